What follows belongs to an exercise in optimizing a design on an open flow for small area; a production flow would make more cautious choices. At most, simulation tests tie the RTL to the original design; equivalence was not proved. Runs are listed by start time; runs that overlapped did not see each other's results, and the first one shown may already differ from the original design. Not every run is shown, and edits may drop behaviour that the tests do not exercise. No functional check of the RTL was part of run 3. In runs 9 to 14 the design's own scripts or RTL, not TritonCTS, make the clock network. The clock input has no modelled driver; a real chip could not lean on it and would need a root buffer or a full tree. Power and IR drop assume default switching activity.

$ cat config.mk
export PLATFORM = sky130hd
export DESIGN_NAME = Vending_Machine
export DESIGN_NICKNAME = Vending_Machine
export VERILOG_FILES = /design/flow/design.v
export SDC_FILE = /design/flow/constraint.sdc
export NUM_CORES = 4
export LEC_CHECK = 0
export CAP_MARGIN = 20
export CORE_MARGIN = 2
export CORE_UTILIZATION = 40
export SLEW_MARGIN = 20
$ cat constraint.sdc
create_clock -name core_clock -period 10.0 [get_ports {clk}]
set_input_delay 2.0000 -clock core_clock [delete_from_list [all_inputs] [get_ports {clk}]]
set_output_delay 2.0000 -clock core_clock [all_outputs]
set_load 0.01 [all_outputs]
$ cat design.v
module DFF (input clk, input rst, input ce, input in, output reg out);
always @ (posedge clk)
begin
if (rst)
out <= 1'b0;
else if (ce)
out <= in;
end
endmodule
module synch (input clk, input rst, input ce, input in, output out);
wire meta;
DFF d4(clk,rst,ce,in,meta);
DFF d5 (clk,rst,ce,meta,out);
endmodule
module Debouncer (input clk, input rst, input ce, input in, output out);
wire q1,q2,q3;
DFF d1 (clk,rst,ce,in,q1);
DFF d2 (clk,rst,ce,q1,q2);
DFF d3 (clk,rst,ce,q2,q3);
assign out = q1&q2&q3;
endmodule
module Edge_Detector(input clk, input reset, input level, output reg tick);
localparam [1:0]
zero = 2'b00,
edg = 2'b01,
one = 2'b10;
reg [1:0] state_reg, state_next;
always @(posedge clk)
    if(reset)
        state_reg <= zero;
         else
         state_reg <= state_next;
always @* begin
    state_next = state_reg;        
         tick = 1'b0;              
         case (state_reg)
             zero:
                 if(level)
                     state_next = edg;
             edg:
                 begin
                     tick = 1'b1;
                     if(level)
                         state_next = one;
                     else
                         state_next = zero;
                 end
             one:
                 if(~level)
                     state_next = zero;
             default:
                state_next = zero;
         endcase
     end
endmodule
module Clock_Divider #(parameter n=500000) (input clk,rst, output clk_out, output tick);
reg [31:0]count;
reg clk_ou;
always @(posedge clk) begin
        if (rst == 1'b1) begin
       count <= 32'b0;
       clk_ou <= 1'b0;
end
else if (count ==n-1)begin
       count <=32'b0;
   clk_ou<=~clk_ou;
end
else
     count<=count+1;
end
assign clk_out=clk_ou;
assign tick = (count == n-1) && (clk_ou == 1'b0);
endmodule
module Binary_Counter #(parameter n=4)(input clk, reset, ce, UpDown, Inc, output [n-1:0]count);
reg [n-1:0]temp;
always @(posedge clk) begin
 if (reset == 1)
 temp <= 0; 
 else if (ce == 1) begin
    if((UpDown ==1)&&(Inc == 0) )
        temp <= temp-1;
    else if ((UpDown ==1)&&(Inc ==1))
             temp <= temp-2;
     else if((UpDown ==0)&&(Inc == 0))
        temp <= temp + 1;
     else
            temp <= temp + 2;
            end
end
assign count =temp;
endmodule
module UART #(parameter reset_key = 8'b01100001) (  
input clk,  
input rst,  
input RxD,  
output [7:0] RxData,  
output output_level);  
reg [3:0] bitcounter;  
reg [1:0] samplecounter;  
reg clear_bitcounter, inc_bitcounter, inc_samplecounter, clear_samplecounter;  
reg [13:0] counter;  
reg state;  
reg nextstate;  
reg shift;  
reg [9:0] rxshiftreg;  
reg output_reset;  
reg [31:0] time_counter;  
parameter clk_freq = 16_000;  
parameter baud_rate = 1_000;  
parameter oversamples = 4;  
parameter reset_counter = clk_freq/(baud_rate*oversamples);  
parameter counter_mid_sample = (oversamples/2);  
parameter num_bit = 10;  
parameter reset_high_seconds = 1;
parameter reset_time_counter = clk_freq*reset_high_seconds;
assign RxData = rxshiftreg [8:1];  
assign output_level = output_reset;
always @ (posedge clk) begin
if (rst) begin
counter <= 0;
state <= 0;
rxshiftreg <= 0;
samplecounter <= 0;
bitcounter <= 0;
output_reset <= 0;
time_counter <= 0;
end else begin
counter <= counter +1;  
if (counter >= reset_counter-1) begin  
counter <=0;  
state <= nextstate;  
if (shift)rxshiftreg <= {RxD,rxshiftreg[9:1]};  
if (clear_samplecounter) samplecounter <=0;  
if (inc_samplecounter) samplecounter <= samplecounter +1;  
if (clear_bitcounter) bitcounter <=0;  
if (inc_bitcounter)bitcounter <= bitcounter +1;  
end
if (output_reset == 0 && rxshiftreg[8:1] == reset_key)
output_reset <= 1;
if (output_reset == 1)
if (time_counter >= reset_time_counter) begin
time_counter <= 0;
output_reset <= 0;
rxshiftreg[8:1] <= 0;
end
else time_counter <= time_counter +1;
end
end
always @ (posedge clk) begin  
if (rst) begin
shift <= 0;
clear_samplecounter <= 0;
inc_samplecounter <= 0;
clear_bitcounter <= 0;
inc_bitcounter <= 0;
nextstate <= 0;
end else begin
shift <= 0;  
clear_samplecounter <=0;  
inc_samplecounter <=0;  
clear_bitcounter <=0;  
inc_bitcounter <=0;  
nextstate <=0;  
case (state)
0: begin  
if (RxD)  
nextstate <=0;  
else begin  
nextstate <=1;  
clear_bitcounter <=1;  
clear_samplecounter <=1;  
end
end
1: begin  
nextstate <= 1;  
if (samplecounter == counter_mid_sample - 1) shift <= 1;  
if (samplecounter == oversamples - 1) begin  
if (bitcounter == num_bit - 1)  
nextstate <= 0;  
inc_bitcounter <=1;  
clear_samplecounter <=1;  
end
else inc_samplecounter <=1;  
end
default: nextstate <=0;  
endcase
end
end
endmodule
module fsm(input one,five,ten, input stop, input reset,input clk, input rst, output reg[4:0] number,output reg water_indicator,output reg w,x,y, output [4:0] outLED);
localparam [4:0]
State_zero = 5'b00000,
State_one = 5'b00001,
State_two = 5'b00010,
State_three = 5'b00011,
State_four = 5'b00100,
State_five = 5'b00101,
State_six = 5'b00110,
State_seven = 5'b00111,
State_eight = 5'b01000,
State_nine = 5'b01001,
State_ten = 5'b01010,
State_eleven = 5'b01011,
State_twelve = 5'b01100,
State_thirteen = 5'b01101,
State_fourteen = 5'b01110,
State_fifteen = 5'b01111,
State_sixteen = 5'b10000,
State_seventeen = 5'b10001,
State_eighteen = 5'b10010,
State_nineteen = 5'b10011,
State_twenty = 5'b10100,
State_twenty_one = 5'b10101,
State_twenty_two = 5'b10110,
State_twenty_three = 5'b10111,
State_twenty_four = 5'b11000,
State_twenty_five = 5'b11001,
State_twenty_six = 5'b11010,
State_twenty_seven = 5'b11011,
State_twenty_eight = 5'b11100,
State_twenty_nine = 5'b11101;
reg [4:0] state, next_state;
wire clk_out1, tick1;
Clock_Divider #(500) cd2 (clk, rst, clk_out1, tick1); 
wire[4:0] count;
assign outLED = count;
reg reseter;
Binary_Counter #(5) bc2 (clk, reseter | rst, tick1, 1'b0,1'b0, count);
always @ (*)
begin
if(one || five || ten || stop||reset)
begin
reseter <= 1;
end
else
begin
reseter <= 0;
end
end
always @(*)
begin
case(state)
State_zero: begin
water_indicator <= 1'b0;
if(one)
next_state <= State_one;
else if (five)
next_state <= State_five;
else if (ten)
next_state <= State_ten;
else
next_state <= State_zero;
end
State_one: begin
water_indicator <= 1'b0;
if(one)
next_state <= State_two;
else if (five)
next_state <= State_six;
else if (ten)
next_state <= State_eleven;
else
next_state <= State_one;
end
State_two: begin
water_indicator <= 1'b0;
if(one)
next_state <= State_three;
else if (five)
next_state <= State_seven;
else if (ten)
next_state <= State_twelve;
else
next_state <= State_two;
end
State_three: begin
water_indicator <= 1'b0;
if(one)
next_state <= State_four;
else if (five)
next_state <= State_eight;
else if (ten)
next_state <= State_thirteen;
else
next_state <= State_three;
end
State_four: begin
water_indicator <= 1'b0;
if(one)
next_state <= State_five;
else if (five)
next_state <= State_nine;
else if (ten)
next_state <= State_fourteen;
else
next_state <= State_four;
end
State_five: begin
water_indicator <= 1'b0;
if(one)
next_state <= State_six;
else if (five)
next_state <= State_ten;
else if (ten)
next_state <= State_fifteen;
else
next_state <= State_five;
end
State_six: begin
water_indicator <= 1'b0;
if(one)
next_state <= State_seven;
else if (five)
next_state <= State_eleven;
else if (ten)
next_state <= State_sixteen;
else
next_state <= State_six;
end
State_seven: begin
water_indicator <= 1'b0;
if(one)
next_state <= State_eight;
else if (five)
next_state <= State_twelve;
else if (ten)
next_state <= State_seventeen;
else
next_state <= State_seven;
end
State_eight: begin
water_indicator <= 1'b0;
if(one)
next_state <= State_nine;
else if (five)
next_state <= State_thirteen;
else if (ten)
next_state <= State_eighteen;
else
next_state <= State_eight;
end
State_nine: begin
water_indicator <= 1'b0;
if(one)
next_state <= State_ten;
else if (five)
next_state <= State_fourteen;
else if (ten)
next_state <= State_nineteen;
else
next_state <= State_nine;
end
State_ten: begin
water_indicator <= 1'b0;
if(one)
next_state <= State_eleven;
else if (five)
next_state <= State_fifteen;
else if (ten)
next_state <= State_twenty;
else
next_state <= State_ten;
end
State_eleven: begin
water_indicator <= 1'b0;
if(one)
next_state <= State_twelve;
else if (five)
next_state <= State_sixteen;
else if (ten)
next_state <= State_twenty_one;
else
next_state <= State_eleven;
end
State_twelve: begin
water_indicator <= 1'b0;
if(one)
next_state <= State_thirteen;
else if (five)
next_state <= State_seventeen;
else if (ten)
next_state <= State_twenty_two;
else
next_state <= State_twelve;
end
State_thirteen: begin
water_indicator <= 1'b0;
if(one)
next_state <= State_fourteen;
else if (five)
next_state <= State_eighteen;
else if (ten)
next_state <= State_twenty_three;
else
next_state <= State_thirteen;
end
State_fourteen: begin
water_indicator <= 1'b0;
if(one)
next_state <= State_fifteen;
else if (five)
next_state <= State_nineteen;
else if (ten)
next_state <= State_twenty_four;
else
next_state <= State_fourteen;
end
State_fifteen: begin
water_indicator <= 1'b0;
if(one)
next_state <= State_sixteen;
else if (five)
next_state <= State_twenty;
else if (ten)
next_state <= State_twenty_five;
else
next_state <= State_fifteen;
end
State_sixteen: begin
water_indicator <= 1'b0;
if(one)
next_state <= State_seventeen;
else if (five)
next_state <= State_twenty_one;
else if (ten)
next_state <= State_twenty_six;
else
next_state <= State_sixteen;
end
State_seventeen: begin
water_indicator <= 1'b0;
if(one)
next_state <= State_eighteen;
else if (five)
next_state <= State_twenty_two;
else if (ten)
next_state <= State_twenty_seven;
else
next_state <= State_seventeen;
end
State_eighteen: begin
water_indicator <= 1'b0;
if(one)
next_state <= State_nineteen;
else if (five)
next_state <= State_twenty_three;
else if (ten)
next_state <= State_twenty_eight;
else
next_state <= State_eighteen;
end
State_nineteen: begin
water_indicator <= 1'b0;
if(one)
next_state <= State_twenty;
else if (five)
next_state <= State_twenty_four;
else if (ten)
next_state <= State_twenty_nine;
else
next_state <= State_nineteen;
end
State_twenty: begin
water_indicator <= 1'b1;
if(stop)
begin
next_state<=State_zero;
end
else
begin
next_state <= state;
end
end
State_twenty_one: begin
water_indicator <= 1'b1;
if(stop)
begin
next_state<=State_one;
end
else
begin
next_state <= state;
end
end
State_twenty_two: begin
water_indicator <= 1'b1;
if(stop)
begin
next_state<=State_two;
end
else
begin
next_state <= state;
end
end
State_twenty_three: begin
water_indicator <= 1'b1;
if(stop)
begin
next_state<=State_three;
end
else
begin
next_state <= state;
end
end
State_twenty_four: begin
water_indicator <= 1'b1;
if(stop)
begin
next_state<=State_four;
end
else
begin
next_state <= state;
end
end
State_twenty_five: begin
water_indicator <= 1'b1;
if(stop)
begin
next_state<=State_five;
end
else
begin
next_state <= state;
end
end
State_twenty_six: begin
water_indicator <= 1'b1;
if(stop)
begin
next_state<=State_six;
end
else
begin
next_state <= state;
end
end
State_twenty_seven: begin
water_indicator <= 1'b1;
if(stop)
begin
next_state<=State_seven;
end
else
begin
next_state <= state;
end
end
State_twenty_eight: begin
water_indicator <= 1'b1;
if(stop)
begin
next_state<=State_eight;
end
else
begin
next_state <= state;
end
end
State_twenty_nine: begin
water_indicator <= 1'b1;
if(stop)
begin
next_state<=State_nine;
end
else
begin
next_state <= state;
end
end
default: begin
water_indicator <= 1'b0;
next_state <= State_zero;
end
endcase
end
always @ (posedge clk)
begin
if (rst) begin
state <= State_zero;
number <= 5'd0;
end else begin
state <= next_state;
if(reset)
state <= State_zero;
else 
begin
if(count == 30)
begin
state<=State_zero;
end
case(state)
State_zero: begin
number<= 5'd0;
end
State_one: begin
number<= 5'd1;
end
State_two: begin
number<= 5'd2;
end
State_three: begin
number<= 5'd3;
end
State_four: begin
number<= 5'd4;
end
State_five: begin
number<= 5'd5;
end
State_six: begin
number<= 5'd6;
end
State_seven: begin
number<= 5'd7;
end
State_eight: begin
number<= 5'd8;
end
State_nine: begin
number<= 5'd9;
end
State_ten: begin
number<= 5'd10;
end
State_eleven: begin
number<= 5'd11;
end
State_twelve: begin
number<= 5'd12;
end
State_thirteen: begin
number<= 5'd13;
end
State_fourteen: begin
number<= 5'd14;
end
State_fifteen: begin
number<= 5'd15;
end
State_sixteen: begin
number<= 5'd16;
end
State_seventeen: begin
number<= 5'd17;
end
State_eighteen: begin
number<= 5'd18;
end
State_nineteen: begin
number<= 5'd19;
end
State_twenty: begin
number<= 5'd20;
end
State_twenty_one: begin
number<= 5'd1;
end
State_twenty_two: begin
number<= 5'd2;
end
State_twenty_three: begin
number<= 5'd3;
end
State_twenty_four: begin
number<= 5'd4;
end
State_twenty_five: begin
number<= 5'd5;
end
State_twenty_six: begin
number<= 5'd6;
end
State_twenty_seven: begin
number<= 5'd7;
end
State_twenty_eight: begin
number<= 5'd8;
end
State_twenty_nine: begin
number<= 5'd9;
end
endcase
end
end
end
always @(*)begin
w<= (state==State_zero);
x<= (state==State_one);
y<= (state==State_two);
end
endmodule
module Splitter (input [4:0] number, output reg[3:0] b1,output reg[3:0]b2);
always @ (number)
begin
b1 = number[4:0] % 4'b1010;
b2 = (number[4:0]/4'b1010) % 4'b1010;
end
endmodule
module BCD (in, en,temp);
input wire [3:0] in;
input wire en;
output reg [6:0] temp;
            always @(*) begin
            temp = 7'b1111111;
            if (en==1) begin
                case(in)
                    4'b0000:
                    temp = 7'b0000001;
                    4'b0001:
                    temp = 7'b1001111;
                    4'b0010:
                    temp = 7'b0010010;
                    4'b0011:
                    temp = 7'b0000110;
                    4'b0100:
                    temp = 7'b1001100;
                    4'b0101:
                    temp = 7'b0100100;
                    4'b0110:
                    temp = 7'b0100000;
                    4'b0111:
                    temp = 7'b0001111;
                    4'b1000:
                    temp = 7'b0000000;
                    4'b1001:
                    temp = 7'b0000100;
                    4'b1010:
                    temp = 7'b0001000;
                    4'b1011:
                    temp = 7'b1100000;
                    4'b1100:
                    temp = 7'b0110001;
                    4'b1101:
                    temp = 7'b1000010;
                    4'b1110:
                    temp = 7'b0110000;
                    4'b1111:
                    temp = 7'b0111000;
                endcase
           end
end  
endmodule
module Decoder(input in, output [3:0]out);
assign out[0]= ~(~in);
assign out[1]= ~(in);
assign out[2]= 1;
assign out[3]= 1;
endmodule
module MUX(input [6:0]in1, in2, input sel , output reg [6:0] inseg );
always @(in1,in2,sel) begin
if(sel)
inseg = in2;
else
inseg = in1;
end
endmodule
module Vending_Machine(input clk,input rst,input RxD, output [6:0] out, output [3:0] en, output reg indicator);
wire A,B,C,S,R;
wire As,Bs,Cs,Ss,Rs;
wire Ad,Bd,Cd,Sd,Rd;
wire one, five, ten, stop, reset;
wire clk_out;
wire tick;
wire count;
wire [6:0] bcd_out1;
wire [6:0] bcd_out2;
wire [3:0] b1;
wire [3:0] b2;
wire[4:0] number;
wire water_indicator;
wire w,x,y;
wire[4:0] outLED;
wire [7:0] out1, out2, out3, out4, out5;
Clock_Divider #(100) cd (clk, rst, clk_out, tick);
UART #(8'd97)U1 (clk, rst, RxD,out1, A);
UART #(8'd98)U2 (clk, rst, RxD,out2, B);
UART #(8'd99)U3 (clk, rst, RxD,out3, C);
UART #(8'd115)U4 (clk, rst, RxD,out4, S);
UART #(8'd114)U5 (clk, rst, RxD,out5, R);
synch s1 (clk, rst, tick, A,As);
synch s2 (clk, rst, tick, B,Bs);
synch s3 (clk, rst, tick, C,Cs);
synch s4 (clk, rst, tick, S,Ss);
synch s5 (clk, rst, tick, R,Rs);
Debouncer d1 (clk, rst, tick, As,Ad);
Debouncer d2 (clk, rst, tick, Bs,Bd);
Debouncer d3 (clk, rst, tick, Cs,Cd);
Debouncer d4 (clk, rst, tick, Ss,Sd);
Debouncer d5 (clk, rst, tick, Rs,Rd);
Edge_Detector e1 (clk, rst, Ad, one);
Edge_Detector e2 (clk, rst, Bd, five);
Edge_Detector e3 (clk, rst, Cd, ten);
Edge_Detector e4 (clk, rst, Sd, stop);
Edge_Detector e5 (clk, rst, Rd, reset);
fsm f (one,five,ten,stop,reset,clk,rst,number,water_indicator,w,x,y,outLED);
always @(water_indicator)begin
if(water_indicator == 1'b1)
begin
indicator <= 1;
end
else
begin
indicator <= 0;
end
end
Splitter Sp (number, b1, b2);
Binary_Counter #(1) bc (clk, rst, tick, 1'b0,1'b0, count);
BCD bcd1 (b1, 1'b1, bcd_out1);
BCD bcd2 (b2, 1'b1, bcd_out2);
Decoder d (count, en);
MUX M (bcd_out1, bcd_out2, count, out);
endmodule
$ cat run.sh
#!/bin/bash
# synth_recipe.tcl (not shown) runs the flow's synth.tcl, then flattens the netlist and writes it again
# the make line also repeats each setting of config.mk as NAME=value (left out here)
make -C /OpenROAD-flow-scripts/flow DESIGN_CONFIG=/design/flow/config.mk WORK_HOME=/design/flow/orfs CLKGATE_MAP_FILE= SYNTH_SCRIPT=/design/flow/synth_recipe.tcl finish
==> results.yml, run 1 <==
sta:
  period_needed_ns: 6.10
  fin_crit_sh: 0.610
  fmax_mhz: 164
  rsz0062_at_grt: "no"
  worst_slew_pin_slew_ns: 0.904
  slew-limit-headroom: 0.393
  hold_viol: 0
  setup_viol: 0
  slew_viol_final: 0
  fin_setup_tns_ns: 0
  worst_clock_skew_ns: 0.0186
detailed_routing:
  drc: 0
  vias: 13900
  drtAntennaViolNets: 0
  wl_per_cell_um: 11.9
  first_iter_violations: 759
  vias_per_cell: 5.01
  drtPass1Iterations: 5
  totalWireLength_mm: 33.0
critical_path:
  startpoint: "f.number[4]"
  path_max_fanout: 10
  cp-endpoint: "out[3]"
  crit_slowest_cell: "clkdlybuf4s50_1"
  max_stage_delay_ns: 0.52
  cp_cell_sequence: "nor2b_1 > a21oi_1 > ha_1 > nor2_1 > o21ai_0 > a21boi_0 > xnor2_1 > inv_1 > ha_1 > mux2_2 > nand2_1 > o311ai_0 > clkdlybuf4s50_1"
  crit_path_frequent_cell: "ha_1"
  crit-reg2reg-launch: "U4.output_reset"
  cp-start-kind: "flop"
  reg2reg_depth: 5
  timing.rr.end: "U4.time_counter[27]"
  regToRegSetupSlack_ns: 7.63
  crit_path_end_kind: "primary output"
  arrival_ns: 4.10
  crit_type: "reg -> out"
  crit_required_ns: 8.00
clocking:
  htreeDepth: 2
  cts_tree: "built"
  hold_buffers: 0
  cts.clk_slew.worst_paths_ns: 0.06
  cts_root_buf: "clkbuf_16"
  cts_resized: 0
  cts_buffer_depth: 3
  clock_latency_ns: 0.60
  post_cts_buffers: 0
  numCtsBuffers: 49
  clock_sinks: 462
worst_hold_path:
  hold_path.class: "reg -> reg"
synthesis:
  ys_ff_latch: 462
  yosys.area.top_type: "dfxtp_1"
  ys_seq_area_frac: 0.504
  synthFlopType: "dfxtp_1"
  synth_common_cells: "dfxtp_1, nor2_1, nand2_1"
  synthTopCellsByArea: "dfxtp_1, nor2_1, nand2_1, xor2_1, a21oi_1"
  synth_edf_count: 0
  synthArstFlopShare: 0
  synth_area_per_cell_sq_um: 8.80
  synth_top_area_share: 0.504
  synth_most_common_cell: "dfxtp_1"
  syn_area_sq_um: 18400
  syn-instance-count: 2087
  yosysWarnings: 16
  synth.distinct_cells: 67
floorplan:
  dieArea_sq_um: 47600
  fp.dieW_um: 218
  initial_core_util: 0.405
  coreArea_sq_um: 45400
  io_pins: 15
  num_rows: 78
  die_y_um: 218
global_routing:
  grt_max_degree: 64
  grt_first_pass_wirelength_mm: 58.2
  grt_pass1_vias: 13151
  met2_usage: 0.235
  antenna_found_initial: 0
  gr-usage-met1: 0.179
  grt-busiest-layer: "met2"
  overflow: 0
  grt_usage: 0.141
  use_met3: 0.0320
placement:
  place_hpwl_mm: 21.5
  portBuffers: 12
  gp_congestion: 0.807
power_and_ir_drop:
  power.leakage_nw: 7.68
  powerDensity_nw_per_um2: 181
  peakVddDrop_mv: 0.122
  clock_power_share: 0.493
  p_int_mw: 3.00
  power_frac_seq: 0.493
  p_sw_uw: 786
  swShare: 0.207
  combPwrFrac: 0.013
final_layout:
  fill_cells: 4321
  antenna-diode-count: 0
  postLayoutCoreUtil: 0.460
  drive_gt1_frac: 0.0525
  multi_input_area_sq_um: 8830
  regArea_sq_um: 9250
  fin_nets: 2186
  area_growth_pct: 13.8
outcome:
  status: "timing/DRC/antenna clean"
job:
  maxCapViolations: 0
[worst min path at each step]
stage | startpoint | endpoint | slack [ns] | cells past startpoint
detailed placement | U5.counter[0] | U5.counter[0] | 0.43 | 1
global route | U1.counter[0] | U1.counter[0] | 0.46 | 1
global placement | U4.counter[0] | U4.counter[0] | 0.42 | 1
floorplan | U1.counter[0] | U1.counter[0] | 0.41 | 1
finish | U2.counter[0] | U2.counter[0] | 0.43 | 1
CTS | U5.counter[0] | U5.counter[0] | 0.44 | 1
[per-layer routing]
metal / vias to the layer above / part of all wire
met5: - / 0
li1: 7199 / -
met1: 6454 / 0.49
met2: 177 / 0.45
met3: 70 / 0.038
met4: 0 / 0.022
[power by group through the flow]
stage | clock (mW) | sequential, mW | combinational, mW
6_report | 1.87 | 1.87 | 0.0500
5_1_grt | 2.01 | 1.87 | 0.0579
4_1_cts | 1.94 | 1.87 | 0.0506
3_5_place_dp | 0 | 1.91 | 0.0504
3_3_place_gp | 0 | 1.91 | 0.0498
2_1_floorplan | 0 | 1.91 | 0.0400
[metrics by stage]
stage / cells / total power [mW] / hold WS (ns) / cell area, sq um / setup slack [ns]
6_report: 2772 / 3.79 / 0.433 / 20900 / 3.90
5_1_grt: 2772 / 3.94 / 0.464 / 20900 / 3.46
4_1_cts: 2772 / 3.86 / 0.440 / 20900 / 3.87
3_5_place_dp: 2685 / 1.96 / 0.428 / 19200 / 4.51
3_3_place_gp: 2685 / 1.96 / 0.416 / 19200 / 4.68
2_1_floorplan: 2147 / 1.95 / 0.408 / 18600 / 5.33
[worst max-delay path: cells and delay by family (launching register included)]
kind            cells  cell delay [ns]
compound gates      4             0.67
fa+ha+maj           2             0.59
simple gates        3             0.59
flops               1             0.46
xor+xnor            1             0.27
buf+inv             2             0.67
mux                 1             0.27
[kinds of logic after synthesis]
| family | synth area share |
|---|---|
| and+or+nand+nor | 0.259 |
| DFF | 0.504 |
| AOI/OAI and AO/OA | 0.0879 |
| xor gates and xnor gates | 0.0687 |
| buffers and inverters | 0.0283 |
| adders and majority gates | 0.0320 |
| muxes | 0.0197 |
| other | 0.000409 |
[cell usage in the layout (no fill, tap or decap), drive strengths merged, types with 13 or more instances in the layout]
cell	instances
conb	62
and3	36
nor2	399
and4	20
nand2b	18
nand4	57
xor2	89
inv	51
nand3	71
nor3	50
ha	47
a21oi	124
mux2i	35
o21ai	32
clkbuf	69
dfxtp	462
nand2	213
a31oi	33
nor4	46
and2	26
a41oi	13
xnor2	55
[layout make-up]
cell class	instances	share of cell area
clock inverters	18	0.0130
repair buffers	19	0.00815
flip-flops and latches	462	0.443
multi-input cells	1554	0.423
clock buffers	69	0.0685
inverters	50	0.00898
well taps	600	0.0359
==> inputs of run 2 (changes only) <==
==> design.v (replaced) <==
module UART #(parameter [7:0] KEY = 8'd97) (
  input clk, input rst,
  input [8:1] S,    
  input sh,         
  input ph1, ph3,   
  input tk,         
  input evc,        
  output ev);
reg P, f;
reg [11:0] u;
reg m;
integer j;
always @* begin
  m = 1'b1;
  for (j = 1; j <= 8; j = j + 1) begin
    if (j == 1) begin
      if (KEY[0]) m = m & S[1] & u[3];
      else        m = m & (~S[1] | ~u[3]);
    end else begin
      if (KEY[j-1]) m = m & S[j] & (u[3] | (u[2:0] >= 9 - j));
      else          m = m & (~S[j] | ~(u[3] | (u[2:0] >= 9 - j)));
    end
  end
end
wire match = ~P & m;
wire fin = P & ph1 & (&u[11:7]) & u[5];    
assign ev = evc & P & ~f & (u >= 12'd201);
wire clr = rst | match | fin;
wire inc = ph3 & (P | (sh & ~u[3]));
always @(posedge clk) begin
  u <= clr ? 12'd0 : u + {11'd0, inc};
  P <= ~rst & (match | (P & ~fin));
  f <= ~rst & ~(tk & ~P) & (f | ev);
end
endmodule
module Vending_Machine(input clk, input rst, input RxD, output [6:0] out, output [3:0] en, output indicator);
reg [7:0] c;
wire tk = &c;
wire ph3 = c[1] & c[0];
wire ph1 = ~c[1] & c[0];
wire evc = (c == 8'd57);           
always @(posedge clk)
  if (rst) c <= 8'd156;
  else c <= (c + 8'd1) | {2'b00, {3{tk}}, 3'b000};
reg [2:0] q;
reg sel;
wire tick1 = tk & q[2];
always @(posedge clk)
  if (rst) begin q <= 3'd2; sel <= 1'b0; end
  else if (tk) begin q <= q[2] ? 3'd0 : q + 3'd1; sel <= ~sel; end
reg r;
reg [5:0] p;
reg [9:1] S;
wire idle = p[5] & p[3];
wire sh = ph3 & ~idle & (p[1:0] == 2'b01);
always @(posedge clk) begin
  r <= RxD;
  if (rst) p <= 6'd40;
  else if (ph3) begin
    if (idle) begin if (~r) p <= 6'd0; end
    else p <= p + 6'd1;
  end
  if (rst) S <= 9'd0;
  else if (sh) S <= {RxD, S[9:2]};
end
wire one, five, ten, stop, reset;
UART #(8'd97)  U1 (clk, rst, S[8:1], sh, ph1, ph3, tk, evc, one);
UART #(8'd98)  U2 (clk, rst, S[8:1], sh, ph1, ph3, tk, evc, five);
UART #(8'd99)  U3 (clk, rst, S[8:1], sh, ph1, ph3, tk, evc, ten);
UART #(8'd115) U4 (clk, rst, S[8:1], sh, ph1, ph3, tk, evc, stop);
UART #(8'd114) U5 (clk, rst, S[8:1], sh, ph1, ph3, tk, evc, reset);
reg [4:0] st, num, cnt;
wire any = one | five | ten | stop | reset;
always @(posedge clk) begin
  if (rst | any) cnt <= 5'd0;
  else if (tick1) cnt <= cnt + 5'd1;
  if (rst | reset | (cnt == 5'd30)) st <= 5'd0;
  else if (st < 5'd20) st <= one ? st + 5'd1 : five ? st + 5'd5 : ten ? st + 5'd10 : st;
  else if (stop) st <= st - 5'd20;
  if (rst) num <= 5'd0;
  else if (~reset) num <= (st > 5'd20) ? st - 5'd20 : st;
end
assign indicator = (st >= 5'd20);
wire [3:0] ones = num % 5'd10;
wire [3:0] tens = num / 5'd10;
wire [3:0] dig = sel ? tens : ones;
reg [6:0] seg;
always @* begin
  case (dig)
    4'd0: seg = 7'b0000001;
    4'd1: seg = 7'b1001111;
    4'd2: seg = 7'b0010010;
    4'd3: seg = 7'b0000110;
    4'd4: seg = 7'b1001100;
    4'd5: seg = 7'b0100100;
    4'd6: seg = 7'b0100000;
    4'd7: seg = 7'b0001111;
    4'd8: seg = 7'b0000000;
    default: seg = 7'b0000100;
  endcase
end
assign out = seg;
assign en = {2'b11, ~sel, sel};
endmodule
==> run 2 against run 1 <==
Still clean on timing, DRC and antenna. Flip-flop and latch count fell by 349. First-iteration DRC count fell by 49%. Via count fell by 65%. Global-route usage rose by 2.5 points. Wire length fell by 63%. Hold slack improved by 0.019 ns. Sequential power fell by 76%. Clock power fell by about 70%. Synthesized cell count fell by 66%. Largest power group is now clock.
==> results.yml, run 2 <==
outcome:
  status: "timing/DRC/antenna clean"
final_layout:
  regArea_sq_um: 2260
  final_cells: 919
  fill_cells: 1411
  fin_nets: 758
  drive_gt1_frac: 0.0639
  mostFrequentLayoutCells: "nor2_1, dfxtp_1, nand2_1"
  area_growth_pct: 14.3
  multi_input_area_sq_um: 3330
  layout_commonest_cell: "nor2_1"
  postLayoutCoreUtil: 0.463
  antenna-diode-count: 0
sta:
  fin_crit_sh: 0.586
  setup_viol: 0
  hold_viol: 0
  period_needed_ns: 5.86
  slew_viol_final: 0
  worst_clock_skew_ns: 0.00895
  slew-limit-headroom: 0.356
  fin_setup_tns_ns: 0
  worst_slew_pin_slew_ns: 0.965
  rsz0062_at_grt: "no"
  fmax_mhz: 171
clocking:
  post_cts_buffers: 0
  hold_buffers: 0
  cts_tree: "built"
  cts.clk_slew.worst_paths_ns: 0.05
  numCtsBuffers: 17
  clock_sinks: 113
  clock_latency_ns: 0.42
  cts_resized: 0
  cts_buffer_depth: 2
  cts_root_buf: "clkbuf_16"
  htreeDepth: 4
detailed_routing:
  wl_per_cell_um: 13.3
  totalWireLength_mm: 12.2
  drc: 0
  first_iter_violations: 386
  drtPass1Iterations: 5
  drtAntennaViolNets: 0
  vias: 4802
  vias_per_cell: 5.23
synthesis:
  ys_seq_area_frac: 0.388
  syn_area_sq_um: 5830
  synthTopCellsByArea: "dfxtp_1, nor2_1, ha_1, xnor2_1, nand3_1"
  synth_top_area_share: 0.388
  synth_area_per_cell_sq_um: 8.21
  yosys.area_share.simple: 0.264
  synth_top_family_by_area: "simple AND/OR/NAND/NOR gates"
  synth-xor-area-share: 0.0902
  synth_common_cells: "nor2_1, dfxtp_1, nand2_1"
  synth_most_common_cell: "nor2_1"
  yosys.area.top_type: "dfxtp_1"
  synth.distinct_cells: 61
  synthArstFlopShare: 0
  synthAdderAreaFrac: 0.0687
  synth_compound_area_frac: 0.136
  muxShareOfSynthArea: 0.0103
  synth_edf_count: 0
  ys_ff_latch: 113
  syn-instance-count: 710
  synthFlopType: "dfxtp_1"
  yosysWarnings: 6
floorplan:
  dieArea_sq_um: 15500
  io_pins: 15
  coreArea_sq_um: 14400
  die_y_um: 125
  initial_core_util: 0.405
  fp.dieW_um: 125
  num_rows: 44
job:
  maxCapViolations: 0
placement:
  dp_cells: 888
  gp_congestion: 0.822
  portBuffers: 12
  place_hpwl_mm: 8.70
global_routing:
  antenna_found_initial: 0
  grt_max_degree: 44
  overflow: 0
  grt_pass1_vias: 4707
  grt_first_pass_wirelength_mm: 21.4
  grt_usage: 0.165
power_and_ir_drop:
  swShare: 0.216
  p_int_uw: 809
  p_sw_uw: 223
  power.leakage_nw: 2.39
  power_frac_seq: 0.442
  clock_power_share: 0.538
  powerDensity_nw_per_um2: 155
  peakVddDrop_mv: 0.123
  combPwrFrac: 0.020
critical_path:
  crit_type: "reg -> out"
  crit_required_ns: 8.00
  arrival_ns: 3.86
  path_max_fanout: 10
  cp-start-kind: "flop"
  crit_path_end_kind: "primary output"
worst_hold_path:
  hold_path.class: "reg -> reg"
-- run 2: changes by cell type in the layout (fill, tap and decap cells not counted), moves of 32 or more --
cell       before  now
conb_1         62    2
a21oi_1       124   35
nor2_1        399  126
nor4_1         43    4
dfxtp_1       462  113
clkbuf_16      49   17
nand4_1        56   13
nor3_1         48   12
nand2_1       213   59
xor2_1         89   23
-- run 2: power groups by stage --
stage	Clock [mW]	Combinational [mW]	Sequential [mW]
final	0.555	0.0210	0.456
after global routing	0.590	0.0234	0.456
after CTS	0.568	0.0213	0.456
after detailed placement	0	0.0210	0.465
after global placement	0	0.0207	0.465
after floorplan	0	0.0149	0.464
-- run 2: critical path: stages, from the launching register on --
cell	delay, ns
dfxtp_1	0.50
inv_1	0.17
nor3_1	0.22
nor2_1	0.10
ha_1	0.26
o31ai_1	0.30
a21oi_1	0.11
o31ai_1	0.52
inv_1	0.14
ha_1	0.34
inv_1	0.07
mux2i_1	0.07
nor2_1	0.10
clkdlybuf4s50_1	0.54
-- run 2: kinds of logic (layout without fill, tap and decap cells) --
group,count (synthesis),after routing
DFF,113,113
and+or+nand+nor,325,325
muxes,6,6
xor gates and xnor gates,60,60
AOI/OAI and AO/OA,114,114
other,1,2
buffers and inverters,59,83
adders and majority gates,32,32
-- run 2: final timing paths --
kind	depth (start not counted)	slack, ns	from	to
worst max-delay path	13	4.14	num[3]	out[3]
worst min-delay path	2	0.45	S[9]	S[8]
worst max register to register	12	6.68	c[0]	U2.u[10]
worst min register to register	2	0.45	S[9]	S[8]
-- run 2: per-layer routing --
metal  track usage  wire [um]  up-vias  share of wire
met2         0.268       5740       87           0.47
li1              -          -     2479              -
met4        0.0496        137        0          0.011
met5             0          0        -              0
met3        0.0515        537       14          0.044
met1         0.211       5830     2222           0.48
-- run 2: cell type report --
class	count	share of cell area
inverter	34	0.0192
clock buffer	20	0.0686
clock inverter	11	0.0135
multi-input combinational	539	0.500
timing repair buffer	18	0.0248
sequential	113	0.340
tap	184	0.0346
-- run 2: stage by stage --
step	cell area (sq um)	setup slack, ns	hold slack (ns)	total power [mW]
after global placement	6110	4.88	0.440	0.485
final	6660	4.14	0.452	1.03
after CTS	6660	4.15	0.454	1.05
after detailed placement	6110	4.58	0.446	0.486
after floorplan	5830	5.42	0.432	0.479
after global routing	6660	3.67	0.471	1.07
==> inputs of run 3 (changes only) <==
--- a/design.v
+++ b/design.v
@@ -23,13 +23,12 @@
   end
 end
 wire match = ~P & m;
-wire fin = P & ph1 & (&u[11:7]) & u[5];    
-assign ev = evc & P & ~f & (u >= 12'd201);
-wire clr = rst | match | fin;
-wire inc = ph3 & (P | (sh & ~u[3]));
+assign ev = evc & P & ~f & (u >= 12'd296);
+wire inc = P ? ph1 : (sh & ~u[3]);
+wire [12:0] nx = {P, u} + {12'd0, inc};
 always @(posedge clk) begin
-  u <= clr ? 12'd0 : u + {11'd0, inc};
-  P <= ~rst & (match | (P & ~fin));
+  u <= match ? 12'd95 : nx[11:0];
+  P <= ~rst & (match | nx[12]);
   f <= ~rst & ~(tk & ~P) & (f | ev);
 end
 endmodule
@@ -69,21 +68,28 @@
 UART #(8'd99)  U3 (clk, rst, S[8:1], sh, ph1, ph3, tk, evc, ten);
 UART #(8'd115) U4 (clk, rst, S[8:1], sh, ph1, ph3, tk, evc, stop);
 UART #(8'd114) U5 (clk, rst, S[8:1], sh, ph1, ph3, tk, evc, reset);
-reg [4:0] st, num, cnt;
+reg [1:0] t, nt;
+reg [3:0] o, no;
+reg [4:0] cnt;
 wire any = one | five | ten | stop | reset;
+wire o9 = o[3] & o[0];
+wire o5 = o[3] | (o[2] & (o[1] | o[0]));
 always @(posedge clk) begin
   if (rst | any) cnt <= 5'd0;
   else if (tick1) cnt <= cnt + 5'd1;
-  if (rst | reset | (cnt == 5'd30)) st <= 5'd0;
-  else if (st < 5'd20) st <= one ? st + 5'd1 : five ? st + 5'd5 : ten ? st + 5'd10 : st;
-  else if (stop) st <= st - 5'd20;
-  if (rst) num <= 5'd0;
-  else if (~reset) num <= (st > 5'd20) ? st - 5'd20 : st;
+  if (rst | reset | (cnt == 5'd30)) begin t <= 2'd0; o <= 4'd0; end
+  else if (~t[1]) begin
+    if (one) begin
+      if (o9) begin t <= t + 2'd1; o <= 4'd0; end else o <= o + 4'd1;
+    end else if (five) begin
+      if (o5) begin t <= t + 2'd1; o <= o - 4'd5; end else o <= o + 4'd5;
+    end else if (ten) t <= t + 2'd1;
+  end else if (stop) t <= 2'd0;
+  if (rst) begin nt <= 2'd0; no <= 4'd0; end
+  else if (~reset) begin no <= o; nt <= (t[1] & (o != 4'd0)) ? 2'd0 : t; end
 end
-assign indicator = (st >= 5'd20);
-wire [3:0] ones = num % 5'd10;
-wire [3:0] tens = num / 5'd10;
-wire [3:0] dig = sel ? tens : ones;
+assign indicator = t[1];
+wire [3:0] dig = sel ? {2'b00, nt} : no;
 reg [6:0] seg;
 always @* begin
   case (dig)
--- a/config.mk
+++ b/config.mk
@@ -7,5 +7,6 @@
 export LEC_CHECK = 0
 export CAP_MARGIN = 20
 export CORE_MARGIN = 2
-export CORE_UTILIZATION = 40
+export CORE_UTILIZATION = 70
+export CTS_BUF_LIST = sky130_fd_sc_hd__clkbuf_4
 export SLEW_MARGIN = 20
==> run 3 against run 2 <==
Final area is 11% lower. Wire length is 14% lower. Hold slack better by 0.017 ns. Critical endpoint unchanged. Clock skew is 0.0097 ns higher. Sequential share of layout area is 4.7 points higher. Clock power is 41% lower. Die area is 44% lower. First-iteration DRC count is 54% lower. Count of clock-buffer cells in the layout is 1 higher. Fmax is 23% higher. Critical path depth is 6 lower. Register-to-register slack worse by 0.07 ns.
==> results.yml, run 3 <==
power_and_ir_drop:
  power.leakage_nw: 2.42
  combPwrFrac: 0.021
  powerDensity_nw_per_um2: 136
  clock_power_share: 0.403
  peakVddDrop_mv: 0.159
  power_frac_seq: 0.576
  p_int_uw: 626
  p_sw_uw: 186
  swShare: 0.229
synthesis:
  synthFlopType: "dfxtp_1"
  syn-instance-count: 639
  ys_ff_latch: 115
  synth_most_common_cell: "dfxtp_1"
  yosysWarnings: 6
  synthTopCellsByArea: "dfxtp_1, xor2_1, ha_1, nand2_1, nor2_1"
  synth_common_cells: "dfxtp_1, nand2_1, nor2_1"
  syn_area_sq_um: 5540
  synth_top_area_share: 0.416
  synth_area_per_cell_sq_um: 8.67
  synth_edf_count: 0
  yosys.area.top_type: "dfxtp_1"
  synth.distinct_cells: 63
  synthArstFlopShare: 0
  ys_seq_area_frac: 0.416
sta:
  setup_viol: 0
  fmax_mhz: 210
  worst_clock_skew_ns: 0.0186
  slew-limit-headroom: 0.509
  fin_setup_tns_ns: 0
  period_needed_ns: 4.75
  slew_viol_final: 0
  hold_viol: 0
  worst_slew_pin_slew_ns: 0.732
  fin_crit_sh: 0.475
  rsz0062_at_grt: "no"
global_routing:
  gr-usage-met1: 0.311
  grt_max_degree: 45
  grt_usage: 0.263
  antenna_found_initial: 0
  grt_pass1_vias: 4224
  overflow: 0
  grt-busiest-layer: "met2"
  grt_first_pass_wirelength_mm: 18.2
  use_met3: 0.0675
  met2_usage: 0.449
critical_path:
  crit_path_end_kind: "primary output"
  cp-start-kind: "flop"
  arrival_ns: 2.75
  crit_type: "reg -> out"
  crit_required_ns: 8.00
  path_max_fanout: 9
clocking:
  post_cts_buffers: 0
  numCtsBuffers: 17
  cts_root_buf: "clkbuf_4"
  hold_buffers: 0
  htreeDepth: 4
  cts_resized: 0
  clock_latency_ns: 0.55
  cts_tree: "built"
  cts.clk_slew.worst_paths_ns: 0.10
  clock_sinks: 115
  cts_buffer_depth: 2
outcome:
  status: "timing/DRC/antenna clean"
floorplan:
  coreArea_sq_um: 7690
  io_pins: 15
  die_y_um: 93.0
  initial_core_util: 0.721
  dieArea_sq_um: 8640
  fp.dieW_um: 93.0
  num_rows: 32
final_layout:
  fill_cells: 550
  mostFrequentLayoutCells: "dfxtp_1, nand2_1, nor2_1"
  fin_nets: 677
  area_growth_pct: 7.54
  postLayoutCoreUtil: 0.775
  regArea_sq_um: 2300
  layout_commonest_cell: "dfxtp_1"
  multi_input_area_sq_um: 3060
  drive_gt1_frac: 0.0682
  antenna-diode-count: 0
placement:
  gp_congestion: 0.823
  place_hpwl_mm: 7.32
  portBuffers: 12
detailed_routing:
  first_iter_violations: 178
  drtAntennaViolNets: 0
  drc: 0
  totalWireLength_mm: 10.6
  drtPass1Iterations: 5
  vias_per_cell: 5.79
  wl_per_cell_um: 13.9
  vias: 4414
job:
  maxCapViolations: 0
worst_hold_path:
  hold_path.class: "reg -> reg"
## run 3: cell count changes after synthesis, moves of 13 or more
cell / delta
nor2_1: -56
nand3_1: -18
inv_1: -15
xor2_1: +15
nand2_1: +24
xnor2_1: -13
## run 3: area by class of cell
cell class,count,area share
clock buffer,21,0.0265
clock inverter,11,0.0189
inverter,19,0.0120
multi-input combinational,481,0.513
sequential,115,0.386
tap,102,0.0214
timing repair buffer,13,0.0214
## run 3: cells by family after synthesis
family          synth area share
compound gates             0.126
xor+xnor                  0.0980
fa+ha+maj                 0.0623
buf+inv                   0.0341
flops                      0.416
mux                       0.0163
other cells             0.000677
simple gates               0.247
## run 3: path summary, 6_finish.rpt
check | start | end | slack, ns | cells after the start
setup / recovery | sel | out[3] | 5.25 | 7
hold / removal | S[6] | S[5] | 0.47 | 2
setup reg to reg | c[0] | U5.P | 6.61 | 11
hold reg to reg | S[6] | S[5] | 0.47 | 2
## run 3: per-stage QoR
| stage | area [sq um] | cells | setup slack, ns | power, mW | hold WS, ns |
|---|---|---|---|---|---|
| floorplan | 5540 | 640 | 6.32 | 0.491 | 0.432 |
| global placement | 5680 | 730 | 5.88 | 0.494 | 0.436 |
| detailed placement | 5680 | 730 | 5.79 | 0.495 | 0.458 |
| CTS | 5950 | 762 | 5.23 | 0.815 | 0.477 |
| global route | 5960 | 762 | 5.05 | 0.841 | 0.496 |
| finish | 5960 | 762 | 5.25 | 0.812 | 0.469 |
## run 3: worst max-delay path, cell delays in order (launching register included)
cell and delay (ns):
dfxtp_1 0.53, mux2i_1 0.45, inv_1 0.13, ha_1 0.23, nor2b_1 0.14, a31oi_1 0.16, o21ai_0 0.09, clkdlybuf4s50_1 0.49
## run 3: power groups by stage
stage / clock (mW) / combinational, mW / sequential (mW)
after CTS: 0.330 / 0.0172 / 0.468
after detailed placement: 0 / 0.0170 / 0.478
final: 0.327 / 0.0172 / 0.468
after global routing: 0.352 / 0.0195 / 0.469
after global placement: 0 / 0.0161 / 0.478
after floorplan: 0 / 0.0136 / 0.477
## run 3: routing by layer
layer / wire length (um) / part of all wire
met1: 4800 / 0.45
met2: 5180 / 0.49
met3: 350 / 0.033
met4: 242 / 0.023
met5: 0 / 0
==> inputs of run 4 (changes only) <==
--- a/design.v
+++ b/design.v
@@ -23,7 +23,7 @@
   end
 end
 wire match = ~P & m;
-assign ev = evc & P & ~f & (u >= 12'd296);
+assign ev = evc & P & ~f & u[8] & (u[6] | (u[5] & (u[4] | u[3])));
 wire inc = P ? ph1 : (sh & ~u[3]);
 wire [12:0] nx = {P, u} + {12'd0, inc};
 always @(posedge clk) begin
@@ -69,42 +69,44 @@
 UART #(8'd115) U4 (clk, rst, S[8:1], sh, ph1, ph3, tk, evc, stop);
 UART #(8'd114) U5 (clk, rst, S[8:1], sh, ph1, ph3, tk, evc, reset);
 reg [1:0] t, nt;
-reg [3:0] o, no;
+reg h, nh;
+reg [2:0] l, nl;
 reg [4:0] cnt;
 wire any = one | five | ten | stop | reset;
-wire o9 = o[3] & o[0];
-wire o5 = o[3] | (o[2] & (o[1] | o[0]));
+wire l4 = l[2];
 always @(posedge clk) begin
   if (rst | any) cnt <= 5'd0;
   else if (tick1) cnt <= cnt + 5'd1;
-  if (rst | reset | (cnt == 5'd30)) begin t <= 2'd0; o <= 4'd0; end
+  if (rst | reset | (cnt == 5'd30)) begin t <= 2'd0; h <= 1'b0; l <= 3'd0; end
   else if (~t[1]) begin
     if (one) begin
-      if (o9) begin t <= t + 2'd1; o <= 4'd0; end else o <= o + 4'd1;
+      l <= l4 ? 3'd0 : l + 3'd1;
+      if (l4) begin h <= ~h; if (h) t <= t + 2'd1; end
     end else if (five) begin
-      if (o5) begin t <= t + 2'd1; o <= o - 4'd5; end else o <= o + 4'd5;
+      h <= ~h; if (h) t <= t + 2'd1;
     end else if (ten) t <= t + 2'd1;
   end else if (stop) t <= 2'd0;
-  if (rst) begin nt <= 2'd0; no <= 4'd0; end
-  else if (~reset) begin no <= o; nt <= (t[1] & (o != 4'd0)) ? 2'd0 : t; end
+  if (rst) begin nt <= 2'd0; nh <= 1'b0; nl <= 3'd0; end
+  else if (~reset) begin nh <= h; nl <= l; nt <= (t[1] & (h | (l != 3'd0))) ? 2'd0 : t; end
 end
 assign indicator = t[1];
-wire [3:0] dig = sel ? {2'b00, nt} : no;
-reg [6:0] seg;
-always @* begin
-  case (dig)
-    4'd0: seg = 7'b0000001;
-    4'd1: seg = 7'b1001111;
-    4'd2: seg = 7'b0010010;
-    4'd3: seg = 7'b0000110;
-    4'd4: seg = 7'b1001100;
-    4'd5: seg = 7'b0100100;
-    4'd6: seg = 7'b0100000;
-    4'd7: seg = 7'b0001111;
-    4'd8: seg = 7'b0000000;
-    default: seg = 7'b0000100;
+function [6:0] seg7(input [3:0] d);
+  case (d)
+    4'd0: seg7 = 7'b0000001;
+    4'd1: seg7 = 7'b1001111;
+    4'd2: seg7 = 7'b0010010;
+    4'd3: seg7 = 7'b0000110;
+    4'd4: seg7 = 7'b1001100;
+    4'd5: seg7 = 7'b0100100;
+    4'd6: seg7 = 7'b0100000;
+    4'd7: seg7 = 7'b0001111;
+    4'd8: seg7 = 7'b0000000;
+    default: seg7 = 7'b0000100;
   endcase
-end
+endfunction
+wire nl34 = nl[2] | (nl[1] & nl[0]);
+wire [3:0] d1 = {nh & nl34, nh ? ~nl34 : nl[2], nh ? nl[1] ^ nl[0] : nl[1], nh ^ nl[0]};
+wire [6:0] seg = seg7(sel ? {2'b00, nt} : d1);
 assign out = seg;
 assign en = {2'b11, ~sel, sel};
 endmodule
--- a/config.mk
+++ b/config.mk
@@ -7,6 +7,7 @@
 export LEC_CHECK = 0
 export CAP_MARGIN = 20
 export CORE_MARGIN = 2
-export CORE_UTILIZATION = 70
-export CTS_BUF_LIST = sky130_fd_sc_hd__clkbuf_4
+export CORE_UTILIZATION = 85
+export CTS_BUF_LIST = sky130_fd_sc_hd__clkbuf_8
+export CTS_CLUSTER_SIZE = 30
 export SLEW_MARGIN = 20
==> run 4 against run 3 <==
The run now fails in 4_1_cts. Synthesized cell count down 4.4%. Area after synthesis down 3.6%.
==> results.yml, run 4 <==
synthesis:
  synthTopCellsByArea: "dfxtp_1, xor2_1, ha_1, nand2_1, nor2_1"
  synth_edf_count: 0
  synth_area_per_cell_sq_um: 8.74
  ys_seq_area_frac: 0.431
  yosysWarnings: 6
  synthFlopType: "dfxtp_1"
  synth_top_area_share: 0.431
  synth_common_cells: "dfxtp_1, nand2_1, nor2_1"
  synthArstFlopShare: 0
  synth_most_common_cell: "dfxtp_1"
  syn-instance-count: 611
  syn_area_sq_um: 5340
  synth.distinct_cells: 54
  ys_ff_latch: 115
  yosys.area.top_type: "dfxtp_1"
clocking:
  clock_sinks: 115
  hold_buffers: 0
  numCtsBuffers: 17
  htreeDepth: 4
  cts_resized: 0
  cts_buffer_depth: 2
  cts_root_buf: "clkbuf_8"
  post_cts_buffers: 0
outcome:
  status: "aborted with a tool error"
  failing_step: "4_1_cts"
  error_line: "[ERROR DPL-0033] detailed placement checks failed during check placement."
floorplan:
  die_y_um: 83.3
  fp.dieW_um: 83.3
  num_rows: 28
  initial_core_util: 0.892
  io_pins: 15
placement:
  place_hpwl_mm: 8.06
  gp_congestion: 0.813
  portBuffers: 12
[run 4: worst max-delay path by stage]
stage,start,endpoint,slack [ns]
2_1_floorplan,nl[0],out[3],6.26
3_3_place_gp,nl[0],out[3],5.77
3_5_place_dp,nl[0],out[3],5.56
[run 4: kinds of logic after synthesis]
kind of cell,share of synthesized area
muxes,0.0169
and+or+nand+nor,0.253
xor gates and xnor gates,0.102
other,0.000702
AOI/OAI and AO/OA,0.0984
adders and majority gates,0.0585
buffers and inverters,0.0396
DFF,0.431
[run 4: through the flow]
step                      power (mW)  instances  setup slack [ns]  area [sq um]
after floorplan                0.491        612              6.26          5350
after global placement         0.494        676              5.77          5440
after detailed placement       0.496        676              5.56          5440
[run 4: power groups by stage]
stage          Clock, mW  Sequential [mW]  Combinational (mW)
2_1_floorplan          0            0.477              0.0138
3_5_place_dp           0            0.478              0.0173
3_3_place_gp           0            0.478              0.0157
==> inputs of run 5 (changes only) <==
--- a/config.mk
+++ b/config.mk
@@ -7,7 +7,7 @@
 export LEC_CHECK = 0
 export CAP_MARGIN = 20
 export CORE_MARGIN = 2
-export CORE_UTILIZATION = 85
-export CTS_BUF_LIST = sky130_fd_sc_hd__clkbuf_8
-export CTS_CLUSTER_SIZE = 30
+export CORE_UTILIZATION = 80
+export CTS_BUF_LIST = sky130_fd_sc_hd__clkbuf_4
+export CTS_CLUSTER_SIZE = 20
 export SLEW_MARGIN = 20
==> run 5 against run 4 <==
The run now finishes clean. Area after synthesis unchanged. Synthesized cell count is the same.
==> results.yml, run 5 <==
outcome:
  status: "timing/DRC/antenna clean"
critical_path:
  crit_family: "buffers and inverters"
  cp-endpoint: "out[3]"
  crit_slowest_cell: "clkdlybuf4s50_1"
  reg2reg_depth: 11
  cp-start-kind: "flop"
  crit_required_ns: 8.00
  path_max_fanout: 4
  startpoint: "nl[0]"
  crit-reg2reg-launch: "c[0]"
  path_buf_inv: 2
  regToRegSetupSlack_ns: 6.26
  crit_path_frequent_cell: "ha_1"
  cp_cell_sequence: "ha_1 > mux2i_1 > nor2_1 > a21oi_1 > inv_1 > ha_1 > o31ai_1 > clkdlybuf4s50_1"
  timing.rr.end: "U1.u[8]"
  cp.depth: 8
  max_stage_delay_ns: 0.58
  crit_path_end_kind: "primary output"
  crit_type: "reg -> out"
  arrival_ns: 2.97
synthesis:
  synthArstFlopShare: 0
  synthTopCellsByArea: "dfxtp_1, xor2_1, ha_1, nand2_1, nor2_1"
  syn_area_sq_um: 5340
  synth_most_common_cell: "dfxtp_1"
  synthFlopType: "dfxtp_1"
  synth_edf_count: 0
  yosys.area.top_type: "dfxtp_1"
  synth_area_per_cell_sq_um: 8.74
  synth_common_cells: "dfxtp_1, nand2_1, nor2_1"
  synth_top_area_share: 0.431
  synth.distinct_cells: 54
  ys_seq_area_frac: 0.431
  syn-instance-count: 611
  yosysWarnings: 6
  ys_ff_latch: 115
sta:
  fin_crit_sh: 0.497
  hold_viol: 0
  setup_viol: 0
  fin_setup_tns_ns: 0
  worst_clock_skew_ns: 0.0191
  slew_viol_final: 0
  fmax_mhz: 201
  setup_ws_ns: 5.03
  period_needed_ns: 4.97
  slew-limit-headroom: 0.231
  worst_slew_pin_slew_ns: 1.12
  rsz0062_at_grt: "no"
final_layout:
  area_growth_pct: 8.24
  drive_gt1_frac: 0.0695
  fin_nets: 648
  layout_commonest_cell: "dfxtp_1"
  antenna-diode-count: 0
  postLayoutCoreUtil: 0.900
  mostFrequentLayoutCells: "dfxtp_1, nand2_1, nor2_1"
power_and_ir_drop:
  power.leakage_nw: 2.47
  powerDensity_nw_per_um2: 155
  power.total_uw: 895
  peakVddDrop_mv: 0.145
clocking:
  cts_resized: 0
  cts_root_buf: "clkbuf_4"
  post_cts_buffers: 0
  clock_sinks: 115
  cts_buffer_depth: 2
  htreeDepth: 4
  clock_latency_ns: 0.53
  cts.clk_slew.worst_paths_ns: 0.11
  cts_tree: "built"
  hold_buffers: 0
  numCtsBuffers: 17
worst_hold_path:
  holdPathStages: 2
  hold_path.class: "reg -> reg"
placement:
  place_hpwl_mm: 7.30
  gp_congestion: 0.807
  portBuffers: 12
  place_ws_ns: 5.68
global_routing:
  grt_pass1_vias: 4331
  grt_first_pass_wirelength_mm: 19.3
  antenna_found_initial: 0
  grt_usage: 0.333
  grt_max_degree: 45
  overflow: 0
detailed_routing:
  wl_per_cell_um: 16.3
  drtPass1Iterations: 21
  drtAntennaViolNets: 0
  vias: 4424
  totalWireLength_mm: 11.6
  vias_per_cell: 6.23
  drc: 0
  first_iter_violations: 338
floorplan:
  coreArea_sq_um: 6420
  fp.dieW_um: 85.7
  num_rows: 29
  dieArea_sq_um: 7350
  io_pins: 15
  die_y_um: 85.7
  initial_core_util: 0.832
job:
  maxCapViolations: 0
==> run 5: cell counts after synthesis <==
No cell type changed its count.
==> run 5: area by class of cell <==
type                    count  area, sq um
multi-input cells         453         2830
clock inverters            14          210
flip-flops and latches    115         2300
fillers                   290          639
clock buffers              18          135
repair buffers             14          135
well taps                  77         96.3
inverters                  19         71.3
==> run 5: cell families (layout without fill, tap and decap cells) <==
kind of cell / after synthesis / in the layout / synth area share
flops: 115 / 115 / 0.431
fa+ha+maj: 25 / 25 / 0.0585
mux: 9 / 9 / 0.0169
simple gates: 277 / 277 / 0.253
xor+xnor: 62 / 62 / 0.102
compound gates: 78 / 78 / 0.0984
buf+inv: 44 / 65 / 0.0396
other cells: 1 / 2 / 0.000702
==> run 5: through the flow <==
| step | cell area, sq um | cells | hold WS [ns] |
|---|---|---|---|
| finish | 5780 | 710 | 0.478 |
| global route | 5780 | 710 | 0.501 |
| global placement | 5440 | 678 | 0.442 |
| CTS | 5780 | 710 | 0.470 |
| floorplan | 5350 | 612 | 0.431 |
| detailed placement | 5440 | 678 | 0.455 |
==> run 5: tightest hold or removal path, stage by stage (launching register included) <==
cell and delay [ns]:
dfxtp_1 0.34, nand2_1 0.06, a21oi_1 0.05
==> run 5: worst min path at each step <==
stage / startpoint / to
2_1_floorplan: U3.f / U3.f
3_3_place_gp: U3.f / U3.f
3_5_place_dp: U3.f / U3.f
4_1_cts: U3.f / U3.f
5_1_grt: S[9] / S[8]
6_report: S[8] / S[7]
==> run 5: metal layers <==
layer,wire length [um],share of wire,vias up,global-route usage
li1,-,-,2094,-
met1,4740,0.41,2091,0.373
met2,5910,0.51,199,0.587
met3,614,0.053,40,0.0876
met4,299,0.026,0,0.160
met5,0,0,-,0
==> run 5: power breakdown <==
group | leakage, nW | switching (mW) | total [mW] | internal [mW]
sequential | 0.929 | 0.00489 | 0.468 | 0.463
combinational | 1.37 | 0.0100 | 0.0174 | 0.00740
clock | 0.170 | 0.184 | 0.409 | 0.225
total | 2.47 | 0.199 | 0.895 | 0.696
==> inputs of run 6 (changes only) <==
==> design.v (replaced) <==
module Vending_Machine(input clk, input rst, input RxD, output [6:0] out, output [3:0] en, output indicator);
reg [3:0] j;
reg [4:0] m;
wire m24 = m[4] & m[3];
wire ph3 = j[3] ^ j[2];
wire ph1 = j[1] ^ j[0];
wire tk = ~j[3] & j[2] & m24;
wire evc = j[1] & ~j[0] & (m == 5'd1);
always @(posedge clk) begin
  if (rst) j <= 4'd0;
  else j <= {j[2:0], ~j[3]};
  if (rst | m24) m <= 5'd0;
  else m <= m + 5'd1;
end
reg [2:0] q;
reg sel;
wire tick1 = tk & q[2];
always @(posedge clk)
  if (rst) begin q <= 3'd2; sel <= 1'b0; end
  else if (tk) begin q <= q[2] ? 3'd0 : q + 3'd1; sel <= ~sel; end
reg r;
reg [5:0] p;
reg [9:1] S;
wire idle = p[5] & p[3];
wire sh = ph3 & ~idle & (p[1:0] == 2'b01);
always @(posedge clk) begin
  r <= RxD;
  if (rst) p <= 6'd40;
  else if (ph3) begin
    if (idle) begin if (~r) p <= 6'd0; end
    else p <= p + 6'd1;
  end
  if (rst) S <= 9'd0;
  else if (sh) S <= {RxD, S[9:2]};
end
localparam [39:0] KEYS = {8'd114, 8'd115, 8'd99, 8'd98, 8'd97};
wire [4:0] ev;
genvar g;
generate for (g = 0; g < 5; g = g + 1) begin : key
  localparam [7:0] K = KEYS[8*g +: 8];
  reg P, f;
  reg [11:0] u;
  reg mt;
  integer i;
  always @* begin
    mt = 1'b1;
    for (i = 1; i <= 8; i = i + 1) begin
      if (i == 1) begin
        if (K[0]) mt = mt & S[1] & u[3];
        else      mt = mt & (~S[1] | ~u[3]);
      end else begin
        if (K[i-1]) mt = mt & S[i] & (u[3] | (u[2:0] >= 9 - i));
        else        mt = mt & (~S[i] | ~(u[3] | (u[2:0] >= 9 - i)));
      end
    end
  end
  wire match = ~P & mt;
  wire inc = P ? ph1 : (sh & ~u[3]);
  wire [12:0] nx = {P, u} + {12'd0, inc};
  assign ev[g] = evc & P & ~f & u[8] & (u[6] | (u[5] & (u[4] | u[3])));
  always @(posedge clk) begin
    u <= match ? 12'd95 : nx[11:0];
    P <= ~rst & (match | nx[12]);
    f <= ~rst & ~(tk & ~P) & (f | ev[g]);
  end
end endgenerate
wire one = ev[0], five = ev[1], ten = ev[2], stop = ev[3], reset = ev[4];
reg [1:0] t, nt;
reg h, nh;
reg [2:0] l, nl;
reg [4:0] cnt;
wire any = one | five | ten | stop | reset;
wire l4 = l[2];
always @(posedge clk) begin
  if (rst | any) cnt <= 5'd0;
  else if (tick1) cnt <= cnt + 5'd1;
  if (rst | reset | (cnt == 5'd30)) begin t <= 2'd0; h <= 1'b0; l <= 3'd0; end
  else if (~t[1]) begin
    if (one) begin
      l <= l4 ? 3'd0 : l + 3'd1;
      if (l4) begin h <= ~h; if (h) t <= t + 2'd1; end
    end else if (five) begin
      h <= ~h; if (h) t <= t + 2'd1;
    end else if (ten) t <= t + 2'd1;
  end else if (stop) t <= 2'd0;
  if (rst) begin nt <= 2'd0; nh <= 1'b0; nl <= 3'd0; end
  else if (~reset) begin nh <= h; nl <= l; nt <= (t[1] & (h | (l != 3'd0))) ? 2'd0 : t; end
end
assign indicator = t[1];
function [6:0] seg7(input [3:0] d);
  case (d)
    4'd0: seg7 = 7'b0000001;
    4'd1: seg7 = 7'b1001111;
    4'd2: seg7 = 7'b0010010;
    4'd3: seg7 = 7'b0000110;
    4'd4: seg7 = 7'b1001100;
    4'd5: seg7 = 7'b0100100;
    4'd6: seg7 = 7'b0100000;
    4'd7: seg7 = 7'b0001111;
    4'd8: seg7 = 7'b0000000;
    default: seg7 = 7'b0000100;
  endcase
endfunction
wire nl34 = nl[2] | (nl[1] & nl[0]);
wire [3:0] d1 = {nh & nl34, nh ? ~nl34 : nl[2], nh ? nl[1] ^ nl[0] : nl[1], nh ^ nl[0]};
assign out = seg7(sel ? {2'b00, nt} : d1);
assign en = {2'b11, ~sel, sel};
endmodule
==> flow/run.sh (new file) <==
#!/bin/bash
# Own layout flow: the standard ORFS flow (standard.sh), with two changes:
#  - synthesis maps the logic with an area-oriented ABC script (flow/abc_area.script)
#    instead of ORFS's delay-oriented one; registers are unchanged
#  - clock tree synthesis does not insert dummy loads
# Each tool's output is in orfs/logs/...; make's output is in flow_make.log.
set -euo pipefail
W=$(pwd)
rm -rf "$W/scripts"
cp -r "$FLOW_HOME/scripts" "$W/scripts"
cp "$W/flow/abc_area.script" "$W/scripts/abc_speed.script"
export SCRIPTS_DIR="$W/scripts"
export CTS_ARGS="-sink_clustering_enable -repair_clock_nets -dont_use_dummy_load -buf_list sky130_fd_sc_hd__clkbuf_4 -sink_clustering_size 20"
bash "$W/standard.sh" > "$W/flow_make.log" 2>&1
==> flow/abc_area.script (new file) <==
strash
balance
rewrite
refactor
balance
rewrite
rewrite -z
balance
refactor -z
rewrite -z
balance
&get -n
&st
&dch -f
&nf -R 1000
&put
topo
stime -c
==> standard.sh (new file) <==
#!/bin/bash
# synth_recipe.tcl (not shown) runs the flow's synth.tcl, then flattens the netlist and writes it again
# the make line also repeats each setting of config.mk as NAME=value (left out here)
make -C /OpenROAD-flow-scripts/flow DESIGN_CONFIG=/design/flow/config.mk WORK_HOME=/design/flow/orfs CLKGATE_MAP_FILE= SYNTH_SCRIPT=/design/flow/synth_recipe.tcl "${@:-finish}"
--- a/config.mk
+++ b/config.mk
@@ -8,6 +8,4 @@
 export CAP_MARGIN = 20
 export CORE_MARGIN = 2
 export CORE_UTILIZATION = 80
-export CTS_BUF_LIST = sky130_fd_sc_hd__clkbuf_4
-export CTS_CLUSTER_SIZE = 20
 export SLEW_MARGIN = 20
removed: run.sh
==> run 6 against run 5 <==
Still clean on timing, DRC and antenna. Hold slack worse by 0.041 ns. Wire length is 4.9% lower. Final cell count is 4.4% lower. Global-route usage is 0.12 points lower. Clock power is 47% lower. First-iteration DRC count is 9.8% higher. Largest power group unchanged.
==> results.yml, run 6 <==
outcome:
  status: "timing/DRC/antenna clean"
power_and_ir_drop:
  power.leakage_nw: 2.13
  powerDensity_nw_per_um2: 135
  peakVddDrop_mv: 0.132
placement:
  place_hpwl_mm: 7.64
  dp_cells: 662
  gp_congestion: 0.826
  portBuffers: 12
  placedInstanceArea_sq_um: 5230
global_routing:
  grt_usage: 0.332
  overflow: 0
  grt_pass1_vias: 4361
  grt_max_degree: 42
  antenna_found_initial: 0
  grt_first_pass_wirelength_mm: 18.9
synthesis:
  synth_common_cells: "dfxtp_1, a21oi_1, nand2_1"
  synth_top_area_share: 0.463
  ys_seq_area_frac: 0.463
  synthTopCellsByArea: "dfxtp_1, ha_1, a21oi_1, nand2_1, nor2_1"
  synthFlopType: "dfxtp_1"
  yosys.area.top_type: "dfxtp_1"
  synth_edf_count: 0
  yosysWarnings: 1
  syn-instance-count: 575
  syn_area_sq_um: 5020
  synth.distinct_cells: 38
  synthArstFlopShare: 0
  synth_area_per_cell_sq_um: 8.73
  ys_ff_latch: 116
  synth_most_common_cell: "dfxtp_1"
final_layout:
  largest_reg_flops: 60
  layout_commonest_cell: "dfxtp_1"
  fin_nets: 636
  largestRegisters: "key.u: 60 flops, S: 9 flops, p: 6 flops"
  regMostFlops: "key.u"
  final_cells: 679
  stdcell_area_sq_um: 5360
  antenna-diode-count: 0
  mostFrequentLayoutCells: "dfxtp_1, a21oi_1, nand2_1"
  drive_gt1_frac: 0.0331
  area_growth_pct: 6.86
  fill_cells: 282
detailed_routing:
  wl_per_cell_um: 16.2
  vias: 4419
  drtPass1Iterations: 5
  vias_per_cell: 6.51
  totalWireLength_mm: 11.0
  drtAntennaViolNets: 0
  first_iter_violations: 371
  drc: 0
sta:
  slew_viol_final: 0
  worst_slew_pin_slew_ns: 0.733
  hold_viol: 0
  fmax_mhz: 202
  slew-limit-headroom: 0.511
  worst_clock_skew_ns: 0.0309
  fin_crit_sh: 0.494
  setup_viol: 0
  period_needed_ns: 4.94
  rsz0062_at_grt: "no"
  fin_setup_tns_ns: 0
clocking:
  clock_latency_ns: 0.50
  cts_buffer_depth: 2
  numCtsBuffers: 17
  htreeDepth: 4
  cts_root_buf: "clkbuf_4"
  cts_tree: "built"
  clock_sinks: 116
  hold_buffers: 0
  cts.clk_slew.worst_paths_ns: 0.08
  cts_resized: 0
  post_cts_buffers: 0
job:
  maxCapViolations: 0
critical_path:
  crit_type: "reg -> out"
  crit_path_end_kind: "primary output"
  cp-start-kind: "flop"
  path_max_fanout: 5
  arrival_ns: 2.94
  crit_required_ns: 8.00
floorplan:
  coreArea_sq_um: 5990
  num_rows: 28
  dieArea_sq_um: 6920
  fp.dieW_um: 83.2
  die_y_um: 83.2
  initial_core_util: 0.838
  io_pins: 15
worst_hold_path:
  hold_path.class: "reg -> reg"
[run 6: layer usage]
layer	share of wire	up-vias	track usage	wire length [um]
li1	-	2129	-	-
met3	0.051	37	0.0765	559
met5	0	-	0	0
met1	0.42	2096	0.388	4610
met4	0.025	0	0.131	274
met2	0.50	157	0.587	5550
[run 6: per-stage QoR]
step	total power [mW]	util	setup slack [ns]	hold WS [ns]
floorplan	0.508	-	6.39	0.396
global placement	0.515	0.873	5.84	0.406
detailed placement	0.519	0.873	5.60	0.439
CTS	0.727	0.894	5.07	0.436
global route	0.749	0.895	4.92	0.446
finish	0.726	0.895	5.06	0.438
[run 6: logic make-up after synthesis]
group	synth area share
buffers and inverters	0.0172
other	0.000747
muxes	0.00997
DFF	0.463
and+or+nand+nor	0.243
AOI/OAI and AO/OA	0.166
xor gates and xnor gates	0.0332
adders and majority gates	0.0673
[run 6: layout make-up]
type,count,area [sq um],area share
flip-flops and latches,116,2320,0.433
inverters,17,63.8,0.0119
repair buffers,14,135,0.0252
multi-input cells,440,2620,0.489
well taps,75,93.8,0.0175
clock buffers,17,128,0.0238
[run 6: path summary, 6_finish.rpt]
path / from / to / slack (ns) / depth (start not counted)
worst min-delay path: j[0] / j[1] / 0.44 / 2
worst max register to register: j[3] / key[2].P / 5.94 / 16
worst min register to register: j[0] / j[1] / 0.44 / 2
worst max-delay path: nh / out[2] / 5.06 / 8
[run 6: worst max-delay path: stages (launching register included)]
cell,delay [ns]
dfxtp_1,0.43
xnor2_1,0.08
o21ai_0,0.44
clkinv_1,0.24
ha_1,0.26
o21ai_0,0.22
a21oi_1,0.07
a21oi_1,0.16
clkdlybuf4s50_1,0.55
[run 6: report_power, final]
part	switching (mW)	total [mW]	internal [mW]
combinational	0.0137	0.0254	0.0117
clock	0.139	0.217	0.0775
sequential	0.00938	0.484	0.474
==> inputs of run 7 (changes only) <==
==> flow/run.sh (replaced) <==
#!/bin/bash
# Own layout flow: the standard ORFS flow (standard.sh) with these changes:
#  - synthesis leaves adders to ABC (no ADDER_MAP_FILE) and maps the logic with an
#    area-oriented ABC script (flow/abc_area.script) instead of ORFS's delay-oriented
#    one; the registers are the standard synthesis's
#  - ports are buffered with sky130_fd_sc_hd__buf_1
#  - clock tree synthesis uses clkbuf_4/clkbuf_8 and no dummy loads
# Each tool writes its own log under orfs/logs/; make's output is in flow_make.log.
set -euo pipefail
W=$(pwd)
rm -rf "$W/scripts"
cp -r "$FLOW_HOME/scripts" "$W/scripts"
cp "$W/flow/abc_area.script" "$W/scripts/abc_speed.script"
export CTS_ARGS="-sink_clustering_enable -repair_clock_nets -dont_use_dummy_load -buf_list {sky130_fd_sc_hd__clkbuf_4 sky130_fd_sc_hd__clkbuf_8} -sink_clustering_size 20"
export BUFFER_PORTS_ARGS="-buffer_cell sky130_fd_sc_hd__buf_1"
bash "$W/standard.sh" "SCRIPTS_DIR=$W/scripts" "ADDER_MAP_FILE=" finish > "$W/flow_make.log" 2>&1
--- a/flow/abc_area.script
+++ b/flow/abc_area.script
@@ -1,4 +1,8 @@
 strash
+&get -n
+&st
+&deepsyn -T 20
+&put
 balance
 rewrite
 refactor
--- a/config.mk
+++ b/config.mk
@@ -7,5 +7,6 @@
 export LEC_CHECK = 0
 export CAP_MARGIN = 20
 export CORE_MARGIN = 2
-export CORE_UTILIZATION = 80
+export CORE_UTILIZATION = 70
+export GPL_TIMING_DRIVEN = 0
 export SLEW_MARGIN = 20
==> run 7 against run 6 <==
Register-to-register slack improved by 0.44 ns. Setup slack improved by 0.83 ns. Clock skew decreased by 0.010 ns. Core utilization decreased by 12 points. Fmax increased by 20%. Clock power increased by 35%. Hold slack improved by 0.013 ns. Non-clock buffer count increased by 1. Final cell count decreased by 9.9%.
==> results.yml, run 7 <==
clocking:
  clock_sinks: 116
  numCtsBuffers: 17
  cts_tree: "built"
  hold_buffers: 0
  cts.clk_slew.worst_paths_ns: 0.05
  cts_root_buf: "clkbuf_8"
  post_cts_buffers: 0
  cts_buffer_depth: 2
  clock_latency_ns: 0.41
  cts_resized: 0
  htreeDepth: 4
synthesis:
  synth_area_per_cell_sq_um: 8.87
  yosys.area.top_type: "dfxtp_1"
  synth_edf_count: 0
  yosysWarnings: 1
  synthFlopType: "dfxtp_1"
  synth_top_area_share: 0.518
  synth.distinct_cells: 39
  ys_ff_latch: 116
  synthArstFlopShare: 0
  synth_common_cells: "dfxtp_1, nor2_1, a21oi_1"
  synthTopCellsByArea: "dfxtp_1, nor2_1, a21oi_1, nand2_1, o21ai_0"
  syn_area_sq_um: 4480
  synth_most_common_cell: "dfxtp_1"
  ys_seq_area_frac: 0.518
  syn-instance-count: 505
detailed_routing:
  vias_per_cell: 5.84
  drtPass1Iterations: 4
  first_iter_violations: 139
  drc: 0
  drtAntennaViolNets: 0
  totalWireLength_mm: 8.29
  wl_per_cell_um: 13.5
  vias: 3575
sta:
  period_needed_ns: 4.11
  fmax_mhz: 243
  slew-limit-headroom: 0.322
  holdWs_ns: 0.451
  worst_clock_skew_ns: 0.0205
  hold_viol: 0
  fin_setup_tns_ns: 0
  setup_ws_ns: 5.89
  setup_viol: 0
  rsz0062_at_grt: "no"
  fin_crit_sh: 0.411
  slew_viol_final: 0
  worst_slew_pin_slew_ns: 1.01
floorplan:
  initial_core_util: 0.714
  dieArea_sq_um: 7060
  fp.dieW_um: 84.0
  coreArea_sq_um: 6280
  io_pins: 15
  die_y_um: 84.0
  num_rows: 29
global_routing:
  grt-busiest-layer: "met2"
  met2_usage: 0.384
  gr-usage-met1: 0.323
  grt_pass1_vias: 3214
  overflow: 0
  antenna_found_initial: 0
  grt_first_pass_wirelength_mm: 14.1
  use_met3: 0.0821
  grt_usage: 0.249
  grt_max_degree: 27
placement:
  dp_cells: 595
  portBuffers: 12
  gp_congestion: 0.876
  place_hpwl_mm: 5.83
  placedInstanceArea_sq_um: 4630
  place_ws_ns: 6.34
critical_path:
  crit_path_end_kind: "primary output"
  cp-start-kind: "flop"
  crit_required_ns: 8.00
  path_max_fanout: 7
  crit_type: "reg -> out"
  regToRegSetupSlack_ns: 6.38
  arrival_ns: 2.11
final_layout:
  largestRegisters: "key.u: 60 flops, S: 9 flops, p: 6 flops"
  drive_gt1_frac: 0.0393
  area_growth_pct: 8.49
  fill_cells: 463
  mostFrequentLayoutCells: "dfxtp_1, nor2_1, a21oi_1"
  antenna-diode-count: 0
  fin_nets: 540
  largest_reg_flops: 60
  regMostFlops: "key.u"
  stdcell_area_sq_um: 4860
  final_cells: 612
  multi_input_area_sq_um: 2070
  regArea_sq_um: 2320
  layout_commonest_cell: "dfxtp_1"
  postLayoutCoreUtil: 0.774
outcome:
  status: "timing/DRC/antenna clean"
power_and_ir_drop:
  power.leakage_nw: 1.96
  powerDensity_nw_per_um2: 162
  power.total_uw: 789
  peakVddDrop_mv: 0.154
worst_hold_path:
  hold_path.class: "reg -> reg"
job:
  maxCapViolations: 0
[run 7: cell count changes in the layout (fill, tap and decap cells not counted), moves of 10 or more]
cell,previous run,this run
nand2_1,58,42
and2_0,8,19
a22o_1,0,14
ha_1,27,0
clkdlybuf4s50_1,12,0
a31oi_1,17,7
and3_1,30,16
clkbuf_4,17,0
a21oi_1,65,47
buf_1,0,11
clkbuf_8,0,17
[run 7: critical path, cell delays in order, from the launching register on]
cell and delay [ns]:
dfxtp_1 0.45, clkinv_1 0.17, o21ai_0 0.29, nand2b_1 0.19
a21oi_1 0.07, o21bai_1 0.18, nor3_1 0.19, buf_1 0.17
[run 7: layout make-up]
type | instances | share of cell area
Tap cell | 77 | 0.0198
Timing Repair Buffer | 12 | 0.00952
Multi-Input combinational cell | 369 | 0.426
Sequential cell | 116 | 0.478
Buffer | 3 | 0.00463
Clock buffer | 17 | 0.0481
Inverter | 18 | 0.0139
[run 7: path summary, 6_finish.rpt]
check | start | endpoint | cells past startpoint
max | sel | out[5] | 7
min | nt[1] | nt[1] | 2
max reg2reg | j[3] | key[1].P | 14
min reg2reg | nt[1] | nt[1] | 2
[run 7: logic make-up (layout without fill, tap and decap cells)]
kind of cell              after synthesis  in the layout  synth area share
other                                   1              2          0.000837
xor gates and xnor gates               17             17            0.0332
buffers and inverters                  21             50            0.0201
muxes                                   1              1           0.00223
DFF                                   116            116             0.518
AOI/OAI and AO/OA                     134            134             0.187
and+or+nand+nor                       215            215             0.238
[run 7: power by group]
part / internal (mW) / switching (mW) / total (mW)
registers: 0.471 / 0.00625 / 0.477
clock network: 0.149 / 0.145 / 0.293
logic: 0.00772 / 0.0110 / 0.0187
total: 0.627 / 0.162 / 0.789
[run 7: layer usage]
layer / part of all wire / wire, um
met5: 0 / 0
met4: 0.015 / 127
met3: 0.034 / 283
met2: 0.47 / 3870
met1: 0.48 / 4010
==> inputs of run 8 (changes only) <==
==> flow/run.sh (replaced) <==
#!/bin/bash
# Own layout flow: the standard ORFS flow (standard.sh) with these changes:
#  - synthesis leaves adders to ABC (no ADDER_MAP_FILE) and maps the logic with an
#    area-oriented ABC script (flow/abc_area.script) instead of ORFS's delay-oriented
#    one; the registers are the standard synthesis's
#  - ports are buffered with sky130_fd_sc_hd__buf_1
#  - clock tree synthesis uses clkbuf_4 and no dummy loads
# Each tool writes its own log under orfs/logs/; make's output is in flow_make.log.
set -euo pipefail
W=$(pwd)
rm -rf "$W/scripts"
cp -r "$FLOW_HOME/scripts" "$W/scripts"
cp "$W/flow/abc_area.script" "$W/scripts/abc_speed.script"
export CTS_ARGS="-sink_clustering_enable -repair_clock_nets -dont_use_dummy_load -buf_list sky130_fd_sc_hd__clkbuf_4"
export BUFFER_PORTS_ARGS="-buffer_cell sky130_fd_sc_hd__buf_1"
bash "$W/standard.sh" "SCRIPTS_DIR=$W/scripts" "ADDER_MAP_FILE=" finish > "$W/flow_make.log" 2>&1
==> run 8 against run 7 <==
Still clean on timing, DRC and antenna. Hold slack better by 0.0069 ns. Fmax decreased by 2.4%. Core utilization down 1.7 points. Final cell count unchanged. Die area stayed put. Register-to-register slack about the same. First-iteration DRC count is 16% higher. Area after synthesis did not move.
==> results.yml, run 8 <==
power_and_ir_drop:
  power.leakage_nw: 1.91
  peakVddDrop_mv: 0.122
  swShare: 0.215
  p_sw_uw: 152
  p_int_uw: 555
  combPwrFrac: 0.027
  power_frac_seq: 0.673
  powerDensity_nw_per_um2: 149
  clock_power_share: 0.300
detailed_routing:
  vias: 3592
  drc: 0
  wl_per_cell_um: 13.6
  vias_per_cell: 5.87
  drtAntennaViolNets: 0
  totalWireLength_mm: 8.30
  first_iter_violations: 161
  drtPass1Iterations: 4
sta:
  setup_viol: 0
  slew_viol_final: 0
  fin_setup_tns_ns: 0
  worst_clock_skew_ns: 0.0316
  fin_crit_sh: 0.421
  rsz0062_at_grt: "no"
  period_needed_ns: 4.21
  slew-limit-headroom: 0.340
  worst_slew_pin_slew_ns: 0.981
  hold_viol: 0
  fmax_mhz: 238
final_layout:
  mostFrequentLayoutCells: "dfxtp_1, nor2_1, a21oi_1"
  fill_cells: 479
  area_growth_pct: 6.12
  fin_nets: 540
  regMostFlops: "key.u"
  regArea_sq_um: 2320
  drive_gt1_frac: 0.0393
  antenna-diode-count: 0
  largestRegisters: "key.u: 60 flops, S: 9 flops, p: 6 flops"
  postLayoutCoreUtil: 0.757
  layout_commonest_cell: "dfxtp_1"
  largest_reg_flops: 60
  multi_input_area_sq_um: 2070
global_routing:
  overflow: 0
  grt_usage: 0.248
  grt_first_pass_wirelength_mm: 14.0
  grt_pass1_vias: 3207
  grt_max_degree: 27
  antenna_found_initial: 0
synthesis:
  synth.distinct_cells: 39
  yosys.area.top_type: "dfxtp_1"
  synth_top_area_share: 0.518
  syn-instance-count: 505
  yosysWarnings: 1
  synth_edf_count: 0
  syn_area_sq_um: 4480
  synth_common_cells: "dfxtp_1, nor2_1, a21oi_1"
  synthArstFlopShare: 0
  synthFlopType: "dfxtp_1"
  synth_most_common_cell: "dfxtp_1"
  ys_seq_area_frac: 0.518
  synth_area_per_cell_sq_um: 8.87
  ys_ff_latch: 116
  synthTopCellsByArea: "dfxtp_1, nor2_1, a21oi_1, nand2_1, o21ai_0"
critical_path:
  crit_family: "compound AO/OA/AOI/OAI gates"
  path_max_fanout: 6
  cp-start-kind: "flop"
  crit_type: "reg -> out"
  arrival_ns: 2.21
  path_buf_inv: 1
  crit_slowest_cell: "o21ai_0"
  cp_cell_sequence: "o21ai_0 > nand2b_1 > a21oi_1 > o21bai_1 > nor3_1 > buf_1"
  max_stage_delay_ns: 0.56
  crit_path_end_kind: "primary output"
  crit_required_ns: 8.00
outcome:
  status: "timing/DRC/antenna clean"
job:
  maxCapViolations: 0
floorplan:
  coreArea_sq_um: 6280
  dieArea_sq_um: 7060
  initial_core_util: 0.714
  num_rows: 29
  die_y_um: 84.0
  fp.dieW_um: 84.0
  io_pins: 15
clocking:
  htreeDepth: 4
  clock_sinks: 116
  hold_buffers: 0
  cts.clk_slew.worst_paths_ns: 0.09
  cts_buffer_depth: 2
  numCtsBuffers: 17
  clock_latency_ns: 0.49
  post_cts_buffers: 0
  cts_root_buf: "clkbuf_4"
  cts_resized: 0
  cts_tree: "built"
worst_hold_path:
  hold_path.class: "reg -> reg"
placement:
  place_hpwl_mm: 5.83
  gp_congestion: 0.876
  portBuffers: 12
## run 8: worst paths after layout
| kind | startpoint | endpoint | cells past startpoint | slack [ns] |
|---|---|---|---|---|
| worst min register to register | q[0] | q[1] | 2 | 0.46 |
| worst min-delay path | q[0] | q[1] | 2 | 0.46 |
| worst max register to register | j[3] | key[1].P | 14 | 6.37 |
| worst max-delay path | nh | out[5] | 6 | 5.79 |
## run 8: area by class of cell
class / instances / share of cell area
buffer: 3 / 0.00474
inverter: 18 / 0.0142
timing repair buffer: 12 / 0.00974
multi-input combinational: 369 / 0.436
sequential: 116 / 0.488
tap: 77 / 0.0203
clock buffer: 17 / 0.0268
## run 8: metal layers
metal	wire, um	part of all wire	global-route usage	vias to the layer above
li1	-	-	-	1858
met1	3990	0.48	0.319	1635
met2	3800	0.46	0.387	81
met3	370	0.045	0.0870	18
met4	144	0.017	0.0894	0
met5	0	0	0	-
## run 8: power groups by stage
| stage | Clock, mW | Sequential [mW] | Combinational [mW] |
|---|---|---|---|
| floorplan | 0 | 0.485 | 0.0135 |
| global placement | 0 | 0.486 | 0.0179 |
| detailed placement | 0 | 0.486 | 0.0187 |
| CTS | 0.218 | 0.476 | 0.0190 |
| global route | 0.238 | 0.477 | 0.0209 |
| finish | 0.212 | 0.476 | 0.0188 |
## run 8: worst register-to-register path, stage by stage, from the launching register on
cell and delay, ns:
dfxtp_1 0.40, xnor2_1 0.14, a21oi_1 0.17, and2_0 0.27, nand2b_1 0.26, o31ai_1 0.46
and3_1 0.30, and3_1 0.21, and2_0 0.29, and4_1 0.31, and3_1 0.22, and2_0 0.22
nand2_1 0.08, a21oi_1 0.14, nor2_1 0.05
## run 8: cell families after synthesis
logic type	Yosys count	share of synthesized area
simple gates	215	0.238
buf+inv	21	0.0201
mux	1	0.00223
flops	116	0.518
other cells	1	0.000837
xor+xnor	17	0.0332
compound gates	134	0.187
## run 8: per-stage QoR
step / total power [mW] / hold slack, ns / area, sq um / setup WS (ns) / std cells
floorplan: 0.498 / 0.423 / 4480 / 6.37 / 506
global placement: 0.504 / 0.439 / 4630 / 5.87 / 595
detailed placement: 0.505 / 0.441 / 4630 / 6.34 / 595
CTS: 0.713 / 0.453 / 4750 / 5.80 / 612
global route: 0.736 / 0.473 / 4750 / 5.66 / 612
finish: 0.706 / 0.458 / 4750 / 5.79 / 612
==> inputs of run 9 (changes only) <==
==> flow/run.sh (replaced) <==
#!/bin/bash
# Own layout flow: the standard ORFS flow (standard.sh) with these changes:
#  - synthesis leaves adders to ABC (no ADDER_MAP_FILE) and maps the logic with an
#    area-oriented ABC script (flow/abc_area.script) instead of ORFS's delay-oriented
#    one; the registers are the standard synthesis's
#  - ports are buffered with sky130_fd_sc_hd__buf_1
#  - the clock tree is built by flow/manual_cts.tcl (a root inverter and five
#    leaf inverters, one per region of flip-flops) in place of clock_tree_synthesis;
#    the rest of the CTS step (legalisation, timing repair) is ORFS's
# Each tool writes its own log under orfs/logs/; make's output is in flow_make.log.
set -euo pipefail
W=$(pwd)
rm -rf "$W/scripts"
cp -r "$FLOW_HOME/scripts" "$W/scripts"
cp "$W/flow/abc_area.script" "$W/scripts/abc_speed.script"
cp "$W/flow/manual_cts.tcl" "$W/scripts/manual_cts.tcl"
sed -i 's|^log_cmd clock_tree_synthesis {\*}\$cts_args$|source $::env(SCRIPTS_DIR)/manual_cts.tcl|' "$W/scripts/cts.tcl"
grep -q manual_cts.tcl "$W/scripts/cts.tcl"
export MCTS_CLK=clk MCTS_NLEAF=5 MCTS_LEAF=sky130_fd_sc_hd__inv_8 MCTS_ROOT=sky130_fd_sc_hd__inv_12
export BUFFER_PORTS_ARGS="-buffer_cell sky130_fd_sc_hd__buf_1"
bash "$W/standard.sh" "SCRIPTS_DIR=$W/scripts" "ADDER_MAP_FILE=" finish > "$W/flow_make.log" 2>&1
==> flow/manual_cts.tcl (new file) <==
# Clock tree for a small design, in place of clock_tree_synthesis: the clock
# port drives one root inverter, which drives MCTS_NLEAF leaf inverters, each
# driving the flip-flops of one region (two inversions, so every flip-flop sees
# the clock's own polarity). The regions split the sinks into groups of equal
# size by recursive bisection along the longer side.
set nleaf $::env(MCTS_NLEAF)
set leafcell $::env(MCTS_LEAF)
set rootcell $::env(MCTS_ROOT)
set block [ord::get_db_block]
set db [ord::get_db]
set clknet [$block findNet $::env(MCTS_CLK)]
$clknet setSigType CLOCK
set sinks {}
foreach it [$clknet getITerms] {
  set inst [$it getInst]
  set bb [$inst getBBox]
  lappend sinks [list [expr { ([$bb xMin] + [$bb xMax]) / 2 }] [expr { ([$bb yMin] + [$bb yMax]) / 2 }] $it]
}
puts "manual cts: [llength $sinks] sinks, root $rootcell, $nleaf leaves of $leafcell"
proc bisect { items parts } {
  if { $parts <= 1 } { return [list $items] }
  set xs {}; set ys {}
  foreach s $items { lappend xs [lindex $s 0]; lappend ys [lindex $s 1] }
  set xs [lsort -integer $xs]; set ys [lsort -integer $ys]
  set idx [expr { ([lindex $xs end] - [lindex $xs 0]) >= ([lindex $ys end] - [lindex $ys 0]) ? 0 : 1 }]
  set items [lsort -integer -index $idx $items]
  set p1 [expr { $parts / 2 }]
  set p2 [expr { $parts - $p1 }]
  set n1 [expr { ([llength $items] * $p1) / $parts }]
  return [concat [bisect [lrange $items 0 [expr { $n1 - 1 }]] $p1] [bisect [lrange $items $n1 end] $p2]]
}
set groups [bisect $sinks $nleaf]
proc place_at { inst x y } {
  $inst setLocation $x $y
  $inst setPlacementStatus PLACED
}
# root
set rinst [odb::dbInst_create $block [$db findMaster $rootcell] "clkinv_root"]
set rnet [odb::dbNet_create $block "clknet_root"]
$rnet setSigType CLOCK
[$rinst findITerm A] connect $clknet
[$rinst findITerm Y] connect $rnet
set lmaster [$db findMaster $leafcell]
set i 0
set ax 0; set ay 0
foreach g $groups {
  set sx 0; set sy 0
  foreach s $g { incr sx [lindex $s 0]; incr sy [lindex $s 1] }
  set cx [expr { $sx / [llength $g] }]
  set cy [expr { $sy / [llength $g] }]
  set inst [odb::dbInst_create $block $lmaster "clkinv_leaf_$i"]
  set net [odb::dbNet_create $block "clknet_leaf_$i"]
  $net setSigType CLOCK
  foreach s $g {
    set it [lindex $s 2]
    $it disconnect
    $it connect $net
  }
  [$inst findITerm A] connect $rnet
  [$inst findITerm Y] connect $net
  place_at $inst $cx $cy
  incr ax $cx; incr ay $cy
  puts "manual cts: clkinv_leaf_$i at ($cx, $cy) drives [llength $g] sinks"
  incr i
}
place_at $rinst [expr { $ax / $nleaf }] [expr { $ay / $nleaf }]
set_propagated_clock [all_clocks]
==> run 9 against run 8 <==
Critical endpoint unchanged. Critical path depth unchanged. Sequential power is essentially flat. Wire length decreased by 2.7%. Largest cell class unchanged. Largest power group unchanged. Fmax increased by 8.3%. First-iteration DRC count down 25%. Final cell count shrank 1.8%.
==> results.yml, run 9 <==
outcome:
  status: "timing/DRC/antenna clean"
placement:
  dp_cells: 595
  place_hpwl_mm: 5.83
  gp_congestion: 0.876
  portBuffers: 12
global_routing:
  antenna_found_initial: 0
  grt_pass1_vias: 3077
  grt_first_pass_wirelength_mm: 13.7
  overflow: 0
  grt_max_degree: 27
  grt_usage: 0.223
sta:
  worst_clock_skew_ns: 0.0139
  slew_viol_final: 0
  slew-limit-headroom: 0.331
  rsz0062_at_grt: "no"
  fin_crit_sh: 0.389
  period_needed_ns: 3.89
  fin_setup_tns_ns: 0
  setup_viol: 0
  worst_slew_pin_slew_ns: 0.995
  fmax_mhz: 257
  hold_viol: 0
power_and_ir_drop:
  swShare: 0.246
  combPwrFrac: 0.028
  peakVddDrop_mv: 0.139
  power_frac_seq: 0.713
  p_sw_uw: 164
  clock_power_share: 0.259
  power.leakage_nw: 1.87
  p_int_uw: 503
  powerDensity_nw_per_um2: 142
critical_path:
  path_max_fanout: 6
  crit_family: "compound AO/OA/AOI/OAI gates"
  cp-start-kind: "flop"
  path_buf_inv: 1
  crit_slowest_cell: "o21ai_0"
  crit_type: "reg -> out"
  crit_required_ns: 8.00
  arrival_ns: 1.89
  crit_path_end_kind: "primary output"
  max_stage_delay_ns: 0.54
  cp_cell_sequence: "o21ai_0 > nand2b_1 > a21oi_1 > o21bai_1 > nor3_1 > buf_1"
clocking:
  cts_resized: 0
  hold_buffers: 0
  cts.clk_slew.worst_paths_ns: 0.12
  post_cts_buffers: 0
  clock_latency_ns: 0.16
synthesis:
  syn_area_sq_um: 4480
  synthTopCellsByArea: "dfxtp_1, nor2_1, a21oi_1, nand2_1, o21ai_0"
  ys_seq_area_frac: 0.518
  synth_edf_count: 0
  synth_common_cells: "dfxtp_1, nor2_1, a21oi_1"
  syn-instance-count: 505
  synthFlopType: "dfxtp_1"
  yosys.area_share.simple: 0.238
  synth_top_family_by_area: "simple AND/OR/NAND/NOR gates"
  synthAdderAreaFrac: 0
  ys_ff_latch: 116
  synth.distinct_cells: 39
  synth_compound_area_frac: 0.187
  yosys.area.top_type: "dfxtp_1"
  synth-xor-area-share: 0.0332
  muxShareOfSynthArea: 0.00223
  synth_area_per_cell_sq_um: 8.87
  synth_most_common_cell: "dfxtp_1"
  yosysWarnings: 1
  synthArstFlopShare: 0
  synth_top_area_share: 0.518
final_layout:
  largestRegisters: "key.u: 60 flops, S: 9 flops, p: 6 flops"
  antenna-diode-count: 0
  mostFrequentLayoutCells: "dfxtp_1, nor2_1, a21oi_1"
  layout_commonest_cell: "dfxtp_1"
  multi_input_area_sq_um: 2070
  fin_nets: 529
  regArea_sq_um: 2320
  final_cells: 601
  fill_cells: 482
  regMostFlops: "key.u"
  postLayoutCoreUtil: 0.749
  largest_reg_flops: 60
  drive_gt1_frac: 0.0191
  area_growth_pct: 4.89
floorplan:
  io_pins: 15
  num_rows: 29
  dieArea_sq_um: 7060
  initial_core_util: 0.714
  fp.dieW_um: 84.0
  coreArea_sq_um: 6280
  die_y_um: 84.0
detailed_routing:
  drtAntennaViolNets: 0
  vias: 3540
  first_iter_violations: 121
  drtPass1Iterations: 4
  vias_per_cell: 5.89
  totalWireLength_mm: 8.08
  drc: 0
  wl_per_cell_um: 13.4
worst_hold_path:
  hold_path.class: "reg -> reg"
job:
  maxCapViolations: 0
[run 9: cell counts after synthesis]
Identical to the previous run, type by type.
[run 9: worst reg2reg max path, delay by kind of cell (launching register included)]
kind,cells,cell delay [ns]
compound gates,3,0.77
simple gates,10,2.20
flops,1,0.41
xor+xnor,1,0.14
[run 9: metrics by stage]
stage / hold WS [ns] / worst slack, ns / cell area (sq um) / power [mW]
floorplan: 0.423 / 6.37 / 4480 / 0.498
global placement: 0.439 / 5.87 / 4630 / 0.504
detailed placement: 0.441 / 6.34 / 4630 / 0.505
CTS: 0.458 / 6.12 / 4700 / 0.674
global route: 0.474 / 5.98 / 4700 / 0.691
finish: 0.458 / 6.11 / 4700 / 0.667
[run 9: cell type report]
| cell class | count | area share |
|---|---|---|
| timing repair buffer | 12 | 0.00985 |
| inverter | 24 | 0.0298 |
| multi-input combinational | 369 | 0.441 |
| buffer | 3 | 0.00479 |
| tap | 77 | 0.0205 |
| sequential | 116 | 0.494 |
[run 9: cells by family (layout without fill, tap and decap cells)]
family                 Yosys count  count (layout)
multiplexers                     1               1
XOR/XNOR                        17              17
buffers and inverters           21              39
AO/OA/AOI/OAI                  134             134
other                            1               2
flip-flops                     116             116
AND/OR/NAND/NOR                215             215
[run 9: power groups by stage]
stage / sequential, mW / combinational [mW] / clock [mW]
CTS: 0.476 / 0.0189 / 0.179
global placement: 0.486 / 0.0179 / 0
finish: 0.476 / 0.0188 / 0.173
detailed placement: 0.486 / 0.0187 / 0
floorplan: 0.485 / 0.0135 / 0
global route: 0.477 / 0.0209 / 0.193
[run 9: per-layer routing]
metal,vias up,GRT usage,share of wire
met5,-,0,0
met2,53,0.368,0.46
met3,11,0.0188,0.034
li1,1843,-,-
met1,1633,0.323,0.50
met4,0,0.0484,0.015
[run 9: worst paths after layout]
check,cells after the start,slack (ns),startpoint,endpoint
max,6,6.11,nh,out[5]
min,2,0.46,nt[1],nt[1]
max reg2reg,14,6.38,j[3],key[1].P
min reg2reg,2,0.46,nt[1],nt[1]
==> inputs of run 10 (changes only) <==
--- a/flow/run.sh
+++ b/flow/run.sh
@@ -4,7 +4,7 @@
 #    area-oriented ABC script (flow/abc_area.script) instead of ORFS's delay-oriented
 #    one; the registers are the standard synthesis's
 #  - ports are buffered with sky130_fd_sc_hd__buf_1
-#  - the clock tree is built by flow/manual_cts.tcl (a root inverter and five
+#  - the clock tree is built by flow/manual_cts.tcl (a root inverter and six
 #    leaf inverters, one per region of flip-flops) in place of clock_tree_synthesis;
 #    the rest of the CTS step (legalisation, timing repair) is ORFS's
 # Each tool writes its own log under orfs/logs/; make's output is in flow_make.log.
@@ -16,6 +16,6 @@
 cp "$W/flow/manual_cts.tcl" "$W/scripts/manual_cts.tcl"
 sed -i 's|^log_cmd clock_tree_synthesis {\*}\$cts_args$|source $::env(SCRIPTS_DIR)/manual_cts.tcl|' "$W/scripts/cts.tcl"
 grep -q manual_cts.tcl "$W/scripts/cts.tcl"
-export MCTS_CLK=clk MCTS_NLEAF=5 MCTS_LEAF=sky130_fd_sc_hd__inv_8 MCTS_ROOT=sky130_fd_sc_hd__inv_12
+export MCTS_CLK=clk MCTS_NLEAF=6 MCTS_LEAF=sky130_fd_sc_hd__inv_8 MCTS_ROOT=sky130_fd_sc_hd__inv_12
 export BUFFER_PORTS_ARGS="-buffer_cell sky130_fd_sc_hd__buf_1"
 bash "$W/standard.sh" "SCRIPTS_DIR=$W/scripts" "ADDER_MAP_FILE=" finish > "$W/flow_make.log" 2>&1
==> run 10 against run 9 <==
Hold slack worse by 0.00057 ns. Fmax about the same. Sequential share of layout area is 0.12 points lower. Highest routed layer unchanged.
==> results.yml, run 10 <==
outcome:
  status: "timing/DRC/antenna clean"
critical_path:
  regToRegSetupSlack_ns: 6.38
  timing.rr.end: "key[2].P"
  path_max_fanout: 6
  arrival_ns: 1.88
  crit_type: "reg -> out"
  crit_path_end_kind: "primary output"
  reg2reg_depth: 15
  crit-reg2reg-launch: "j[3]"
  cp-start-kind: "flop"
  crit_required_ns: 8.00
final_layout:
  regMostFlops: "key.u"
  area_growth_pct: 5.14
  antenna-diode-count: 0
  largestRegisters: "key.u: 60 flops, S: 9 flops, p: 6 flops"
  fill_cells: 480
  stdcell_area_sq_um: 4710
  fin_nets: 530
  mostFrequentLayoutCells: "dfxtp_1, nor2_1, a21oi_1"
  drive_gt1_frac: 0.0210
  layout_commonest_cell: "dfxtp_1"
  largest_reg_flops: 60
synthesis:
  synth_edf_count: 0
  syn_area_sq_um: 4480
  synthTopCellsByArea: "dfxtp_1, nor2_1, a21oi_1, nand2_1, o21ai_0"
  synth_common_cells: "dfxtp_1, nor2_1, a21oi_1"
  ys_seq_area_frac: 0.518
  synthFlopType: "dfxtp_1"
  syn-instance-count: 505
  yosys.area.top_type: "dfxtp_1"
  synth.distinct_cells: 39
  ys_ff_latch: 116
  synth_area_per_cell_sq_um: 8.87
  synth_top_area_share: 0.518
  yosysWarnings: 1
  synth_most_common_cell: "dfxtp_1"
  synthArstFlopShare: 0
global_routing:
  overflow: 0
  antenna_found_initial: 0
  grt_pass1_vias: 3106
  grt_first_pass_wirelength_mm: 13.7
  grt_max_degree: 27
  grt_usage: 0.224
detailed_routing:
  drtAntennaViolNets: 0
  wl_per_cell_um: 13.4
  vias_per_cell: 5.82
  drtPass1Iterations: 4
  vias: 3505
  totalWireLength_mm: 8.07
  drc: 0
  first_iter_violations: 87
job:
  maxCapViolations: 0
clocking:
  hold_buffers: 0
  post_cts_buffers: 0
  cts_resized: 0
  cts.clk_slew.worst_paths_ns: 0.09
  clock_latency_ns: 0.16
sta:
  period_needed_ns: 3.88
  holdWs_ns: 0.457
  slew_viol_final: 0
  fmax_mhz: 257
  worst_clock_skew_ns: 0.0133
  slew-limit-headroom: 0.331
  setup_viol: 0
  hold_viol: 0
  fin_crit_sh: 0.388
  rsz0062_at_grt: "no"
  fin_setup_tns_ns: 0
  worst_slew_pin_slew_ns: 0.994
floorplan:
  die_y_um: 84.0
  coreArea_sq_um: 6280
  io_pins: 15
  num_rows: 29
  fp.dieW_um: 84.0
  dieArea_sq_um: 7060
  initial_core_util: 0.714
power_and_ir_drop:
  peakVddDrop_mv: 0.125
  power.leakage_nw: 1.88
  powerDensity_nw_per_um2: 144
  power.total_uw: 677
placement:
  gp_congestion: 0.876
  placedInstanceArea_sq_um: 4630
  portBuffers: 12
  place_hpwl_mm: 5.83
worst_hold_path:
  hold_path.class: "reg -> reg"
  holdPathStages: 2
  hold_end: "key[3].u[6]"
  worstHoldStart: "key[3].u[6]"
[run 10: cell counts after synthesis]
Identical to the previous run, type by type.
[run 10: routing by layer]
layer | vias up | wire length, um | share of wire | GRT usage
met5 | - | 0 | 0 | 0
met4 | 0 | 127 | 0.016 | 0.0440
met3 | 9 | 240 | 0.030 | 0.0178
met2 | 39 | 3700 | 0.46 | 0.379
met1 | 1625 | 4000 | 0.50 | 0.318
li1 | 1832 | - | - | -
[run 10: power breakdown]
| group | switching, mW | internal, mW |
|---|---|---|
| combinational | 0.0110 | 0.00773 |
| clock | 0.154 | 0.0286 |
| sequential | 0.00603 | 0.469 |
| total | 0.171 | 0.506 |
[run 10: worst max path at each step]
stage	cells past startpoint	slack (ns)	startpoint	endpoint
floorplan	6	6.37	sel	out[5]
global placement	4	5.87	rst	S[7]
detailed placement	7	6.34	sel	out[5]
CTS	7	6.13	sel	out[5]
global route	15	5.94	j[3]	key[2].P
finish	6	6.12	nh	out[5]
[run 10: cells by family (layout without fill, tap and decap cells)]
family | Yosys count | in the layout | share of synthesized area
buffers and inverters | 21 | 40 | 0.0201
AND/OR/NAND/NOR | 215 | 215 | 0.238
flip-flops | 116 | 116 | 0.518
AO/OA/AOI/OAI | 134 | 134 | 0.187
multiplexers | 1 | 1 | 0.00223
other | 1 | 2 | 0.000837
XOR/XNOR | 17 | 17 | 0.0332
[run 10: final cells by class]
cell class              count  area [sq um]  area share
plain buffers               3          22.5     0.00478
inverters                  25           151      0.0321
multi-input cells         369          2070       0.440
flip-flops and latches    116          2320       0.493
well taps                  77          96.3      0.0205
repair buffers             12          46.3     0.00983
[run 10: worst max-delay path: stages, from the launching register on]
cell and delay [ns]:
dfxtp_1 0.37, o21ai_0 0.56, nand2b_1 0.19, a21oi_1 0.07, o21bai_1 0.18, nor3_1 0.19
buf_1 0.17
[run 10: stage by stage]
stage	util	cells	setup WS [ns]
after floorplan	-	506	6.37
after global placement	0.737	595	5.87
after detailed placement	0.737	595	6.34
after CTS	0.750	602	6.13
after global routing	0.750	602	5.94
final	0.750	602	6.12
==> inputs of run 11 (changes only) <==
--- a/design.v
+++ b/design.v
@@ -1,16 +1,16 @@
 module Vending_Machine(input clk, input rst, input RxD, output [6:0] out, output [3:0] en, output indicator);
 reg [3:0] j;
 reg [4:0] m;
-wire m24 = m[4] & m[3];
+wire m24 = (m == 5'd29);
 wire ph3 = j[3] ^ j[2];
 wire ph1 = j[1] ^ j[0];
 wire tk = ~j[3] & j[2] & m24;
-wire evc = j[1] & ~j[0] & (m == 5'd1);
+wire evc = j[1] & ~j[0] & (m == 5'd2);
 always @(posedge clk) begin
   if (rst) j <= 4'd0;
   else j <= {j[2:0], ~j[3]};
-  if (rst | m24) m <= 5'd0;
-  else m <= m + 5'd1;
+  if (rst | m24) m <= 5'd1;
+  else m <= {m[3:0], m[4] ^ m[2]};
 end
 reg [2:0] q;
 reg sel;
--- a/flow/run.sh
+++ b/flow/run.sh
@@ -3,7 +3,8 @@
 #  - synthesis leaves adders to ABC (no ADDER_MAP_FILE) and maps the logic with an
 #    area-oriented ABC script (flow/abc_area.script) instead of ORFS's delay-oriented
 #    one; the registers are the standard synthesis's
-#  - ports are buffered with sky130_fd_sc_hd__buf_1
+#  - ports, and wires that pass straight to a port, are buffered with
+#    sky130_fd_sc_hd__buf_1
 #  - the clock tree is built by flow/manual_cts.tcl (a root inverter and six
 #    leaf inverters, one per region of flip-flops) in place of clock_tree_synthesis;
 #    the rest of the CTS step (legalisation, timing repair) is ORFS's
@@ -18,4 +19,4 @@
 grep -q manual_cts.tcl "$W/scripts/cts.tcl"
 export MCTS_CLK=clk MCTS_NLEAF=6 MCTS_LEAF=sky130_fd_sc_hd__inv_8 MCTS_ROOT=sky130_fd_sc_hd__inv_12
 export BUFFER_PORTS_ARGS="-buffer_cell sky130_fd_sc_hd__buf_1"
-bash "$W/standard.sh" "SCRIPTS_DIR=$W/scripts" "ADDER_MAP_FILE=" finish > "$W/flow_make.log" 2>&1
+bash "$W/standard.sh" "SCRIPTS_DIR=$W/scripts" "ADDER_MAP_FILE=" "MIN_BUF_CELL_AND_PORTS=sky130_fd_sc_hd__buf_1 A X" finish > "$W/flow_make.log" 2>&1
==> flow/abc_area.script (replaced) <==
strash
&get -n
&st
&deepsyn -T 20
&put
&get -n
&st
&dch
&nf -R 1000
&put
&get -n
&st
&dch
&nf -R 1000
&put
&get -n
&st
&dch
&nf -R 1000
&put
topo
stime -c
==> run 11 against run 10 <==
Critical path depth up 3. Global-route usage up 0.27 points. Clock power about the same. Critical endpoint is now l[1]. Largest power group unchanged.
==> results.yml, run 11 <==
outcome:
  status: "timing/DRC/antenna clean"
critical_path:
  arrival_ns: 4.20
  path_max_fanout: 28
  crit_type: "in -> reg"
  crit_path_end_kind: "flop"
  crit_required_ns: 10.10
  crit-reg2reg-launch: "j[2]"
  reg2reg_depth: 13
  cp-start-kind: "input pin"
  startpoint: "rst"
sta:
  slew-limit-headroom: 0.395
  fin_crit_sh: 0.411
  worst_slew_pin_slew_ns: 0.900
  period_needed_ns: 4.11
  fmax_mhz: 243
  slew_viol_final: 0
  setup_ws_ns: 5.89
  fin_setup_tns_ns: 0
  hold_viol: 0
  worst_clock_skew_ns: 0.00759
  rsz0062_at_grt: "no"
  setup_viol: 0
worst_hold_path:
  hold_path.class: "reg -> reg"
  worstHoldStart: "nt[0]"
  holdPathStages: 2
job:
  maxCapViolations: 0
synthesis:
  synth_most_common_cell: "dfxtp_1"
  yosys.area.top_type: "dfxtp_1"
  synth.distinct_cells: 42
  yosys.area_share.simple: 0.225
  muxShareOfSynthArea: 0.00486
  yosysWarnings: 1
  synth_top_area_share: 0.530
  synth_area_per_cell_sq_um: 8.99
  synth-xor-area-share: 0.0420
  synth_compound_area_frac: 0.187
  synth_common_cells: "dfxtp_1, nor2_1, a21oi_1"
  syn_area_sq_um: 4380
  ys_seq_area_frac: 0.530
  synthAdderAreaFrac: 0
  synthArstFlopShare: 0
  synthTopCellsByArea: "dfxtp_1, a21oi_1, o21ai_0, nor2_1, nand2_1"
  synth_top_family_by_area: "simple AND/OR/NAND/NOR gates"
  ys_ff_latch: 116
  synthFlopType: "dfxtp_1"
  syn-instance-count: 487
  synth_edf_count: 0
power_and_ir_drop:
  power.leakage_nw: 1.88
  peakVddDrop_mv: 0.117
  powerDensity_nw_per_um2: 145
final_layout:
  layout_commonest_cell: "dfxtp_1"
  fin_nets: 513
  antenna-diode-count: 0
  area_growth_pct: 5.60
  mostFrequentLayoutCells: "dfxtp_1, nor2_1, a21oi_1"
  largestRegisters: "key.u: 60 flops, S: 9 flops, p: 6 flops"
  regMostFlops: "key.u"
  postLayoutCoreUtil: 0.772
  fill_cells: 447
  largest_reg_flops: 60
  drive_gt1_frac: 0.0217
placement:
  place_ws_ns: 5.72
  place_hpwl_mm: 5.66
  gp_congestion: 0.877
  portBuffers: 12
detailed_routing:
  vias_per_cell: 5.97
  drtPass1Iterations: 5
  drc: 0
  drtAntennaViolNets: 0
  first_iter_violations: 149
  wl_per_cell_um: 13.7
  vias: 3483
  totalWireLength_mm: 7.99
floorplan:
  io_pins: 15
  coreArea_sq_um: 5990
  fp.dieW_um: 83.1
  dieArea_sq_um: 6910
  initial_core_util: 0.731
  die_y_um: 83.1
  num_rows: 28
clocking:
  hold_buffers: 0
  post_cts_buffers: 0
  cts_resized: 0
  clock_latency_ns: 0.16
  cts.clk_slew.worst_paths_ns: 0.09
global_routing:
  overflow: 0
  grt_usage: 0.227
  grt_pass1_vias: 3126
  grt_max_degree: 29
  antenna_found_initial: 0
  grt_first_pass_wirelength_mm: 13.7
-- run 11: changes by cell type after synthesis, moves of 3 or more --
cell      delta
clkinv_1    -10
nand4b_1     -3
or3_1        -4
o21ai_0     +13
and3_1       +9
nand2_1      +3
nor2_1      -14
buf_4        -3
xor2_1       +6
buf_1        +3
and2_0       -6
nand2b_1     +4
o21a_1       -5
a21o_1       -7
-- run 11: area by class of cell --
cell class,count,area [sq um],share of cell area
multi-input combinational,361,2030,0.440
inverter,15,114,0.0246
buffer,3,11.3,0.00243
tap,75,93.8,0.0203
sequential,116,2320,0.502
timing repair buffer,13,51.3,0.0111
-- run 11: kinds of logic (layout without fill, tap and decap cells) --
logic type	count (synthesis)	in the layout
AOI/OAI and AO/OA	136	136
xor gates and xnor gates	21	21
buffers and inverters	11	31
DFF	116	116
muxes	2	2
other	1	2
and+or+nand+nor	200	200
-- run 11: metrics by stage --
step                area (sq um)  total power [mW]  hold WS [ns]  std cells
finish                      4630             0.670         0.455        583
global route                4630             0.698         0.475        583
CTS                         4630             0.676         0.456        583
detailed placement          4540             0.501         0.443        576
global placement            4520             0.500         0.434        575
floorplan                   4380             0.495         0.420        488
-- run 11: worst paths after layout --
kind / to / slack, ns
max: l[1] / 5.89
min: nt[0] / 0.45
max reg2reg: key[0].P / 6.49
min reg2reg: nt[0] / 0.45
-- run 11: critical path, stage by stage --
cell       delay (ns)
buf_2            0.46
a2111oi_2        0.08
buf_2            0.20
nor2_1           0.33
o21ai_0          0.31
nor4_1           0.38
nor2b_1          0.23
nor2_1           0.07
a21oi_1          0.14
-- run 11: report_power, final --
part | internal (mW) | total, mW | switching [mW]
Clock | 0.0285 | 0.180 | 0.151
Combinational | 0.00640 | 0.0164 | 0.00999
Sequential | 0.469 | 0.475 | 0.00588
-- run 11: per-layer routing --
| metal | track usage | share of wire | routed length (um) | vias up |
|---|---|---|---|---|
| met2 | 0.389 | 0.47 | 3770 | 80 |
| li1 | - | - | - | 1793 |
| met1 | 0.318 | 0.47 | 3720 | 1599 |
| met5 | 0 | 0 | 0 | - |
| met3 | 0.0249 | 0.050 | 399 | 11 |
| met4 | 0.0328 | 0.012 | 97 | 0 |
==> inputs of run 12 (changes only) <==
--- a/design.v
+++ b/design.v
@@ -6,6 +6,7 @@
 wire ph1 = j[1] ^ j[0];
 wire tk = ~j[3] & j[2] & m24;
 wire evc = j[1] & ~j[0] & (m == 5'd2);
+wire evc1 = j[2] & ~j[1] & (m == 5'd4);
 always @(posedge clk) begin
   if (rst) j <= 4'd0;
   else j <= {j[2:0], ~j[3]};
@@ -34,7 +35,7 @@
   else if (sh) S <= {RxD, S[9:2]};
 end
 localparam [39:0] KEYS = {8'd114, 8'd115, 8'd99, 8'd98, 8'd97};
-wire [4:0] ev;
+wire [4:0] ev, ev0;
 genvar g;
 generate for (g = 0; g < 5; g = g + 1) begin : key
   localparam [7:0] K = KEYS[8*g +: 8];
@@ -57,7 +58,8 @@
   wire match = ~P & mt;
   wire inc = P ? ph1 : (sh & ~u[3]);
   wire [12:0] nx = {P, u} + {12'd0, inc};
-  assign ev[g] = evc & P & ~f & u[8] & (u[6] | (u[5] & (u[4] | u[3])));
+  assign ev[g] = evc1 & P & ~f & u[8] & (u[6] | (u[5] & (u[4] | (u[3] & (u[2] | u[1] | u[0])))));
+  assign ev0[g] = evc & P & ~f & u[8] & (u[6] | (u[5] & (u[4] | u[3])));
   always @(posedge clk) begin
     u <= match ? 12'd95 : nx[11:0];
     P <= ~rst & (match | nx[12]);
@@ -65,28 +67,40 @@
   end
 end endgenerate
 wire one = ev[0], five = ev[1], ten = ev[2], stop = ev[3], reset = ev[4];
-reg [1:0] t, nt;
-reg h, nh;
-reg [2:0] l, nl;
+reg [1:0] t;
+reg h;
+reg [2:0] l;
 reg [4:0] cnt;
+reg tmo_d;
 wire any = one | five | ten | stop | reset;
 wire l4 = l[2];
 always @(posedge clk) begin
   if (rst | any) cnt <= 5'd0;
   else if (tick1) cnt <= cnt + 5'd1;
-  if (rst | reset | (cnt == 5'd30)) begin t <= 2'd0; h <= 1'b0; l <= 3'd0; end
+  tmo_d <= (cnt == 5'd30);
+end
+reg [1:0] st;
+reg sh5;
+reg [2:0] sl;
+always @* begin
+  st = t; sh5 = h; sl = l;
+  if (tmo_d | reset) begin st = 2'd0; sh5 = 1'b0; sl = 3'd0; end
   else if (~t[1]) begin
     if (one) begin
-      l <= l4 ? 3'd0 : l + 3'd1;
-      if (l4) begin h <= ~h; if (h) t <= t + 2'd1; end
+      sl = l4 ? 3'd0 : l + 3'd1;
+      if (l4) begin sh5 = ~h; if (h) st = t + 2'd1; end
     end else if (five) begin
-      h <= ~h; if (h) t <= t + 2'd1;
-    end else if (ten) t <= t + 2'd1;
-  end else if (stop) t <= 2'd0;
-  if (rst) begin nt <= 2'd0; nh <= 1'b0; nl <= 3'd0; end
-  else if (~reset) begin nh <= h; nl <= l; nt <= (t[1] & (h | (l != 3'd0))) ? 2'd0 : t; end
+      sh5 = ~h; if (h) st = t + 2'd1;
+    end else if (ten) st = t + 2'd1;
+  end else if (stop) st = 2'd0;
 end
-assign indicator = t[1];
+always @(posedge clk)
+  if (rst) begin t <= 2'd0; h <= 1'b0; l <= 3'd0; end
+  else if (~ev0[4]) begin t <= st; h <= sh5; l <= sl; end
+assign indicator = st[1];
+wire [1:0] nt = (t[1] & (h | (l != 3'd0))) ? 2'd0 : t;
+wire nh = h;
+wire [2:0] nl = l;
 function [6:0] seg7(input [3:0] d);
   case (d)
     4'd0: seg7 = 7'b0000001;
==> run 12 against run 11 <==
Still clean on timing, DRC and antenna. Global-route usage grew 1.3 points. Final cell count increased by 0.86%. Hold slack better by 0.0040 ns. Wire length barely moved. Sequential share of layout area down 1.4 points. Core utilization shrank 0.70 points. Clock power about the same. Largest cell class unchanged. Synthesized cell count increased by 1.2%. Critical endpoint is now indicator. Power shrank 1.8%.
==> results.yml, run 12 <==
synthesis:
  synthTopCellsByArea: "dfxtp_1, a21oi_1, nand2_1, nor2_1, o21ai_0"
  yosysWarnings: 1
  ys_ff_latch: 111
  syn-instance-count: 493
  synth_area_per_cell_sq_um: 8.78
  synth_top_area_share: 0.513
  synth_common_cells: "dfxtp_1, nand2_1, nor2_1"
  synth_most_common_cell: "dfxtp_1"
  syn_area_sq_um: 4330
  synthFlopType: "dfxtp_1"
  synth_edf_count: 0
  yosys.area.top_type: "dfxtp_1"
  synthArstFlopShare: 0
  synth.distinct_cells: 42
  ys_seq_area_frac: 0.513
critical_path:
  crit-reg2reg-launch: "j[2]"
  crit_path_end_kind: "primary output"
  cp-start-kind: "flop"
  max_stage_delay_ns: 0.69
  cp_cell_sequence: "nor3_1 > nand3_1 > nor3_1 > o2111ai_1 > o22ai_1 > mux2_1 > nand3_1 > mux2_1 > nor3_1 > buf_1"
  arrival_ns: 3.18
  reg2reg_depth: 14
  crit_path_frequent_cell: "nor3_1"
  crit_slowest_cell: "nor3_1"
  path_max_fanout: 5
  timing.rr.end: "key[2].P"
  regToRegSetupSlack_ns: 6.40
  crit_required_ns: 8.00
  crit_type: "reg -> out"
floorplan:
  coreArea_sq_um: 5960
  dieArea_sq_um: 6830
  io_pins: 15
  fp.dieW_um: 82.6
  num_rows: 28
  die_y_um: 82.6
  initial_core_util: 0.727
detailed_routing:
  vias: 3504
  drtPass1Iterations: 4
  drtAntennaViolNets: 0
  vias_per_cell: 5.96
  wl_per_cell_um: 13.6
  first_iter_violations: 166
  totalWireLength_mm: 7.99
  drc: 0
clocking:
  cts.clk_slew.worst_paths_ns: 0.09
  post_cts_buffers: 0
  cts_resized: 0
  hold_buffers: 0
  clock_latency_ns: 0.16
sta:
  fmax_mhz: 193
  hold_viol: 0
  slew_viol_final: 0
  setup_ws_ns: 4.82
  fin_setup_tns_ns: 0
  setup_viol: 0
  slew-limit-headroom: 0.408
  worst_slew_pin_slew_ns: 0.881
  period_needed_ns: 5.18
  fin_crit_sh: 0.518
  rsz0062_at_grt: "no"
  worst_clock_skew_ns: 0.00994
global_routing:
  grt_max_degree: 30
  grt_usage: 0.240
  grt_first_pass_wirelength_mm: 13.4
  antenna_found_initial: 0
  grt_pass1_vias: 3110
  overflow: 0
placement:
  place_hpwl_mm: 5.76
  place_ws_ns: 5.03
  portBuffers: 12
  gp_congestion: 0.824
final_layout:
  area_growth_pct: 5.26
  fin_nets: 518
  layout_commonest_cell: "dfxtp_1"
  antenna-diode-count: 0
  regMostFlops: "key.u"
  mostFrequentLayoutCells: "dfxtp_1, nand2_1, nor2_1"
  fill_cells: 455
  largest_reg_flops: 60
  drive_gt1_frac: 0.0156
  largestRegisters: "key.u: 60 flops, S: 9 flops, p: 6 flops"
  regArea_sq_um: 2220
  multi_input_area_sq_um: 2070
power_and_ir_drop:
  power.leakage_nw: 1.81
  peakVddDrop_mv: 0.109
  powerDensity_nw_per_um2: 144
job:
  maxCapViolations: 0
worst_hold_path:
  hold_path.class: "reg -> reg"
  hold_end: "key[3].u[6]"
  holdPathStages: 2
  worstHoldStart: "key[3].u[6]"
outcome:
  status: "timing/DRC/antenna clean"
-- run 12: changes by cell type in the layout (fill, tap and decap cells not counted), sizes merged, moves of 5 or more --
cell / before / now
nand2: 45 / 54
or3: 1 / 7
dfxtp: 116 / 111
nor3: 23 / 28
o21ai: 41 / 36
-- run 12: per-stage QoR --
| step | total power, mW | util | instances | area [sq um] | hold WS [ns] |
|---|---|---|---|---|---|
| after global placement | 0.489 | 0.751 | 581 | 4470 | 0.440 |
| after global routing | 0.682 | 0.765 | 588 | 4560 | 0.487 |
| after detailed placement | 0.491 | 0.751 | 581 | 4470 | 0.451 |
| after CTS | 0.664 | 0.765 | 588 | 4560 | 0.463 |
| final | 0.658 | 0.765 | 588 | 4560 | 0.459 |
| after floorplan | 0.482 | - | 494 | 4330 | 0.426 |
-- run 12: where the power goes --
part	leakage (nW)	total, mW	switching (mW)	internal (mW)
Sequential	0.899	0.457	0.00777	0.449
Combinational	0.870	0.0235	0.0134	0.0102
Clock	0.0436	0.178	0.149	0.0285
-- run 12: metal layers --
layer	part of all wire	vias up	track usage
met4	0.0075	0	0.0213
li1	-	1806	-
met2	0.47	58	0.440
met5	0	-	0
met1	0.48	1635	0.320
met3	0.044	5	0.0207
-- run 12: cell type report --
cell class	instances	area share
sequential	111	0.488
multi-input combinational	373	0.455
inverter	14	0.0242
tap	75	0.0206
timing repair buffer	12	0.0102
buffer	3	0.00247
-- run 12: worst max-delay path by stage --
| stage | start | endpoint | slack, ns |
|---|---|---|---|
| detailed placement | j[1] | indicator | 5.03 |
| global placement | j[1] | indicator | 5.04 |
| global route | j[1] | indicator | 4.55 |
| CTS | j[1] | indicator | 4.80 |
| finish | j[1] | indicator | 4.82 |
| floorplan | j[1] | indicator | 5.80 |
-- run 12: critical path, delay by kind of cell (launching register included) --
family,cells,cell delay [ns]
multiplexers,2,0.51
buffers and inverters,1,0.18
flip-flops,1,0.35
AO/OA/AOI/OAI,2,0.67
AND/OR/NAND/NOR,5,1.31
-- run 12: logic make-up (layout without fill, tap and decap cells) --
logic type	count (synthesis)	after routing	share of synthesized area
multiplexers	2	2	0.00520
flip-flops	111	111	0.513
AND/OR/NAND/NOR	220	220	0.254
XOR/XNOR	17	17	0.0344
other	1	2	0.000866
buffers and inverters	10	29	0.00867
AO/OA/AOI/OAI	132	132	0.184
==> inputs of run 13 (changes only) <==
==> flow/run.sh (replaced) <==
#!/bin/bash
# Own layout flow: the standard ORFS flow (standard.sh) with these changes:
#  - synthesis leaves adders to ABC (no ADDER_MAP_FILE) and maps the logic with an
#    area-oriented ABC script (flow/abc_area.script) instead of ORFS's delay-oriented
#    one. It runs four times in parallel with four random seeds of the script's
#    &deepsyn, and the smallest netlist goes on to the layout. The registers are
#    the standard synthesis's in every run (ABC does not touch them).
#  - ports, and wires that pass straight to a port, are buffered with
#    sky130_fd_sc_hd__buf_1
#  - the clock tree is built by flow/manual_cts.tcl (a root inverter and six
#    leaf inverters, one per region of flip-flops) in place of clock_tree_synthesis;
#    the rest of the CTS step (legalisation, timing repair) is ORFS's
# Each tool writes its own log under orfs/logs/ (alt1..3/logs/ for the other
# synthesis runs); make's output is in synth_*.log and flow_make.log.
set -euo pipefail
W=$(pwd)
RES=results/sky130hd/Vending_Machine/base
mk_scripts() {
  rm -rf "$1"
  cp -r "$FLOW_HOME/scripts" "$1"
  sed "s/@SEED@/$2/" "$W/flow/abc_area.script" > "$1/abc_speed.script"
  cp "$W/flow/manual_cts.tcl" "$1/manual_cts.tcl"
  sed -i 's|^log_cmd clock_tree_synthesis {\*}\$cts_args$|source $::env(SCRIPTS_DIR)/manual_cts.tcl|' "$1/cts.tcl"
  grep -q manual_cts.tcl "$1/cts.tcl"
}
export MCTS_CLK=clk MCTS_NLEAF=6 MCTS_LEAF=sky130_fd_sc_hd__inv_8 MCTS_ROOT=sky130_fd_sc_hd__inv_12
export BUFFER_PORTS_ARGS="-buffer_cell sky130_fd_sc_hd__buf_1"
ARGS=("ADDER_MAP_FILE=" "MIN_BUF_CELL_AND_PORTS=sky130_fd_sc_hd__buf_1 A X")
for s in 0 1 2 3; do mk_scripts "$W/scripts$s" $s; done
pids=()
for s in 1 2 3; do
  sed "s|WORK_HOME=$W/orfs |WORK_HOME=$W/alt$s |" "$W/standard.sh" > "$W/standard_alt$s.sh"
  grep -q "WORK_HOME=$W/alt$s " "$W/standard_alt$s.sh"
  bash "$W/standard_alt$s.sh" "SCRIPTS_DIR=$W/scripts$s" "${ARGS[@]}" synth > "$W/synth_alt$s.log" 2>&1 &
  pids+=($!)
done
bash "$W/standard.sh" "SCRIPTS_DIR=$W/scripts0" "${ARGS[@]}" synth > "$W/synth_0.log" 2>&1
for p in "${pids[@]}"; do wait "$p" || true; done
area() {
  grep -oE "Chip area for module .*: [0-9.]+" "$1/reports/sky130hd/Vending_Machine/base/synth_stat.txt" 2>/dev/null \
    | grep -oE '[0-9.]+$' || echo 1e9
}
best=orfs
ba=$(area "$W/orfs")
for s in 1 2 3; do
  a=$(area "$W/alt$s")
  if [[ -s "$W/alt$s/$RES/1_2_yosys.v" ]] && awk "BEGIN { exit !($a < $ba) }"; then best=alt$s; ba=$a; fi
done
echo "synthesis areas: orfs $(area "$W/orfs") alt1 $(area "$W/alt1") alt2 $(area "$W/alt2") alt3 $(area "$W/alt3"); using $best" | tee "$W/synth_choice.log"
if [[ $best != orfs ]]; then
  cp "$W/$best/$RES/1_2_yosys.v" "$W/orfs/$RES/1_2_yosys.v"
  rm -f "$W/orfs/$RES/1_synth.odb" "$W/orfs/$RES/1_synth.sdc"
  touch "$W/orfs/$RES/1_2_yosys.v"
fi
bash "$W/standard.sh" "SCRIPTS_DIR=$W/scripts0" "${ARGS[@]}" finish > "$W/flow_make.log" 2>&1
--- a/flow/abc_area.script
+++ b/flow/abc_area.script
@@ -1,7 +1,7 @@
 strash
 &get -n
 &st
-&deepsyn -T 20
+&deepsyn -T 20 -S @SEED@
 &put
 &get -n
 &st
==> run 13 against run 12 <==
Fmax grew 10%. Final cell count down 0.85%. Setup slack improved by 0.47 ns. Flip-flop and latch count is the same. Hold slack improved by 0.0021 ns. Critical path type unchanged. Largest power group unchanged.
==> results.yml, run 13 <==
final_layout:
  area_growth_pct: 5.28
  largestRegisters: "key.u: 60 flops, S: 9 flops, p: 6 flops"
  regMostFlops: "key.u"
  antenna-diode-count: 0
  largest_reg_flops: 60
  fin_nets: 513
  drive_gt1_frac: 0.0138
  mostFrequentLayoutCells: "dfxtp_1, a21oi_1, nor2_1"
  layout_commonest_cell: "dfxtp_1"
critical_path:
  crit-reg2reg-launch: "j[2]"
  regToRegSetupSlack_ns: 6.32
  crit_required_ns: 8.00
  timing.rr.end: "key[1].P"
  crit_family: "simple AND/OR/NAND/NOR gates"
  reg2reg_depth: 17
  max_stage_delay_ns: 0.44
  crit_type: "reg -> out"
  arrival_ns: 2.70
  cp_cell_sequence: "nor3b_1 > nand3_1 > a211o_1 > or2_0 > o21a_1 > nand2b_1 > o21ai_0 > nor2_1 > nand2_1 > a211oi_1 > buf_1"
  cp-start-kind: "flop"
  crit_path_end_kind: "primary output"
  path_buf_inv: 1
  path_max_fanout: 7
  crit_slowest_cell: "dfxtp_1"
global_routing:
  grt_pass1_vias: 3085
  met2_usage: 0.438
  grt_max_degree: 23
  overflow: 0
  grt-busiest-layer: "met2"
  grt_usage: 0.246
  grt_first_pass_wirelength_mm: 13.6
  use_met3: 0.0283
  antenna_found_initial: 0
  gr-usage-met1: 0.327
detailed_routing:
  vias: 3517
  vias_per_cell: 6.03
  totalWireLength_mm: 8.14
  wl_per_cell_um: 14.0
  drtPass1Iterations: 5
  drtAntennaViolNets: 0
  first_iter_violations: 192
  drc: 0
placement:
  place_hpwl_mm: 5.78
  gp_congestion: 0.768
  portBuffers: 12
floorplan:
  num_rows: 28
  coreArea_sq_um: 5920
  dieArea_sq_um: 6770
  initial_core_util: 0.725
  fp.dieW_um: 82.3
  die_y_um: 82.3
  io_pins: 15
power_and_ir_drop:
  power.total_uw: 675
  combPwrFrac: 0.038
  power_frac_seq: 0.699
  p_sw_uw: 178
  swShare: 0.263
  powerDensity_nw_per_um2: 149
  clock_power_share: 0.263
  p_int_uw: 498
  peakVddDrop_mv: 0.132
  power.leakage_nw: 1.77
clocking:
  cts_resized: 0
  cts.clk_slew.worst_paths_ns: 0.09
  hold_buffers: 0
  clock_latency_ns: 0.16
  post_cts_buffers: 0
sta:
  slew-limit-headroom: 0.297
  fin_crit_sh: 0.470
  fmax_mhz: 213
  rsz0062_at_grt: "no"
  setup_viol: 0
  slew_viol_final: 0
  period_needed_ns: 4.70
  worst_slew_pin_slew_ns: 1.06
  hold_viol: 0
  worst_clock_skew_ns: 0.00863
  fin_setup_tns_ns: 0
worst_hold_path:
  holdPathStages: 1
  hold_end: "p[0]"
  hold_path.class: "reg -> reg"
  worstHoldStart: "p[0]"
synthesis:
  yosysWarnings: 1
  syn-instance-count: 488
  synth_area_per_cell_sq_um: 8.79
  syn_area_sq_um: 4290
outcome:
  status: "timing/DRC/antenna clean"
job:
  maxCapViolations: 0
==> run 13: cell types whose count changed in the layout (fill, tap and decap cells not counted), moves of 6 or more <==
| cell | previous run | this run |
|---|---|---|
| nand2_1 | 54 | 34 |
| a21oi_1 | 48 | 57 |
| o21ai_0 | 36 | 45 |
| nor3_1 | 28 | 36 |
| or3_1 | 7 | 1 |
==> run 13: cell type report <==
type	instances	area, sq um
Multi-Input combinational cell	365	2020
Buffer	3	11.3
Fill cell	431	1400
Sequential cell	111	2220
Timing Repair Buffer	12	45.0
Tap cell	75	93.8
Inverter	17	121
==> run 13: power groups by stage <==
stage | clock network (mW) | logic (mW) | registers, mW
finish | 0.178 | 0.0259 | 0.472
global route | 0.196 | 0.0301 | 0.475
CTS | 0.183 | 0.0258 | 0.472
detailed placement | 0 | 0.0260 | 0.481
global placement | 0 | 0.0247 | 0.481
floorplan | 0 | 0.0202 | 0.478
==> run 13: worst reg2reg max path, cell delays in order (launching register included) <==
cell	delay, ns
dfxtp_1	0.36
xnor2_1	0.34
a21oi_1	0.10
and2_0	0.22
nand2b_1	0.33
nor3_1	0.09
a21oi_1	0.23
clkinv_1	0.12
and3_1	0.25
nand3_1	0.10
clkinv_1	0.09
and2_0	0.19
and2_0	0.22
and3_1	0.26
and3_1	0.25
and3_1	0.21
nand2b_1	0.14
a21oi_1	0.11
==> run 13: how the worst max path moves through the flow <==
stage | startpoint | end | slack, ns | cells past startpoint
3_3_place_gp | m[2] | indicator | 5.56 | 11
3_5_place_dp | m[2] | indicator | 5.52 | 11
2_1_floorplan | m[2] | indicator | 5.96 | 10
4_1_cts | m[2] | indicator | 5.33 | 11
5_1_grt | m[2] | indicator | 5.01 | 11
6_report | m[2] | indicator | 5.30 | 11
==> run 13: through the flow <==
step / cells / area (sq um) / hold WS (ns) / worst slack, ns / util
final: 583 / 4520 / 0.461 / 5.30 / 0.763
after global placement: 576 / 4430 / 0.440 / 5.56 / 0.749
after global routing: 583 / 4520 / 0.477 / 5.01 / 0.763
after detailed placement: 576 / 4430 / 0.448 / 5.52 / 0.749
after floorplan: 489 / 4300 / 0.428 / 5.96 / -
after CTS: 583 / 4520 / 0.463 / 5.33 / 0.763
==> run 13: routing by layer <==
layer	wire length, um	up-vias	part of all wire
met5	0	-	0
li1	-	1807	-
met4	94	0	0.012
met3	351	8	0.043
met2	3870	64	0.48
met1	3820	1638	0.47
==> inputs of run 14 (changes only) <==
==> flow/run.sh (replaced) <==
#!/bin/bash
# Own layout flow: the standard ORFS flow (standard.sh) with these changes:
#  - synthesis leaves adders to ABC (no ADDER_MAP_FILE) and maps the logic with an
#    area-oriented ABC script (flow/abc_area.script) instead of ORFS's delay-oriented
#    one. It runs eight times (four at a time) with eight random seeds of the
#    script's &deepsyn, and the smallest netlist goes on to the layout. The registers are
#    the standard synthesis's in every run (ABC does not touch them).
#  - ports, and wires that pass straight to a port, are buffered with
#    sky130_fd_sc_hd__buf_1
#  - the clock tree is built by flow/manual_cts.tcl (a root inverter and five
#    leaf inverters, one per region of flip-flops) in place of clock_tree_synthesis;
#    the rest of the CTS step (legalisation, timing repair) is ORFS's
# Each tool writes its own log under orfs/logs/ (alt1..7/logs/ for the other
# synthesis runs); make's output is in synth_*.log and flow_make.log.
set -euo pipefail
W=$(pwd)
RES=results/sky130hd/Vending_Machine/base
mk_scripts() {
  rm -rf "$1"
  cp -r "$FLOW_HOME/scripts" "$1"
  sed "s/@SEED@/$2/" "$W/flow/abc_area.script" > "$1/abc_speed.script"
  cp "$W/flow/manual_cts.tcl" "$1/manual_cts.tcl"
  sed -i 's|^log_cmd clock_tree_synthesis {\*}\$cts_args$|source $::env(SCRIPTS_DIR)/manual_cts.tcl|' "$1/cts.tcl"
  grep -q manual_cts.tcl "$1/cts.tcl"
}
export MCTS_CLK=clk MCTS_NLEAF=5 MCTS_LEAF=sky130_fd_sc_hd__inv_8 MCTS_ROOT=sky130_fd_sc_hd__inv_8
export BUFFER_PORTS_ARGS="-buffer_cell sky130_fd_sc_hd__buf_1"
ARGS=("ADDER_MAP_FILE=" "MIN_BUF_CELL_AND_PORTS=sky130_fd_sc_hd__buf_1 A X")
for s in 0 1 2 3 4 5 6 7; do mk_scripts "$W/scripts$s" $s; done
# seed 0 in the standard flow's own work folder (orfs), seeds 1..7 in alt1..alt7, four at a time
run_alt() {
  sed "s|WORK_HOME=$W/orfs |WORK_HOME=$W/alt$1 |" "$W/standard.sh" > "$W/standard_alt$1.sh"
  grep -q "WORK_HOME=$W/alt$1 " "$W/standard_alt$1.sh"
  bash "$W/standard_alt$1.sh" "SCRIPTS_DIR=$W/scripts$1" "${ARGS[@]}" synth > "$W/synth_alt$1.log" 2>&1
}
pids=()
for s in 1 2 3; do run_alt $s & pids+=($!); done
bash "$W/standard.sh" "SCRIPTS_DIR=$W/scripts0" "${ARGS[@]}" synth > "$W/synth_0.log" 2>&1
for p in "${pids[@]}"; do wait "$p" || true; done
pids=()
for s in 4 5 6 7; do run_alt $s & pids+=($!); done
for p in "${pids[@]}"; do wait "$p" || true; done
area() {
  grep -oE "Chip area for module .*: [0-9.]+" "$1/reports/sky130hd/Vending_Machine/base/synth_stat.txt" 2>/dev/null \
    | grep -oE '[0-9.]+$' || echo 1e9
}
best=orfs
ba=$(area "$W/orfs")
msg="orfs $ba"
for s in 1 2 3 4 5 6 7; do
  a=$(area "$W/alt$s")
  msg="$msg alt$s $a"
  if [[ -s "$W/alt$s/$RES/1_2_yosys.v" ]] && awk "BEGIN { exit !($a < $ba) }"; then best=alt$s; ba=$a; fi
done
echo "synthesis areas: $msg; using $best" | tee "$W/synth_choice.log"
if [[ $best != orfs ]]; then
  cp "$W/$best/$RES/1_2_yosys.v" "$W/orfs/$RES/1_2_yosys.v"
  rm -f "$W/orfs/$RES/1_synth.odb" "$W/orfs/$RES/1_synth.sdc"
  touch "$W/orfs/$RES/1_2_yosys.v"
fi
bash "$W/standard.sh" "SCRIPTS_DIR=$W/scripts0" "${ARGS[@]}" finish > "$W/flow_make.log" 2>&1
==> run 14 against run 13 <==
Critical path depth up 2. First-iteration DRC count up 11%. Final cell count down 0.69%. Setup slack worse by 0.0074 ns. Via count down 1.8%. Hold slack worse by 0.0040 ns. Clock power down 7%. Sequential share of layout area up 0.16 points. Critical path type unchanged. Critical endpoint unchanged.
==> results.yml, run 14 <==
final_layout:
  regArea_sq_um: 2220
  layout_commonest_cell: "dfxtp_1"
  antenna-diode-count: 0
  postLayoutCoreUtil: 0.761
  largest_reg_flops: 60
  mostFrequentLayoutCells: "dfxtp_1, nor2_1, a21oi_1"
  drive_gt1_frac: 0.0139
  fill_cells: 457
  area_growth_pct: 4.93
  multi_input_area_sq_um: 2020
  largestRegisters: "key.u: 60 flops, S: 9 flops, p: 6 flops"
  regMostFlops: "key.u"
  fin_nets: 509
critical_path:
  reg2reg_depth: 15
  crit_required_ns: 8.00
  timing.rr.end: "key[1].P"
  startpoint: "m[0]"
  path_max_fanout: 5
  crit_path_end_kind: "primary output"
  crit-reg2reg-launch: "j[2]"
  regToRegSetupSlack_ns: 6.60
  arrival_ns: 2.71
  cp-endpoint: "indicator"
  crit_type: "reg -> out"
  cp-start-kind: "flop"
sta:
  worst_clock_skew_ns: 0.00841
  fmax_mhz: 212
  rsz0062_at_grt: "no"
  worst_slew_pin_slew_ns: 0.867
  period_needed_ns: 4.71
  setup_viol: 0
  holdWs_ns: 0.457
  fin_setup_tns_ns: 0
  slew_viol_final: 0
  fin_crit_sh: 0.471
  hold_viol: 0
  slew-limit-headroom: 0.418
detailed_routing:
  drtPass1Iterations: 4
  totalWireLength_mm: 8.06
  drc: 0
  first_iter_violations: 214
  vias: 3452
  wl_per_cell_um: 13.9
  vias_per_cell: 5.96
  drtAntennaViolNets: 0
global_routing:
  overflow: 0
  grt_first_pass_wirelength_mm: 13.3
  grt_max_degree: 29
  grt_pass1_vias: 3014
  antenna_found_initial: 0
  grt_usage: 0.240
placement:
  gp_congestion: 0.841
  place_hpwl_mm: 5.64
  portBuffers: 12
clocking:
  clock_latency_ns: 0.18
  post_cts_buffers: 0
  cts.clk_slew.worst_paths_ns: 0.11
  cts_resized: 0
  hold_buffers: 0
power_and_ir_drop:
  powerDensity_nw_per_um2: 142
  peakVddDrop_mv: 0.120
  power.leakage_nw: 1.76
synthesis:
  syn_area_sq_um: 4290
  yosysWarnings: 1
  synth_area_per_cell_sq_um: 8.85
  syn-instance-count: 485
job:
  maxCapViolations: 0
floorplan:
  die_y_um: 82.3
  io_pins: 15
  num_rows: 28
  coreArea_sq_um: 5920
  initial_core_util: 0.725
  fp.dieW_um: 82.3
  dieArea_sq_um: 6770
worst_hold_path:
  hold_path.class: "reg -> reg"
  worstHoldStart: "cnt[0]"
outcome:
  status: "timing/DRC/antenna clean"
-- run 14: area by class of cell --
cell class | instances | share of cell area
Tap cell | 75 | 0.0208
Timing Repair Buffer | 12 | 0.0103
Multi-Input combinational cell | 362 | 0.450
Sequential cell | 111 | 0.493
Buffer | 3 | 0.00250
Inverter | 16 | 0.0233
-- run 14: worst max-delay path, cell delays in order (launching register included) --
cell and delay (ns):
dfxtp_1 0.34, nor3_1 0.18, nand2_1 0.07, nor3_1 0.13, nand2_1 0.23, a211o_1 0.38
nor4_1 0.39, nor2_1 0.08, o211a_1 0.15, nand2_1 0.07, clkinv_1 0.07, a21oi_1 0.18
nor3_1 0.09, buf_1 0.15
-- run 14: power breakdown --
| part | total, mW | switching (mW) | internal, mW | leakage, nW |
|---|---|---|---|---|
| Clock | 0.166 | 0.144 | 0.0229 | 0.0363 |
| Sequential | 0.456 | 0.00731 | 0.449 | 0.899 |
| Combinational | 0.0149 | 0.00874 | 0.00615 | 0.824 |
-- run 14: how the worst min path moves through the flow --
stage	to	cells past startpoint
3_3_place_gp	tmo_d	1
4_1_cts	tmo_d	1
6_report	tmo_d	1
3_5_place_dp	key[4].u[11]	1
2_1_floorplan	tmo_d	1
5_1_grt	key[2].u[6]	2
-- run 14: routing by layer --
layer	GRT usage	wire length [um]	vias to the layer above
met5	0	0	-
met4	0.0483	114	0
met3	0.0250	376	12
met2	0.404	3700	69
met1	0.337	3870	1583
li1	-	-	1788
-- run 14: stage by stage --
stage	instance area, sq um	power, mW	cells	setup WS (ns)
after floorplan	4300	0.475	486	6.06
after global placement	4430	0.480	573	5.60
after detailed placement	4440	0.481	573	5.54
after CTS	4500	0.642	579	5.29
after global routing	4500	0.661	579	4.97
final	4500	0.638	579	5.29

-- static timing again, ports no longer ideal --
In the flow no input, the clock included, has a driving cell. The finished layouts below were timed again as built, in two steps. Step 1 (the two cells are an assumption about what drives the block):
set clk [get_ports {clk}]
set_driving_cell -lib_cell sky130_fd_sc_hd__clkbuf_16 $clk
set_driving_cell -lib_cell sky130_fd_sc_hd__buf_2 [delete_from_list [all_inputs] $clk]
Step 2 times the ports against the registers' clock, not the clock port: input delays grow and output delays shrink by t, the midpoint of the rising clock arrivals with the driver on. a / b / c = no drivers / after step 1 / after step 2; a / b = the first two.
run	t (ns)	slack for setup (ns)	worst hold slack (ns)	worst slew at a driven data input, ns	pins driven straight from the clock port
run 1	0.645	3.900 / 3.844 / 4.489	0.433 / 0.433 / 0.433	0.03	1
run 2	0.452	4.135 / 4.096 / 4.547	0.452 / 0.452 / 0.452	0.03	1
run 3	0.572	5.247 / 5.217 / 5.789	0.469 / 0.469 / 0.469	0.03	1
run 5	0.552	5.034 / 5.003 / 5.554	0.478 / 0.478 / 0.478	0.03	1
run 6	0.512	5.062 / 5.032 / 5.545	0.438 / 0.438 / 0.438	0.03	1
run 7	0.438	5.890 / 5.857 / 6.294	0.451 / 0.451 / 0.451	0.03	1
run 8	0.508	5.790 / 5.759 / 6.266	0.458 / 0.458 / 0.458	0.03	1
run 9	0.214	6.114 / 6.056 / 6.271	0.458 / 0.458 / 0.458	0.03	1
run 10	0.209	6.115 / 6.059 / 6.267	0.457 / 0.457 / 0.457	0.03	1
run 11	0.209	5.891 / 5.925 / 5.716	0.455 / 0.455 / 0.455	0.03	1
run 12	0.205	4.823 / 4.768 / 4.973	0.459 / 0.459 / 0.459	0.03	1
run 13	0.206	5.295 / 5.240 / 5.446	0.461 / 0.461 / 0.461	0.03	1
run 14	0.221	5.288 / 5.240 / 5.460	0.457 / 0.457 / 0.457	0.03	1
After both steps setup and hold are still met in every run listed. The setup slack of run 11, which loses most, moves by +0.034 ns with the drivers and by -0.175 ns with both steps.
